From an optimization exercise on the open Yosys and OpenROAD flow, aimed at small area; shortcuts taken in it are not production practice. RTL that was checked went through simulation tests only; none was proved equivalent to the original. Order is by start time. A run may have started before the one above it ended, and the first run may already hold edits. The series may have gaps, and a smaller design here may also do less where the tests do not look. For runs 1 to 3, only the layout was checked, not whether the RTL still works. No activity file was given, so power comes from the tool's default toggle rates.

[flow/run.sh]
#!/bin/bash
# synth_recipe.tcl (not shown) runs the flow's synth.tcl, then flattens the netlist and writes it again
# the make line also repeats each setting of config.mk as NAME=value (left out here)
make -C /OpenROAD-flow-scripts/flow DESIGN_CONFIG=/design/flow/config.mk WORK_HOME=/design/flow/orfs CLKGATE_MAP_FILE= SYNTH_SCRIPT=/design/flow/synth_recipe.tcl finish
[flow/config.mk]
export PLATFORM = sky130hd
export DESIGN_NAME = riscv_simple_datapath
export DESIGN_NICKNAME = riscv_simple_datapath
export VERILOG_FILES = /design/flow/design.v
export SDC_FILE = /design/flow/constraint.sdc
export NUM_CORES = 4
export LEC_CHECK = 0
export CAP_MARGIN = 20
export CORE_MARGIN = 2
export CORE_UTILIZATION = 40
export SETUP_SLACK_MARGIN = 0.3
export SLEW_MARGIN = 20
[flow/constraint.sdc]
create_clock -name core_clock -period 11.0 [get_ports {clk}]
set_input_delay 2.2000 -clock core_clock [delete_from_list [all_inputs] [get_ports {clk}]]
set_output_delay 2.2000 -clock core_clock [all_outputs]
set_load 0.01 [all_outputs]
[flow/design.v]
`timescale 1ns / 1ps
localparam[31:0] INIT_PC_VALUE = 32'h00400000;
localparam[31:0] DEFAULT_PC_UPDATE = 32'h00000004; 
localparam ONE = 2'b01;
localparam ZERO = 2'b00;
localparam S_TYPE = 7'b0100011;
localparam SB_TYPE = 7'b1100011;
`timescale 1ns / 1ps
localparam[3:0] AND_OP = 4'b0000;
localparam[3:0] OR_OP = 4'b0001; 
localparam[3:0] ADD_OP = 4'b0010;
localparam[3:0] SUB_OP = 4'b0011; 
localparam[3:0] LESS_THAN_OP = 4'b0111;
localparam[3:0] X_OR_OP = 4'b1101; 
`timescale 1ns / 1ps
 `timescale 1ns / 1ps
module alu(
output logic [31:0] result,
input wire logic[31:0] op1,
input wire logic[31:0] op2,
input wire logic[3:0] alu_op
    );
always_comb
begin
    case(alu_op)
        AND_OP:
            result = op1 & op2;
        OR_OP:
            result = op1 | op2;
        ADD_OP:
            result = op1 + op2;
        SUB_OP:
            result = op1 - op2;
        LESS_THAN_OP:
            result = $signed(op1) < $signed(op2);
        X_OR_OP:
            result = op1 ^ op2;
        default:
            result = op1 + op2;
    endcase
end
endmodule
`timescale 1ns / 1ps
module regfile(
    output logic[31:0] regReadDataA,
    output logic[31:0] regReadDataB,
    input wire logic clk,
    input wire logic [4:0] regAddrA,
    input wire logic [4:0] regAddrB,
    input wire logic [4:0] regAddrWrite,
    input wire logic [31:0] regWriteData,
    input wire logic regWrite
    );
    localparam ZERO = 0;
    logic[31:0] register[31:0];
    always_ff@(posedge clk) 
    begin
        regReadDataA <= (regAddrA == ZERO) ? ZERO : register[regAddrA];
        regReadDataB <= (regAddrB == ZERO) ? ZERO : register[regAddrB];
        if (regWrite && (regAddrWrite != ZERO)) 
        begin
            register[regAddrWrite] <= (regWriteData);
            if (regAddrA == regAddrWrite)
                regReadDataA <= regWriteData;
            if (regAddrB == regAddrWrite)
                regReadDataB <= regWriteData;
        end
    end
endmodule
`timescale 1ns / 1ps
 `timescale 1ns / 1ps
module riscv_simple_datapath #(parameter [31:0] INITIAL_PC = INIT_PC_VALUE) (
    output logic[31:0] PC,               
    output logic Zero,                   
    output logic[31:0] dAddress,         
    output logic[31:0] dWriteData,       
    output logic[31:0] WriteBackData,    
    input wire logic clk,                
    input wire logic rst,                
    input wire logic[31:0] instruction,  
    input wire logic PCSrc,              
    input wire logic ALUSrc,             
    input wire logic RegWrite,           
    input wire logic MemtoReg,           
    input logic[31:0] dReadData,        
    input wire logic[3:0] ALUCtrl,       
    input wire logic loadPC              
    );
    logic[31:0] regReadDataA;
    logic[31:0] regReadDataB;
    logic [4:0] regAddrA;
    logic [4:0] regAddrB;
    logic [4:0] regAddrWrite;
    logic [31:0] regWriteData;
    logic [31:0] immediate_I;
    logic [31:0] immediate_S;
    logic[31:0] op1;
    logic[31:0] ALUsrc_signal_out;
    logic[31:0] result;
    logic[31:0] branch_offset;
    logic[6:0] opCode;
    regfile myRegFile(
        regReadDataA,    
        regReadDataB,   
        clk,             
        regAddrA,        
        regAddrB,        
        regAddrWrite,    
        regWriteData,
        RegWrite         
    );
    alu myALU(
        result,              
        regReadDataA,        
        ALUsrc_signal_out,   
        ALUCtrl              
    );
    assign dAddress = result;
    assign dWriteData = regReadDataB;
    always_comb
    begin
        if(opCode == S_TYPE)
        begin
            ALUsrc_signal_out = (ALUSrc ? immediate_S : regReadDataB);
        end
        else if (opCode == SB_TYPE)
        begin
           ALUsrc_signal_out = (ALUSrc ? immediate_S : regReadDataB);  
        end
        else
        begin
            ALUsrc_signal_out = (ALUSrc ? immediate_I : regReadDataB);           
        end
    end
    assign regAddrA = instruction[19:15];
    assign regAddrB = instruction[24:20];
    assign regAddrWrite = instruction[11:7];
    assign opCode = instruction[6:0];
    assign immediate_I = 32'(signed'(instruction[31:20]));
    assign immediate_S = {{20{instruction[31]}},{instruction[31:25]},{instruction[11:7]}};   
    assign branch_offset = (immediate_S);
    always_comb
    begin
        if(result == ZERO)
            Zero = ONE;
        else
            Zero = ZERO;
    end
    assign regWriteData = (MemtoReg ? dReadData : result);
    assign WriteBackData = regWriteData;
    always_ff@(posedge clk)
    begin
        if(rst)
            PC <= INITIAL_PC;
        else if (loadPC)
        begin
            if(PCSrc)
                PC <= PC + branch_offset;   
            else
                PC <= PC + DEFAULT_PC_UPDATE;   
        end     
    end
endmodule
==> results of run 1 <==
## logic make-up after synthesis
group | after synthesis | synth area share [%]
AND/OR/NAND/NOR | 624 | 5.08
XOR/XNOR | 40 | 0.596
buffers and inverters | 431 | 2.79
flip-flops | 1120 | 55.5
AO/OA/AOI/OAI | 946 | 10.6
multiplexers | 787 | 22.6
other | 1 | 0.00638
adder cells (fa/ha/maj) | 132 | 2.85
## power by group through the flow
stage / sequential (mW) / combinational (mW) / clock (mW)
3_5_place_dp: 5.18 / 2.47 / 0
5_1_grt: 5.10 / 2.69 / 4.28
4_1_cts: 5.09 / 2.49 / 4.11
3_3_place_gp: 5.18 / 2.46 / 0
6_report: 5.10 / 2.52 / 4.06
2_1_floorplan: 5.16 / 1.35 / 0
## state kept, by name, indices dropped and copies added, names as in the netlist
register,count
myRegFile.register,1024
PC,32
myRegFile.regReadDataB,32
myRegFile.regReadDataA,32
## synth_stat cells (20+ instances only)
| cell type | instances | area share [%] |
|---|---|---|
| a211oi_1 | 34 | 0.43 |
| a21o_1 | 27 | 0.34 |
| a21oi_1 | 213 | 1.8 |
| a221oi_1 | 74 | 1.1 |
| a22oi_1 | 88 | 1.1 |
| a31oi_1 | 22 | 0.23 |
| buf_1 | 73 | 0.47 |
| clkbuf_1 | 211 | 1.3 |
| dfxtp_1 | 96 | 3.3 |
| edfxtp_1 | 1024 | 52 |
| ha_1 | 129 | 2.7 |
| inv_1 | 137 | 0.87 |
| mux2_2 | 74 | 1.4 |
| mux2i_1 | 289 | 4.9 |
| mux4_2 | 424 | 16 |
| nand2_1 | 126 | 0.80 |
| nand2b_1 | 40 | 0.43 |
| nand3_1 | 64 | 0.54 |
| nor2_1 | 214 | 1.4 |
| nor2b_1 | 20 | 0.21 |
| nor3_1 | 46 | 0.39 |
| o211ai_1 | 62 | 0.79 |
| o21ai_0 | 231 | 2.0 |
| o22ai_1 | 39 | 0.41 |
| or3_1 | 21 | 0.22 |
| xnor2_1 | 24 | 0.36 |
## worst max-delay path, delay by kind of cell
family / cells / cell delay (ps)
adders and majority gates: 1 / 460
and+or+nand+nor: 5 / 2080
buffers and inverters: 6 / 1820
AOI/OAI and AO/OA: 5 / 1850
## path summary, 6_finish.rpt
kind | from | end | slack, ps | cells after the start
worst min-delay path | PC[0] | PC[0] | 500 | 2
worst max-delay path | ALUSrc | Zero | 360 | 17
worst max register to register | myRegFile.regReadDataB[1] | myRegFile.register[26][27] | 5550 | 21
worst min register to register | PC[0] | PC[0] | 500 | 2
## layer usage
metal  GRT usage (%)  up-vias  wire [um]
met3            6.05      426      20700
li1                -    17100          -
met4            10.3        6       8570
met2            41.3     2176      92300
met1            35.6    21000      79700
met5               0        -         51
## area by class of cell
| cell class | instances | share of cell area [%] |
|---|---|---|
| tap | 1917 | 3.52 |
| antenna | 3 | 0.0110 |
| inverter | 139 | 0.770 |
| clock inverter | 82 | 1.32 |
| sequential | 1120 | 47.9 |
| timing repair buffer | 414 | 5.36 |
| multi-input combinational | 2561 | 36.7 |
| clock buffer | 137 | 4.43 |
## cell usage in the layout (no fill, tap or decap), types with 96 or more instances in the layout
| cell type | instances |
|---|---|
| clkdlybuf4s50_1 | 185 |
| mux2i_1 | 288 |
| nor2_1 | 180 |
| nand2_1 | 126 |
| mux4_2 | 424 |
| buf_4 | 213 |
| a21oi_1 | 206 |
| ha_1 | 129 |
| edfxtp_1 | 1024 |
| inv_1 | 136 |
| dfxtp_1 | 96 |
| o21ai_0 | 225 |
| clkbuf_16 | 118 |
## what timing repair did
item                                    in CTS  in global routing
pin swaps                                    7                  1
buffers inserted                             0                  1
gates resized for setup                     19                  4
endpoints found under the setup margin       1                  3
endpoints found under the hold margin        0                  0
==> impl_summary.txt, run 1 <==
----------------------------------------------------
[Finish]
  Share of layout cells above drive strength 1 ... roughly 22%
  Final non-filler cell area ... 68200 sq um
  Sequential standard cell area ... ~33000 sq um
  Net count, final ... approximately 4600
  FILL cells ... about 13000
  Area Growth Syn to Fin ... 16.0%
  Non-Filler Instances ... 6373
  Multi-input logic area ... between 20000 and 30000 sq um
  Post-layout utilization of the core ... 46.8%

[Run status]
  Run status ... finished clean

[Timing]
  Final worst clock skew ... about 55 ps
  Setup total negative slack ... 0 ps
  Max-slew headroom ... about a quarter
  Max frequency ... 0.0940 GHz
  RSZ-0062 raised after global routing ... true
  Crit path setup slack, layout ... around 360 ps
  Worst-margin pin slew ... about 1100 ps
  Hold slack ... 504 ps
  Clock period minus final worst setup slack ... 10640 ps
  Total setup violations reported at the end of the flow ... 0
  Ratio of final minimum period to clock period ... 96.8%
  Hold Violations, Final ... 0
  Count of final max-slew check failures ... 0

[Pwr]
  Sum of internal, switching and leakage power ... ~12 mW
  Net switching share of the total power ... between 20% and 30%
  NetSw ... between 3 and 4 mW
  Power share of the combinational group ... about 22%
  Static leakage ... roughly 23 nW
  Pwr dens ... 171 nW/um^2
  P_int ... ~8.3 mW
  Power share of the clock group ... between 30% and 40%
  Flop pwr share ... between 40% and 50%
  Worst vdd ir ... between 0.1 and 0.15 mV

[Route]
  Via-to-Cell Ratio ... approximately 6.4
  Routed length per instance ... between 30 and 40 um
  Number of DRC violations after detailed routing ... 0
  Remaining number of nets flagged by the antenna check after routing ... 0
  WL final ... 201 mm
  Iter 0 DRT Violations ... 5269
  DR pass1 iterations ... 11
  Total vias in the final route ... a little over 40000

[Global route]
  Overflow after GRT ... 0
  Largest net degree at the start of global routing ... 130
  Global-route wire length before repair ... ~290 mm
  Vias in the first global route ... a little under 40000
  Number of antenna violations at the first check in global routing ... 10
  Global-route total usage across every layer ... about a quarter

[Synth]
  Top FF cell, synth ... edfxtp_1
  Number of enable flip-flop cells after synthesis ... ~1000
  Synthesized instance count ... between 4000 and 5000
  Cell area after synthesis ... 58800 sq um
  Share of the yosys chip area belonging to registers ... between 50% and 60%
  FF+latch count, synth ... 1120
  Syn_area_per_cell ... approximately 14 sq um
  Ys async rst share ... 0%
  Post-synthesis cell type count ... between 80 and 90
  Synth Warn # ... 3

[Die]
  Starting density of the core ... 40.3%
  Std cell rows ... 140
  Standard cell core area ... 146000 sq um
  Die Wd ... 387 um
  Die outline area ... 150000 sq um
  Ports placed on the boundary ... between 200 and 250
  Height of the die ... ~390 um

[Clocking]
  Clock transition time at the flip-flop clock pins of the worst setup and hold paths ... 60 ps
  TritonCTS buffer count ... 117
  Latest clock arrival within the worst-skew pair ... roughly 770 ps
  H-tree level count ... 3
  CTS tree ... yes
  Root buffer cell ... clkbuf_16
  Max clock buf depth ... 3
  Hold-fix buffers, CTS ... 0
  TritonCTS Sinks ... about 1100

[Worst setup path]
  Cells along the critical path ... clkdlybuf4s50_1 > buf_12 > clkinvlp_4 > a21oi_1 > ha_1 > nor4_1 > o311ai_4 > buf_4 > a21o_1 > o311ai_0 > nor4b_1 > o21ai_0 > or2_2 > or4_1 > nor4bb_2 > buf_4 > dlygate4sd2_1
  Critical path class ... in2out
  Crit path DAT ... between 8000 and 9000 ps
  Data required time of the worst path ... a little under 9000 ps
  Kind of start point of the critical path ... input pin
  Maximum fanout encountered on the critical timing path ... 18
  Most common cell type on the critical path ... buf_4
  CP peak stage delay ... around 700 ps
  Worst setup EP type ... output port
  Slowest library cell on the worst path ... o311ai_0

[Placed design]
  Setup Slack @ Placement ... -1.72 ps
  Final weighted congestion in routability-driven placement ... 0.960
  Placed Instances ... around 6000
  Instance area at placement ... between 60000 and 70000 sq um
  Half-perimeter wire length of the detailed placement result ... approximately 120 mm
  Count of port buffers added during placement ... about 200

[Flow run]
  Max-cap check violation count ... 0

[Worst hold path]
  Worst min path class ... reg2reg

----------------------------------------------------
==> inputs of run 2 (changes only) <==
==> flow/design.v (replaced) <==
`timescale 1ns / 1ps
localparam[31:0] INIT_PC_VALUE = 32'h00400000;
localparam[31:0] DEFAULT_PC_UPDATE = 32'h00000004; 
localparam ONE = 2'b01;
localparam ZERO = 2'b00;
localparam S_TYPE = 7'b0100011;
localparam SB_TYPE = 7'b1100011;
`timescale 1ns / 1ps
localparam[3:0] AND_OP = 4'b0000;
localparam[3:0] OR_OP = 4'b0001; 
localparam[3:0] ADD_OP = 4'b0010;
localparam[3:0] SUB_OP = 4'b0011; 
localparam[3:0] LESS_THAN_OP = 4'b0111;
localparam[3:0] X_OR_OP = 4'b1101; 
`timescale 1ns / 1ps
 `timescale 1ns / 1ps
module alu(
output logic [31:0] result,
input wire logic[31:0] op1,
input wire logic[31:0] op2,
input wire logic[3:0] alu_op
    );
logic is_and, is_or, is_xor, is_slt, is_sub;
logic [31:0] op2_x;
logic [31:0] sum;
logic lt;
assign is_and = (alu_op == AND_OP);
assign is_or  = (alu_op == OR_OP);
assign is_xor = (alu_op == X_OR_OP);
assign is_slt = (alu_op == LESS_THAN_OP);
assign is_sub = (alu_op == SUB_OP) || is_slt;
assign op2_x = is_sub ? ~op2 : op2;
assign sum = op1 + op2_x + {31'd0, is_sub};
assign lt = (op1[31] ^ op2[31]) ? op1[31] : sum[31];
always_comb
begin
    if (is_and)
        result = op1 & op2;
    else if (is_or)
        result = op1 | op2;
    else if (is_xor)
        result = op1 ^ op2;
    else if (is_slt)
        result = {31'd0, lt};
    else
        result = sum;
end
endmodule
`timescale 1ns / 1ps
module regfile(
    output logic[31:0] regReadDataA,
    output logic[31:0] regReadDataB,
    input wire logic clk,
    input wire logic [4:0] regAddrA,
    input wire logic [4:0] regAddrB,
    input wire logic [4:0] regAddrWrite,
    input wire logic [31:0] regWriteData,
    input wire logic regWrite
    );
    logic [4:0] addrA_q, addrB_q;
    logic [31:0] register [1:31];
    logic [31:1] selA, selB;
    logic [31:0] readA, readB;
    always_ff @(posedge clk)
    begin
        addrA_q <= regAddrA;
        addrB_q <= regAddrB;
    end
    genvar i;
    generate
        for (i = 1; i < 32; i = i + 1) begin : g_reg
            logic we;
            assign we = regWrite && (regAddrWrite == i);
            always_ff @(posedge clk)
                register[i] <= ({32{we}} & regWriteData) | ({32{~we}} & register[i]);
            assign selA[i] = (addrA_q == i);
            assign selB[i] = (addrB_q == i);
        end
    endgenerate
    always_comb
    begin
        readA = 32'd0;
        readB = 32'd0;
        for (int k = 1; k < 32; k = k + 1) begin
            readA = readA | ({32{selA[k]}} & register[k]);
            readB = readB | ({32{selB[k]}} & register[k]);
        end
    end
    assign regReadDataA = readA;
    assign regReadDataB = readB;
endmodule
`timescale 1ns / 1ps
 `timescale 1ns / 1ps
module riscv_simple_datapath #(parameter [31:0] INITIAL_PC = INIT_PC_VALUE) (
    output logic[31:0] PC,               
    output logic Zero,                   
    output logic[31:0] dAddress,         
    output logic[31:0] dWriteData,       
    output logic[31:0] WriteBackData,    
    input wire logic clk,                
    input wire logic rst,                
    input wire logic[31:0] instruction,  
    input wire logic PCSrc,              
    input wire logic ALUSrc,             
    input wire logic RegWrite,           
    input wire logic MemtoReg,           
    input logic[31:0] dReadData,         
    input wire logic[3:0] ALUCtrl,       
    input wire logic loadPC              
    );
    logic[31:0] regReadDataA;
    logic[31:0] regReadDataB;
    logic[31:0] regWriteData;
    logic[31:0] immediate_I;
    logic[31:0] immediate_S;
    logic[31:0] op2;
    logic[31:0] result;
    logic[6:0] opCode;
    logic use_S;
    regfile myRegFile(
        .regReadDataA(regReadDataA),
        .regReadDataB(regReadDataB),
        .clk(clk),
        .regAddrA(instruction[19:15]),
        .regAddrB(instruction[24:20]),
        .regAddrWrite(instruction[11:7]),
        .regWriteData(regWriteData),
        .regWrite(RegWrite)
    );
    alu myALU(
        .result(result),
        .op1(regReadDataA),
        .op2(op2),
        .alu_op(ALUCtrl)
    );
    assign opCode = instruction[6:0];
    assign immediate_I = {{20{instruction[31]}}, instruction[31:20]};
    assign immediate_S = {{20{instruction[31]}}, instruction[31:25], instruction[11:7]};
    assign use_S = (opCode == S_TYPE) || (opCode == SB_TYPE);
    assign op2 = ALUSrc ? (use_S ? immediate_S : immediate_I) : regReadDataB;
    assign dAddress = result;
    assign dWriteData = regReadDataB;
    assign Zero = (result == 32'd0);
    assign regWriteData = MemtoReg ? dReadData : result;
    assign WriteBackData = regWriteData;
    always_ff @(posedge clk)
    begin
        if (rst)
            PC <= INITIAL_PC;
        else if (loadPC)
            PC <= PC + (PCSrc ? immediate_S : DEFAULT_PC_UPDATE);
    end
endmodule
==> run 2 against run 1 <==
Against the previous run:
- combinational power down 19%
- cell count down 9.1%
- non-clock buffer count up 38
- critical endpoint unchanged
- clock-buffer cell count down 18
- still clean
- routed wire length up 21%
- sequential share of layout area up 4.2 points
- largest cell class unchanged
- critical path type is now reg2out
- register-to-register slack worse by 2200 ps
- synthesized cell count down 7.4%
- design area down 14%
==> impl_summary.txt, run 2 <==
----------------------------------------------------
[Run status]
  Run status ... finished clean

[Placed design]
  Instance area at placement ... ~55000 sq um
  Count of port buffers added during placement ... between 150 and 200
  Half-perimeter wire length of the detailed placement result ... ~140 mm
  Placed Instances ... between 5000 and 6000
  Setup Slack @ Placement ... about 260 ps
  Final weighted congestion in routability-driven placement ... roughly 0.96

[Route]
  Iter 0 DRT Violations ... approximately 8500
  Number of DRC violations after detailed routing ... 0
  Remaining number of nets flagged by the antenna check after routing ... 0
  WL final ... 243 mm
  Via-to-Cell Ratio ... between 7 and 8
  Routed length per instance ... around 42 um
  DR pass1 iterations ... 10
  Total vias in the final route ... around 43000

[Worst setup path]
  Data required time of the worst path ... a little under 9000 ps
  Slowest library cell on the worst path ... nor2_4
  Critical path class ... reg2out
  Crit path DAT ... approximately 8500 ps
  R2R setup slack ... between 3000 and 4000 ps
  Worst setup EP type ... output port
  Most common cell type on the critical path ... nand4_1
  Kind of start point of the critical path ... register
  Maximum fanout encountered on the critical timing path ... 19
  Cells along the critical path ... nand2b_1 > nor2_4 > buf_4 > a22oi_1 > nand4_1 > or4_1 > ha_1 > nand4_1 > nand2_1 > a41oi_1 > or3b_2 > a31o_2 > or2_2 > a211o_1 > nor4_1 > and4bb_1 > nand4b_1 > nor3_2 > clkdlybuf4s50_1
  CP peak stage delay ... approximately 1200 ps

[Timing]
  Hold Violations, Final ... 0
  Setup total negative slack ... 0 ps
  Total setup violations reported at the end of the flow ... 0
  Ratio of final minimum period to clock period ... between 90% and 100%
  Hold slack ... between 500 and 600 ps
  RSZ-0062 raised after global routing ... false
  Clock period minus final worst setup slack ... approximately 11000 ps
  Count of final max-slew check failures ... 0
  Max-slew headroom ... between 7 and 8%
  Worst-margin pin slew ... 1380 ps
  Final worst clock skew ... roughly 52 ps
  Max frequency ... 0.0937 GHz
  Crit path setup slack, layout ... roughly 330 ps

[Die]
  Die outline area ... 126000 sq um
  Die Wd ... approximately 360 um
  Ports placed on the boundary ... about 200
  Standard cell core area ... ~120000 sq um
  Height of the die ... 355 um
  Starting density of the core ... between 40% and 50%
  Std cell rows ... 128

[Global route]
  Largest net degree at the start of global routing ... 57
  Number of antenna violations at the first check in global routing ... 11
  Vias in the first global route ... 40200
  Global-route total usage across every layer ... 37.3%
  Global-route wire length before repair ... roughly 330 mm
  Overflow after GRT ... 0

[Finish]
  Most common cell after layout, fill and taps aside ... edfxtp_1
  Post-layout utilization of the core ... roughly half
  Most frequent cells in the layout ... edfxtp_1, a22oi_1, buf_4
  Area Growth Syn to Fin ... 19.3%
  Net count, final ... between 4000 and 5000
  Final non-filler cell area ... around 59000 sq um
  Share of layout cells above drive strength 1 ... around 14%
  FILL cells ... 10700
  Non-Filler Instances ... approximately 5800

[Pwr]
  Pwr dens ... between 150 and 200 nW/um^2
  Worst vdd ir ... ~0.14 mV
  Static leakage ... around 20 nW
  Sum of internal, switching and leakage power ... 10.5 mW

[Synth]
  Post-synthesis cell type count ... 78
  Leading area contributor after synthesis ... edfxtp_1
  Number of enable flip-flop cells after synthesis ... ~990
  Area share of the largest cell type after synthesis ... 60.4%
  Synth cell count leaders ... edfxtp_1, a22oi_1, clkbuf_1, nor2_1
  Syn_area_per_cell ... approximately 13 sq um
  Synth Warn # ... 4
  Synthesized instance count ... ~3800
  Most frequently used cell type in the post-synthesis netlist ... edfxtp_1
  FF+latch count, synth ... approximately 1000
  Leading post-synthesis cells by cell area ... edfxtp_1, a22oi_1, a221oi_1
  Top FF cell, synth ... edfxtp_1
  Cell area after synthesis ... just under 50000 sq um
  Ys async rst share ... 0%
  Share of the yosys chip area belonging to registers ... between 60% and 70%

[Clocking]
  Max clock buf depth ... 3
  Root buffer cell ... clkbuf_16
  TritonCTS buffer count ... 106
  Clock transition time at the flip-flop clock pins of the worst setup and hold paths ... around 60 ps
  Latest clock arrival within the worst-skew pair ... between 700 and 800 ps
  CTS tree ... yes
  H-tree level count ... 3
  TritonCTS Sinks ... around 1000

[Flow run]
  Max-cap check violation count ... 0

[Worst hold path]
  Worst min path class ... reg2reg

----------------------------------------------------
run 2: worst paths after layout:
kind / start / depth (start not counted) / endpoint
min: PC[24] / 2 / PC[24]
min reg2reg: PC[24] / 2 / PC[24]
max: myRegFile.addrA_q[4] / 19 / Zero
max reg2reg: myRegFile.addrA_q[4] / 20 / register
run 2: layout make-up:
class / count / area, sq um / share of cell area [%]
Antenna cell: 10 / 25.0 / 0.0425
Clock buffer: 119 / 2720 / 4.63
Clock inverter: 73 / 877 / 1.49
Inverter: 108 / 405 / 0.689
Multi-Input combinational cell: 2372 / 18000 / 30.7
Sequential cell: 1034 / 30600 / 52.1
Tap cell: 1625 / 2030 / 3.46
Timing Repair Buffer: 452 / 4080 / 6.93
run 2: cell families after synthesis:
group,synth area share [%]
and+or+nand+nor,8.76
DFF,62.1
buffers and inverters,2.92
xor gates and xnor gates,1.23
adders and majority gates,3.25
muxes,1.98
AOI/OAI and AO/OA,19.7
run 2: critical path: cells and delay by family (launching register included):
kind                       cells  cell delay, ps
and+or+nand+nor               12            4830
buffers and inverters          2             940
AOI/OAI and AO/OA              4             820
DFF                            1             720
adders and majority gates      1             420
run 2: power breakdown:
group	internal (mW)	switching, mW
Combinational	0.703	1.35
Sequential	4.66	0.0397
Clock	2.17	1.64
run 2: timing repair:
item                                    in CTS  in global routing
pin swaps                                    0                 15
setup buffers                                0                 22
hold buffers                                 0                  0
endpoints found under the setup margin       2                  9
gates resized for setup                      4                 22
run 2: layer usage:
layer	global-route usage, %	share of wire, %
met1	44.6	33
met2	53.3	40
met3	18.1	18
met4	24.0	8.9
met5	1.62	0.18
==> inputs of run 3 (changes only) <==
--- a/flow/design.v
+++ b/flow/design.v
@@ -47,6 +47,26 @@
 end
 endmodule
 `timescale 1ns / 1ps
+module rf_bit_next(
+    output logic d,
+    input wire logic we,
+    input wire logic wd,
+    input wire logic hold,
+    input wire logic q
+    );
+    assign d = (we & wd) | (hold & q);
+endmodule
+module rf_read3(
+    output logic y_n,
+    input wire logic s0,
+    input wire logic d0,
+    input wire logic s1,
+    input wire logic d1,
+    input wire logic s2,
+    input wire logic d2
+    );
+    assign y_n = ~((s0 & d0) | (s1 & d1) | (s2 & d2));
+endmodule
 module regfile(
     output logic[31:0] regReadDataA,
     output logic[31:0] regReadDataB,
@@ -58,36 +78,46 @@
     input wire logic regWrite
     );
     logic [4:0] addrA_q, addrB_q;
-    logic [31:0] register [1:31];
+    logic [31:0] regq [1:31];
     logic [31:1] selA, selB;
-    logic [31:0] readA, readB;
     always_ff @(posedge clk)
     begin
         addrA_q <= regAddrA;
         addrB_q <= regAddrB;
     end
-    genvar i;
+    genvar i, j, g;
     generate
         for (i = 1; i < 32; i = i + 1) begin : g_reg
-            logic we;
+            logic we, hold;
+            logic [31:0] r;
+            logic [31:0] d;
             assign we = regWrite && (regAddrWrite == i);
+            assign hold = ~we;
+            for (j = 0; j < 32; j = j + 1) begin : g_bit
+                rf_bit_next u_next(.d(d[j]), .we(we), .wd(regWriteData[j]), .hold(hold), .q(r[j]));
+            end
             always_ff @(posedge clk)
-                register[i] <= ({32{we}} & regWriteData) | ({32{~we}} & register[i]);
+                r <= d;
+            assign regq[i] = r;
             assign selA[i] = (addrA_q == i);
             assign selB[i] = (addrB_q == i);
         end
+        for (j = 0; j < 32; j = j + 1) begin : g_col
+            logic [9:0] a_n, b_n;
+            for (g = 0; g < 10; g = g + 1) begin : g_grp
+                rf_read3 u_a(.y_n(a_n[g]),
+                    .s0(selA[3*g+1]), .d0(regq[3*g+1][j]),
+                    .s1(selA[3*g+2]), .d1(regq[3*g+2][j]),
+                    .s2(selA[3*g+3]), .d2(regq[3*g+3][j]));
+                rf_read3 u_b(.y_n(b_n[g]),
+                    .s0(selB[3*g+1]), .d0(regq[3*g+1][j]),
+                    .s1(selB[3*g+2]), .d1(regq[3*g+2][j]),
+                    .s2(selB[3*g+3]), .d2(regq[3*g+3][j]));
+            end
+            assign regReadDataA[j] = ~(&a_n) | (selA[31] & regq[31][j]);
+            assign regReadDataB[j] = ~(&b_n) | (selB[31] & regq[31][j]);
+        end
     endgenerate
-    always_comb
-    begin
-        readA = 32'd0;
-        readB = 32'd0;
-        for (int k = 1; k < 32; k = k + 1) begin
-            readA = readA | ({32{selA[k]}} & register[k]);
-            readB = readB | ({32{selB[k]}} & register[k]);
-        end
-    end
-    assign regReadDataA = readA;
-    assign regReadDataB = readB;
 endmodule
 `timescale 1ns / 1ps
  `timescale 1ns / 1ps
--- a/flow/config.mk
+++ b/flow/config.mk
@@ -5,8 +5,11 @@
 export SDC_FILE = /design/flow/constraint.sdc
 export NUM_CORES = 4
 export LEC_CHECK = 0
-export CAP_MARGIN = 20
+export CAP_MARGIN = 10
 export CORE_MARGIN = 2
 export CORE_UTILIZATION = 40
-export SETUP_SLACK_MARGIN = 0.3
-export SLEW_MARGIN = 20
+export CTS_BUF_LIST = sky130_fd_sc_hd__clkbuf_4 sky130_fd_sc_hd__clkbuf_8
+export SETUP_SLACK_MARGIN = 0.1
+export SLEW_MARGIN = 10
+export SYNTH_HIERARCHICAL = 1
+export SYNTH_MINIMUM_KEEP_SIZE = 0
==> run 3 against run 2 <==
Against the previous run:
- critical endpoint unchanged
- synthesized area shrank 6.5%
- largest power group unchanged
- fmax shrank 0.46%
- setup slack lost 50 ps
- routed wire length shrank 3.5%
==> impl_summary.txt, run 3 <==
----------------------------------------------------
[Global route]
  Largest net degree at the start of global routing ... 45
  Global-route total usage across every layer ... between 30% and 40%
  Number of antenna violations at the first check in global routing ... 17
  Vias in the first global route ... between 40000 and 50000
  Overflow after GRT ... 0
  Global-route wire length before repair ... ~330 mm

[Synth]
  Syn_area_per_cell ... roughly 11 sq um
  Cell area after synthesis ... ~46000 sq um
  Ys async rst share ... 0%
  Synth cell count leaders ... dfxtp_1, a22o_1, a222oi_1, nor2_1, nand2_1
  Leading area contributor after synthesis ... dfxtp_1
  Post-synthesis cell type count ... slightly below 100
  Top FF cell, synth ... dfxtp_1
  Area share of the largest cell type after synthesis ... 44.9%
  Synth Warn # ... 11
  Most frequently used cell type in the post-synthesis netlist ... dfxtp_1
  Number of enable flip-flop cells after synthesis ... 0
  Synthesized instance count ... roughly 4300
  FF+latch count, synth ... roughly 1000
  Share of the yosys chip area belonging to registers ... between 40% and 50%
  Leading post-synthesis cells by cell area ... dfxtp_1, a22o_1, a222oi_1

[Die]
  Height of the die ... approximately 340 um
  Starting density of the core ... 40.3%
  Ports placed on the boundary ... just over 200
  Std cell rows ... ~120
  Standard cell core area ... 114000 sq um
  Die outline area ... between 100000 and 150000 sq um
  Die Wd ... between 300 and 400 um

[Route]
  Via-to-Cell Ratio ... 7.49
  Remaining number of nets flagged by the antenna check after routing ... 0
  Number of DRC violations after detailed routing ... 0
  Total vias in the final route ... between 40000 and 50000
  DR pass1 iterations ... 14
  Iter 0 DRT Violations ... between 9000 and 10000
  Routed length per instance ... ~37 um
  WL final ... between 200 and 250 mm

[Flow run]
  Max-cap check violation count ... 0

[Worst setup path]
  Crit path DAT ... approximately 8500 ps
  Slowest library cell on the worst path ... nor2_4
  Maximum fanout encountered on the critical timing path ... 20
  Critical register-to-register path startpoint ... myRegFile.addrB_q[3]
  Critical path class ... reg2out
  R2R depth ... 22
  Cells along the critical path ... or3_2 > nor2_4 > a222oi_1 > nand4_1 > a2111o_1 > nor2_1 > a21oi_1 > xnor2_1 > ha_1 > o21ai_1 > a2111oi_2 > a21oi_1 > or4_1 > a21oi_1 > or4_1 > nand3_1 > nor4_1 > nand4_1 > nor2_1 > clkdlybuf4s50_1
  Worst setup EP type ... output port
  CP peak stage delay ... a little over 900 ps
  Kind of start point of the critical path ... register
  Worst Setup SP ... myRegFile.addrB_q[0]
  Data required time of the worst path ... slightly below 9000 ps
  Most common cell type on the critical path ... a21oi_1

[Worst hold path]
  Worst hold path startpoint ... myRegFile.g_reg[11].r[31]
  Hold Path Stages ... 1
  Worst min path class ... reg2reg

[Clocking]
  Clock transition time at the flip-flop clock pins of the worst setup and hold paths ... ~60 ps
  Hold-fix buffers, CTS ... 0
  CTS tree ... yes
  Max clock buf depth ... 3
  TritonCTS buffer count ... 175
  H-tree level count ... 4
  Latest clock arrival within the worst-skew pair ... roughly 910 ps
  TritonCTS Sinks ... 1034
  Root buffer cell ... clkbuf_8

[Finish]
  Area Growth Syn to Fin ... 20.5%
  Largest registers in the final layout ... myRegFile.g.r: 992 flops, PC: 32 flops
  Post-layout utilization of the core ... 48.6%
  FILL cells ... around 11000
  Most common cell after layout, fill and taps aside ... dfxtp_1
  Share of layout cells above drive strength 1 ... between 10% and 20%
  Final non-filler cell area ... ~56000 sq um
  Multi-input logic area ... 25200 sq um
  Non-Filler Instances ... 6385
  Net count, final ... a little under 5000
  Sequential standard cell area ... 20700 sq um
  Most frequent cells in the layout ... dfxtp_1, a22o_1, a222oi_1
  Register with the highest flop count ... myRegFile.g.r
  Number of flip-flops under the largest register name ... between 900 and 1000

[Placed design]
  Half-perimeter wire length of the detailed placement result ... ~150 mm
  Final weighted congestion in routability-driven placement ... ~0.96
  Placed Instances ... ~6000
  Instance area at placement ... about 50000 sq um
  Count of port buffers added during placement ... just under 200

[Timing]
  Final worst clock skew ... 47.6 ps
  Total setup violations reported at the end of the flow ... 0
  RSZ-0062 raised after global routing ... false
  Count of final max-slew check failures ... 0
  Setup total negative slack ... 0 ps
  Max frequency ... 0.0933 GHz
  Ratio of final minimum period to clock period ... a little over nine tenths
  Worst-margin pin slew ... between 1000 and 1500 ps
  Clock period minus final worst setup slack ... about 11000 ps
  Hold Violations, Final ... 0
  Max-slew headroom ... about 10%

[Run status]
  Run status ... finished clean

[Pwr]
  Worst vdd ir ... 0.159 mV
  Pwr dens ... 233 nW/um^2
  Static leakage ... about 22 nW

----------------------------------------------------
[run 3: worst paths after layout]
path | end | slack (ps)
setup / recovery | Zero | 280
hold / removal | myRegFile.g_reg[11].r[31] | 490
setup reg to reg | myRegFile.g_reg[21].r[18] | 3430
hold reg to reg | myRegFile.g_reg[11].r[31] | 490
[run 3: logic make-up after synthesis]
kind of cell / count (synthesis) / share of synthesized area, %
xor gates and xnor gates: 75 / 1.42
muxes: 69 / 1.61
AOI/OAI and AO/OA: 2026 / 39.0
and+or+nand+nor: 730 / 8.00
buffers and inverters: 202 / 1.94
adders and majority gates: 115 / 3.15
DFF: 1034 / 44.9
[run 3: worst max-delay path, delay by kind of cell (launching register included)]
family | cells | cell delay, ps
adders and majority gates | 1 | 340
xor gates and xnor gates | 1 | 130
buffers and inverters | 1 | 560
DFF | 1 | 380
and+or+nand+nor | 10 | 4010
AOI/OAI and AO/OA | 7 | 2190
[run 3: repair_timing]
| action | 4_1_cts | 5_1_grt |
|---|---|---|
| setup endpoints to repair | 0 | 6 |
| resized for setup | 0 | 11 |
| buffers inserted | 0 | 7 |
[run 3: per-module statistics from Yosys (local to each module, per instance)]
module                 copies in the design  area (sq um)  flip-flops and latches  cells
regfile                                   1         22800                    1002   1458
alu                                       1          4300                       0    645
riscv_simple_datapath                     1          3960                      32    516
rf_read3                                640          10.0                       0      1
rf_bit_next                             992          8.76                       0      1
[run 3: where the power goes]
group	internal, mW	leakage (nW)	total, mW	switching, mW
combinational	1.44	11.8	3.51	2.07
clock	2.15	2.08	3.87	1.72
sequential	4.76	8.58	5.56	0.799
[run 3: area by class of cell]
type | count | area share [%]
timing repair buffer | 387 | 6.19
clock buffer | 276 | 6.29
clock inverter | 45 | 0.786
inverter | 109 | 0.736
multi-input combinational | 3018 | 45.3
sequential | 1034 | 37.2
tap | 1512 | 3.40
antenna | 4 | 0.0180
[run 3: layer usage]
metal	vias to the layer above	global-route usage (%)	wire length, um
met5	-	1.12	277
met2	4072	51.7	92100
met4	20	24.3	17800
li1	19600	-	-
met3	994	15.5	36500
met1	23100	48.4	87700
[run 3: through the flow]
step                      power (mW)  hold slack [ps]  setup slack (ps)
final                           12.9              494               276
after global routing            13.4              505               137
after CTS                       12.8              495               227
after detailed placement        8.92              477               400
after global placement          8.85              472               374
after floorplan                 7.35              460              2520
==> inputs of run 4 (changes only) <==
--- a/flow/design.v
+++ b/flow/design.v
@@ -21,30 +21,55 @@
 input wire logic[3:0] alu_op
     );
 logic is_and, is_or, is_xor, is_slt, is_sub;
-logic [31:0] op2_x;
-logic [31:0] sum;
+logic gen_en, prop_en, carry_en;
+logic [31:0] bx, p, g, t;
+logic [31:0] G;
+logic [31:0] c;
+logic [31:0] r;
 logic lt;
 assign is_and = (alu_op == AND_OP);
 assign is_or  = (alu_op == OR_OP);
 assign is_xor = (alu_op == X_OR_OP);
 assign is_slt = (alu_op == LESS_THAN_OP);
 assign is_sub = (alu_op == SUB_OP) || is_slt;
-assign op2_x = is_sub ? ~op2 : op2;
-assign sum = op1 + op2_x + {31'd0, is_sub};
-assign lt = (op1[31] ^ op2[31]) ? op1[31] : sum[31];
-always_comb
-begin
-    if (is_and)
-        result = op1 & op2;
-    else if (is_or)
-        result = op1 | op2;
-    else if (is_xor)
-        result = op1 ^ op2;
-    else if (is_slt)
-        result = {31'd0, lt};
-    else
-        result = sum;
-end
+assign gen_en   = is_and | is_or;
+assign prop_en  = ~(is_and | is_slt);
+assign carry_en = ~(is_and | is_or | is_xor | is_slt);
+assign bx = op2 ^ {32{is_sub}};
+assign p = op1 ^ bx;
+assign g = op1 & bx;
+logic [31:0] G0;
+assign G0 = {g[31:1], g[0] | (p[0] & is_sub)};
+genvar k, i;
+generate
+    for (k = 0; k < 9; k = k + 1) begin : g_lvl
+        localparam int S = (k < 5) ? (1 << k) : (8 >> (k - 5));
+        logic [31:0] Gi, Pi, Go, Po;
+        if (k == 0) begin : g_in0
+            assign Gi = G0;
+            assign Pi = p;
+        end else begin : g_in
+            assign Gi = g_lvl[k - 1].Go;
+            assign Pi = g_lvl[k - 1].Po;
+        end
+        for (i = 0; i < 32; i = i + 1) begin : g_bit
+            if ((k < 5 && i % (2 * S) == 2 * S - 1) ||
+                (k >= 5 && i >= 3 * S - 1 && (i - (3 * S - 1)) % (2 * S) == 0)) begin : g_node
+                assign Go[i] = Gi[i] | (Pi[i] & Gi[i - S]);
+                assign Po[i] = Pi[i] & Pi[i - S];
+            end else begin : g_pass
+                assign Go[i] = Gi[i];
+                assign Po[i] = Pi[i];
+            end
+        end
+    end
+endgenerate
+assign G = g_lvl[8].Go;
+assign c = {G[30:0], is_sub};
+assign t = (g & {32{gen_en}}) | (p & {32{prop_en}});
+assign r = t ^ (c & {32{carry_en}});
+assign lt = p[31] ? ~c[31] : op1[31];
+assign result = {r[31:1], is_slt ? lt : r[0]};
 endmodule
 `timescale 1ns / 1ps
 module rf_bit_next(
--- a/flow/config.mk
+++ b/flow/config.mk
@@ -9,6 +9,8 @@
 export CORE_MARGIN = 2
 export CORE_UTILIZATION = 40
 export CTS_BUF_LIST = sky130_fd_sc_hd__clkbuf_4 sky130_fd_sc_hd__clkbuf_8
+export CTS_CLUSTER_DIAMETER = 50
+export CTS_CLUSTER_SIZE = 24
 export SETUP_SLACK_MARGIN = 0.1
 export SLEW_MARGIN = 10
 export SYNTH_HIERARCHICAL = 1
==> run 4 against run 3 <==
Against the previous run:
- clock power fell by 19%
- synthesized area is 4.8% lower
- setup slack improved by 390 ps
- clock-buffer cell count fell by 155
- still clean on timing, DRC and antenna
- synthesized cell count is 8.6% lower
- core utilization fell by 0.93 points
- sequential power about the same
- hold slack improved by 5.6 ps
- design area is 6.6% lower
- register-to-register slack improved by 110 ps
- global-route usage fell by 0.87 points
==> impl_summary.txt, run 4 <==
----------------------------------------------------
[Die]
  Std cell rows ... ~120
  Ports placed on the boundary ... slightly above 200
  Starting density of the core ... just over 40%
  Standard cell core area ... between 100000 and 150000 sq um
  Height of the die ... 335 um
  Die outline area ... 112000 sq um
  Die Wd ... between 300 and 400 um

[Clocking]
  Hold-fix buffers, CTS ... 0
  Post-CTS repair timing setup buffer count ... 0
  Cells resized by post-CTS repair ... 0
  TritonCTS buffer count ... 113
  TritonCTS Sinks ... 1034
  H-tree level count ... 3
  CTS tree ... yes
  Clock transition time at the flip-flop clock pins of the worst setup and hold paths ... approximately 90 ps
  Max clock buf depth ... 3
  Root buffer cell ... clkbuf_8
  Latest clock arrival within the worst-skew pair ... 900 ps

[Finish]
  Share of layout cells above drive strength 1 ... roughly 12%
  Post-layout utilization of the core ... 47.7%
  Area Growth Syn to Fin ... 18.2%
  Most frequent cells in the layout ... dfxtp_1, a22o_1, a222oi_1
  Largest registers in the final layout ... myRegFile.g.r: 992 flops, PC: 32 flops
  Most common cell after layout, fill and taps aside ... dfxtp_1
  Register with the highest flop count ... myRegFile.g.r
  Net count, final ... between 4000 and 5000
  Final non-filler cell area ... between 50000 and 60000 sq um
  Number of flip-flops under the largest register name ... between 900 and 1000
  Non-Filler Instances ... approximately 5800

[Pwr]
  Sum of internal, switching and leakage power ... 11.9 mW
  Power share of the combinational group ... between 20% and 30%
  P_int ... around 7.5 mW
  Power share of the clock group ... roughly a quarter
  Net switching share of the total power ... between 30% and 40%
  NetSw ... about 4.4 mW
  Pwr dens ... between 200 and 250 nW/um^2
  Worst vdd ir ... 0.122 mV
  Static leakage ... about 20 nW
  Flop pwr share ... approximately 47%

[Worst setup path]
  CP peak stage delay ... around 770 ps
  Critical path class ... reg2out
  Data required time of the worst path ... around 8800 ps
  Slowest library cell on the worst path ... nand2b_1
  Worst setup EP type ... output port
  Cell class contributing the biggest share of worst-path delay ... compound AO/OA/AOI/OAI gates
  Cells along the critical path ... nand2b_1 > nor2_4 > buf_4 > a222oi_1 > nand4_1 > a2111o_1 > inv_1 > o21ai_0 > xnor2_1 > ha_1 > a21oi_1 > o21ai_0 > a221oi_1 > o21a_4 > o211ai_4 > a21boi_2 > o21ai_0 > a311oi_1 > mux2_2 > clkdlybuf4s50_1
  Critical register-to-register path startpoint ... myRegFile.addrB_q[1]
  Crit path DAT ... 8130 ps
  Maximum fanout encountered on the critical timing path ... 21
  Kind of start point of the critical path ... register
  Most common cell type on the critical path ... o21ai_0
  Crit path buffers/inverters ... 3
  Worst Setup SP ... myRegFile.addrB_q[1]

[Worst hold path]
  Worst min path class ... reg2reg
  Worst hold path startpoint ... myRegFile.g_reg[29].r[24]

[Synth]
  Share of synthesized cell area in and, or, nand and nor gates ... 7.39%
  Cell area after synthesis ... ~44000 sq um
  Ys async rst share ... 0%
  Top FF cell, synth ... dfxtp_1
  Leading post-synthesis cells by cell area ... dfxtp_1, a22o_1, a222oi_1
  Mux share of post-synthesis cell area ... 1.69%
  Synth cell count leaders ... dfxtp_1, a22o_1, a222oi_1, nor2_1, nand2_1
  FF+latch count, synth ... just over 1000
  Syn_area_per_cell ... roughly 11 sq um
  Most frequently used cell type in the post-synthesis netlist ... dfxtp_1
  Post-synthesis adder-cell area fraction ... between 1 and 1.5%
  Area share of the largest cell type after synthesis ... roughly 47%
  Complex-gate fraction of the synthesized area ... 39.5%
  Leading area contributor after synthesis ... dfxtp_1
  XOR/XNOR share of the synthesized area ... under 10%
  Number of enable flip-flop cells after synthesis ... 0
  Main combinational cell family by area after synthesis ... compound AO/OA/AOI/OAI gates
  Post-synthesis cell type count ... 90
  Synthesized instance count ... between 3000 and 4000
  Synth Warn # ... 10
  Share of the yosys chip area belonging to registers ... around 47%

[Run status]
  Run status ... finished clean

[Route]
  Number of DRC violations after detailed routing ... 0
  DR pass1 iterations ... 14
  Remaining number of nets flagged by the antenna check after routing ... 0
  Routed length per instance ... ~37 um
  Total vias in the final route ... roughly 44000
  Via-to-Cell Ratio ... 7.66
  Iter 0 DRT Violations ... about 9500
  WL final ... 217 mm

[Timing]
  Max-slew headroom ... a little over 9%
  Worst-margin pin slew ... approximately 1400 ps
  Setup total negative slack ... 0 ps
  Hold slack ... between 500 and 600 ps
  Max frequency ... 0.0968 GHz
  Crit path setup slack, layout ... 667 ps
  RSZ-0062 raised after global routing ... false
  Hold Violations, Final ... 0
  Final worst clock skew ... between 100 and 150 ps
  Count of final max-slew check failures ... 0
  Total setup violations reported at the end of the flow ... 0
  Clock period minus final worst setup slack ... 10330 ps
  Ratio of final minimum period to clock period ... between 90% and 100%

[Placed design]
  Half-perimeter wire length of the detailed placement result ... approximately 130 mm
  Setup Slack @ Placement ... 1070 ps
  Count of port buffers added during placement ... roughly 200
  Instance area at placement ... roughly 49000 sq um
  Placed Instances ... approximately 5600
  Final weighted congestion in routability-driven placement ... ~0.97

[Global route]
  Largest net degree at the start of global routing ... 45
  Overflow after GRT ... 0
  Number of antenna violations at the first check in global routing ... 20
  Global-route total usage across every layer ... a little under two fifths
  Global-route wire length before repair ... between 300 and 400 mm
  Vias in the first global route ... around 41000

[Flow run]
  Max-cap check violation count ... 0

----------------------------------------------------
-- run 4: cell count changes after synthesis, moves of 22 or more --
cell     delta
inv_1      -73
ha_1       -63
nand2_1    -44
a21oi_1    -40
nor2_1     -23
o21ai_0    -22
-- run 4: kinds of logic after synthesis --
kind of cell,Yosys count
AO/OA/AOI/OAI,1918
flip-flops,1034
AND/OR/NAND/NOR,629
buffers and inverters,107
XOR/XNOR,78
multiplexers,69
adder cells (fa/ha/maj),51
-- run 4: routing by layer --
layer | vias to the layer above | share of wire (%) | global-route usage [%]
met5 | - | 0.072 | 0
met2 | 3721 | 40 | 51.3
met3 | 836 | 15 | 13.7
met1 | 21600 | 37 | 47.3
met4 | 24 | 7.5 | 24.4
li1 | 18200 | - | -
-- run 4: final cells by class --
class,count,area [sq um]
antenna,5,12.5
timing repair buffer,350,3120
clock buffer,121,1640
inverter,35,131
tap,1414,1770
sequential,1034,20700
multi-input combinational,2745,23300
fill,9901,57000
clock inverter,93,1180
-- run 4: power by group through the flow --
| stage | clock [mW] | sequential, mW | combinational, mW |
|---|---|---|---|
| floorplan | 0 | 5.39 | 1.79 |
| global placement | 0 | 5.55 | 3.05 |
| detailed placement | 0 | 5.57 | 3.09 |
| CTS | 3.15 | 5.51 | 3.10 |
| global route | 3.30 | 5.66 | 3.33 |
| finish | 3.14 | 5.55 | 3.21 |
-- run 4: path summary, 6_finish.rpt --
kind | to | slack [ps] | depth (start not counted)
max | WriteBackData[0] | 670 | 20
min | myRegFile.g_reg[29].r[24] | 500 | 1
max reg2reg | myRegFile.g_reg[9].r[0] | 3540 | 21
min reg2reg | myRegFile.g_reg[29].r[24] | 500 | 1
-- run 4: Yosys stat by module (local to each module, per instance) --
module | area [sq um] | copies in the design
regfile | 22800 | 1
alu | 2080 | 1
rf_bit_next | 8.76 | 992
rf_read3 | 10.0 | 640
riscv_simple_datapath | 3960 | 1
-- run 4: worst reg2reg max path, cell delays in order, from the launching register on --
cell and delay (ps):
dfxtp_1 410, nand2b_1 770, nor2_4 270, buf_4 390
a222oi_1 430, nand4_1 520, a2111o_1 590, inv_1 90
o21ai_0 100, xnor2_1 200, ha_1 350, a21oi_1 150
o21ai_0 170, a221oi_1 370, o21a_4 260, o211ai_4 110
a21boi_2 270, o21ai_0 170, a311oi_1 530, mux2_2 510
buf_4 470, a22o_1 230
==> inputs of run 5 (changes only) <==
==> flow/flow/run.sh (new file) <==
#!/bin/bash
# The standard layout (standard.sh), with two changes to the ORFS
# settings: the port buffers are buf_1 cells rather than the default
# buffer, and power recovery after global routing downsizes gates that
# have slack. Every tool's output goes to standard.log in the work folder.
set -euo pipefail
cat >> "$FLOW_CONFIG" <<'CFG'
export BUFFER_PORTS_ARGS = -buffer_cell sky130_fd_sc_hd__buf_1
export RECOVER_POWER = 100
CFG
bash standard.sh > standard.log 2>&1
==> flow/standard.sh (new file) <==
#!/bin/bash
# synth_recipe.tcl (not shown) runs the flow's synth.tcl, then flattens the netlist and writes it again
# the make line also repeats each setting of config.mk as NAME=value (left out here)
make -C /OpenROAD-flow-scripts/flow DESIGN_CONFIG=/design/flow/config.mk WORK_HOME=/design/flow/orfs CLKGATE_MAP_FILE= SYNTH_SCRIPT=/design/flow/synth_recipe.tcl "${@:-finish}"
--- a/flow/config.mk
+++ b/flow/config.mk
@@ -15,3 +15,5 @@
 export SLEW_MARGIN = 10
 export SYNTH_HIERARCHICAL = 1
 export SYNTH_MINIMUM_KEEP_SIZE = 0
+export BUFFER_PORTS_ARGS = -buffer_cell sky130_fd_sc_hd__buf_1
+export RECOVER_POWER = 100
removed: flow/run.sh
==> run 5 against run 4 <==
Against the previous run:
- now fails the layout checks on max-capacitance violations, max-slew violations
- largest power group unchanged
- core utilization shrank 1.3 points
- first-iteration DRC count grew 1.1%
- fmax shrank 4.2%
- flip-flop and latch count is the same
==> impl_summary.txt, run 5 <==
----------------------------------------------------
[Route]
  Via-to-Cell Ratio ... 7.67
  Remaining number of nets flagged by the antenna check after routing ... 0
  Total vias in the final route ... 44500
  Number of DRC violations after detailed routing ... 0
  WL final ... ~220 mm
  Routed length per instance ... roughly 38 um
  DR pass1 iterations ... 11
  Iter 0 DRT Violations ... 9630

[Die]
  Std cell rows ... 121
  Starting density of the core ... between 40% and 50%
  Die Wd ... between 300 and 400 um
  Die outline area ... approximately 110000 sq um
  Height of the die ... 335 um
  Standard cell core area ... between 100000 and 150000 sq um
  Ports placed on the boundary ... 204

[Placed design]
  Final weighted congestion in routability-driven placement ... slightly below 1
  Count of port buffers added during placement ... approximately 200
  Instance area at placement ... ~48000 sq um
  Half-perimeter wire length of the detailed placement result ... between 100 and 150 mm

[Worst setup path]
  Slowest library cell on the worst path ... nor2_1
  Cell class contributing the biggest share of worst-path delay ... simple AND/OR/NAND/NOR gates
  Data required time of the worst path ... around 8800 ps
  Most common cell type on the critical path ... nor2_1
  Crit path DAT ... 8590 ps
  Kind of start point of the critical path ... register
  Worst setup EP type ... output port
  Critical register-to-register path startpoint ... myRegFile.addrB_q[4]
  Crit path buffers/inverters ... 2
  CP peak stage delay ... around 1400 ps
  Reg2reg end ... myRegFile.g_reg[21].r[23]
  Cells along the critical path ... nand2b_1 > nor2_1 > buf_4 > a222oi_1 > nand4_1 > a2111o_1 > nor2_1 > a21oi_1 > xnor2_1 > ha_1 > nor2_1 > a311oi_4 > a21o_1 > a222oi_1 > a31oi_1 > mux2_1 > buf_1
  R2R depth ... 22
  R2R setup slack ... ~1700 ps
  Critical path class ... reg2out
  Maximum fanout encountered on the critical timing path ... 22

[Run status]
  Layout check fault list ... max-capacitance violations, max-slew violations
  Run status ... complete, but fails checks

[Finish]
  Most frequent cells in the layout ... dfxtp_1, a22o_1, a222oi_1
  Area Growth Syn to Fin ... 14.9%
  Number of flip-flops under the largest register name ... around 1000
  Final non-filler cell area ... 50400 sq um
  Most common cell after layout, fill and taps aside ... dfxtp_1
  Net count, final ... 4398
  Register with the highest flop count ... myRegFile.g.r
  Post-layout utilization of the core ... 46.3%
  Largest registers in the final layout ... myRegFile.g.r: 992 flops, PC: 32 flops
  Share of layout cells above drive strength 1 ... 11.0%

[Timing]
  Hold Violations, Final ... 0
  Hold slack ... ~500 ps
  Worst-margin pin slew ... 2240 ps
  Max frequency ... roughly 0.09 GHz
  Final worst clock skew ... roughly 120 ps
  Setup total negative slack ... 0 ps
  RSZ-0062 raised after global routing ... false
  Total setup violations reported at the end of the flow ... 0
  Count of final max-slew check failures ... roughly 710
  Max-slew headroom ... -49.2%
  Ratio of final minimum period to clock period ... a little over nine tenths
  Clock period minus final worst setup slack ... 10790 ps

[Synth]
  Area share of the largest cell type after synthesis ... 47.2%
  Most frequently used cell type in the post-synthesis netlist ... dfxtp_1
  Syn_area_per_cell ... between 10 and 15 sq um
  Leading area contributor after synthesis ... dfxtp_1
  Leading post-synthesis cells by cell area ... dfxtp_1, a22o_1, a222oi_1
  Synthesized instance count ... slightly below 4000
  FF+latch count, synth ... between 1000 and 1500
  Cell area after synthesis ... between 40000 and 50000 sq um
  Post-synthesis cell type count ... 90
  Ys async rst share ... 0%
  Synth Warn # ... 10
  Number of enable flip-flop cells after synthesis ... 0
  Top FF cell, synth ... dfxtp_1
  Synth cell count leaders ... dfxtp_1, a22o_1, a222oi_1, nor2_1, nand2_1
  Share of the yosys chip area belonging to registers ... between 40% and 50%

[Worst hold path]
  Worst hold path startpoint ... myRegFile.g_reg[23].r[8]
  Worst min path class ... reg2reg
  Hold Path Stages ... 1
  Hold EP ... myRegFile.g_reg[23].r[8]

[Clocking]
  Max clock buf depth ... 3
  H-tree level count ... 3
  Cells resized by post-CTS repair ... 0
  Post-CTS repair timing setup buffer count ... 0
  TritonCTS Sinks ... between 1000 and 1500
  Root buffer cell ... clkbuf_8
  CTS tree ... yes
  Hold-fix buffers, CTS ... 0
  Clock transition time at the flip-flop clock pins of the worst setup and hold paths ... roughly 90 ps
  Latest clock arrival within the worst-skew pair ... approximately 900 ps
  TritonCTS buffer count ... 111

[Global route]
  Global-route total usage across every layer ... about 37%
  Global-route wire length before repair ... between 300 and 400 mm
  Largest net degree at the start of global routing ... 45
  Vias in the first global route ... a little over 40000
  Number of antenna violations at the first check in global routing ... 25
  Overflow after GRT ... 0

[Flow run]
  Max-cap check violation count ... 23

[Pwr]
  Worst vdd ir ... 0.116 mV
  Static leakage ... 19.8 nW
  Pwr dens ... ~230 nW/um^2

----------------------------------------------------
run 5: cell counts after synthesis:
Identical to the previous run, type by type.
run 5: how the worst max path moves through the flow:
| stage | from | endpoint | slack (ps) | cells after the start |
|---|---|---|---|---|
| finish | myRegFile.addrB_q[4] | WriteBackData[4] | 210 | 17 |
| global route | myRegFile.addrB_q[1] | WriteBackData[0] | 390 | 21 |
| CTS | myRegFile.addrB_q[4] | WriteBackData[0] | 1150 | 21 |
| detailed placement | instruction[3] | WriteBackData[0] | 1830 | 18 |
| global placement | instruction[3] | WriteBackData[0] | 1850 | 18 |
| floorplan | instruction[3] | WriteBackData[0] | 2820 | 17 |
run 5: cell type report:
cell class,count,area [sq um]
clock inverters,88,1090
fillers,10100,58400
repair buffers,345,1760
well taps,1414,1770
multi-input cells,2745,23300
clock buffers,123,1670
flip-flops and latches,1034,20700
diodes,10,25.0
inverters,35,131
run 5: metrics by stage:
step | std cells | power [mW] | setup WS, ps
after floorplan | 3886 | 7.18 | 2820
after global placement | 5573 | 8.37 | 1850
after detailed placement | 5573 | 8.43 | 1830
after CTS | 5784 | 11.5 | 1150
after global routing | 5786 | 12.0 | 393
final | 5794 | 11.6 | 210
run 5: report_power, final:
group	leakage, nW	internal, mW	switching [mW]
clock network	1.36	1.41	1.70
registers	8.58	4.76	0.797
logic	9.83	1.12	1.83
run 5: worst reg2reg max path, delay by kind of cell (launching register included):
| family | cells | cell delay (ps) |
|---|---|---|
| compound gates | 9 | 2200 |
| mux | 1 | 470 |
| flops | 1 | 360 |
| fa+ha+maj | 1 | 250 |
| buf+inv | 2 | 2190 |
| simple gates | 7 | 3210 |
| xor+xnor | 2 | 490 |
run 5: cells by family (layout without fill, tap and decap cells):
logic type,count (synthesis),in the layout,share of synthesized area (%)
compound gates,1918,1918,39.5
flops,1034,1034,47.2
simple gates,629,629,7.39
buf+inv,107,591,1.20
xor+xnor,78,78,1.56
mux,69,69,1.69
fa+ha+maj,51,51,1.47
other cells,0,10,0
run 5: layer usage:
metal	GRT usage (%)	routed length, um	up-vias
met5	0.564	226	-
met4	22.9	15900	26
met3	15.6	34400	827
met2	51.5	87700	3646
met1	46.0	79500	21800
li1	-	-	18200
run 5: per-module statistics from Yosys, one instance, submodules excluded:
module	cells	copies in the design
alu	280	1
regfile	1458	1
rf_bit_next	1	992
rf_read3	1	640
riscv_simple_datapath	516	1
==> inputs of run 6 (changes only) <==
--- a/flow/design.v
+++ b/flow/design.v
@@ -198,11 +198,51 @@
     assign Zero = (result == 32'd0);
     assign regWriteData = MemtoReg ? dReadData : result;
     assign WriteBackData = regWriteData;
+    pc_reg #(.INITIAL_PC(INITIAL_PC)) myPC(
+        .PC(PC),
+        .clk(clk),
+        .rst(rst),
+        .loadPC(loadPC),
+        .PCSrc(PCSrc),
+        .offset(immediate_S[11:0])
+    );
+endmodule
+module pc_reg #(parameter [31:0] INITIAL_PC = INIT_PC_VALUE) (
+    output logic[31:0] PC,
+    input wire logic clk,
+    input wire logic rst,
+    input wire logic loadPC,
+    input wire logic PCSrc,
+    input wire logic[11:0] offset
+    );
+    logic[11:0] inc_lo;
+    logic[12:0] sum_lo;
+    logic sign;
+    logic[31:12] z;
+    logic[31:12] t;
+    logic toggle;
+    logic[31:0] pc_next;
+    assign inc_lo = PCSrc ? offset : DEFAULT_PC_UPDATE[11:0];
+    assign sum_lo = {1'b0, PC[11:0]} + {1'b0, inc_lo};
+    assign sign = PCSrc & offset[11];
+    assign z = PC[31:12] ^ {20{sign}};
+    assign toggle = sum_lo[12] ^ sign;
+    genvar i;
+    generate
+        for (i = 12; i < 32; i = i + 1) begin : g_hi
+            if (i == 12) begin : g_first
+                assign t[i] = toggle;
+            end else begin : g_next
+                assign t[i] = t[i - 1] & z[i - 1];
+            end
+        end
+    endgenerate
+    assign pc_next = {PC[31:12] ^ t, sum_lo[11:0]};
     always_ff @(posedge clk)
     begin
         if (rst)
             PC <= INITIAL_PC;
         else if (loadPC)
-            PC <= PC + (PCSrc ? immediate_S : DEFAULT_PC_UPDATE);
+            PC <= pc_next;
     end
 endmodule
==> flow/flow/run.sh (replaced) <==
#!/bin/bash
# The standard layout (standard.sh), with these changes to the ORFS
# settings:
# - the port buffers are buf_1 cells rather than the default buffer;
# - clock tree synthesis inserts no dummy loads (same arguments as ORFS's
#   cts.tcl builds from config.mk otherwise);
# Every tool's output goes to standard.log in the work folder.
set -euo pipefail
cat >> "$FLOW_CONFIG" <<'CFG'
export BUFFER_PORTS_ARGS = -buffer_cell sky130_fd_sc_hd__buf_1
export CTS_ARGS = -sink_clustering_enable -repair_clock_nets -sink_clustering_size 24 -sink_clustering_max_diameter 50 -buf_list {sky130_fd_sc_hd__clkbuf_4 sky130_fd_sc_hd__clkbuf_8} -dont_use_dummy_load
CFG
bash standard.sh > standard.log 2>&1
--- a/flow/config.mk
+++ b/flow/config.mk
@@ -16,4 +16,4 @@
 export SYNTH_HIERARCHICAL = 1
 export SYNTH_MINIMUM_KEEP_SIZE = 0
 export BUFFER_PORTS_ARGS = -buffer_cell sky130_fd_sc_hd__buf_1
-export RECOVER_POWER = 100
+export CTS_ARGS = -sink_clustering_enable -repair_clock_nets -sink_clustering_size 24 -sink_clustering_max_diameter 50 -buf_list {sky130_fd_sc_hd__clkbuf_4 sky130_fd_sc_hd__clkbuf_8} -dont_use_dummy_load
==> run 6 against run 5 <==
Against the previous run:
- the run now finishes clean
- sequential share of layout area increased by 1.6 points
- synthesized area decreased by 2.0%
- cell count shrank 3.7%
- non-clock buffer count up 3
- clock-buffer cell count shrank 10
- routed wire length fell by 2.3%
- setup slack better by 590 ps
- via count decreased by 2.6%
- sequential power about the same
- first-iteration DRC count is 0.77% higher
- combinational power is essentially flat
- critical path type unchanged
- critical endpoint is now Zero
- largest cell class unchanged
- largest power group unchanged
- highest routed layer unchanged
==> impl_summary.txt, run 6 <==
----------------------------------------------------
[Worst setup path]
  Crit path DAT ... around 8000 ps
  Cells along the critical path ... nand2b_1 > nor2_4 > buf_4 > a222oi_1 > nand4_1 > a2111o_1 > nor2_1 > a31oi_1 > xnor2_1 > ha_1 > nor2_1 > a311oi_2 > and3_1 > o2111ai_1 > and2_1 > o2111ai_4 > nand4_2 > nand2_1 > a311oi_1 > buf_4 > nor4_1 > nand4_1 > nor2_1 > buf_1
  Slowest library cell on the worst path ... nand2b_1
  Kind of start point of the critical path ... register
  Cell class contributing the biggest share of worst-path delay ... simple AND/OR/NAND/NOR gates
  Critical path class ... reg2out
  CP peak stage delay ... about 730 ps
  Most common cell type on the critical path ... nor2_1
  Data required time of the worst path ... 8800 ps
  Maximum fanout encountered on the critical timing path ... 20
  Worst setup EP type ... output port
  Crit path buffers/inverters ... 3

[Global route]
  Vias in the first global route ... between 30000 and 40000
  Number of antenna violations at the first check in global routing ... 23
  Global-route wire length before repair ... about 290 mm
  Largest net degree at the start of global routing ... 35
  Global-route total usage across every layer ... 36.4%
  Overflow after GRT ... 0

[Clocking]
  Latest clock arrival within the worst-skew pair ... 860 ps
  Max clock buf depth ... 3
  Hold-fix buffers, CTS ... 0
  CTS tree ... yes
  Clock transition time at the flip-flop clock pins of the worst setup and hold paths ... approximately 80 ps
  Root buffer cell ... clkbuf_8
  H-tree level count ... 3
  TritonCTS Sinks ... around 1000
  Cells resized by post-CTS repair ... 0
  Post-CTS repair timing setup buffer count ... 0
  TritonCTS buffer count ... ~110

[Pwr]
  Worst vdd ir ... around 0.1 mV
  Static leakage ... between 15 and 20 nW
  Pwr dens ... approximately 220 nW/um^2

[Finish]
  FILL cells ... between 10000 and 15000
  Register with the highest flop count ... myRegFile.g.r
  Area Growth Syn to Fin ... 12.9%
  Post-layout utilization of the core ... between 40% and 50%
  Net count, final ... around 4300
  Number of flip-flops under the largest register name ... just under 1000
  Most common cell after layout, fill and taps aside ... dfxtp_1
  Most frequent cells in the layout ... dfxtp_1, a22o_1, a222oi_1
  Largest registers in the final layout ... myRegFile.g.r: 992 flops, myPC.PC: 32 flops
  Share of layout cells above drive strength 1 ... ~10%
  Final non-filler cell area ... ~50000 sq um

[Synth]
  Top FF cell, synth ... dfxtp_1
  Synth Warn # ... 10
  Post-synthesis cell type count ... 73
  Area share of the largest cell type after synthesis ... around 48%
  Synth cell count leaders ... dfxtp_1, a22o_1, a222oi_1, nor2_1, nand2_1
  Most frequently used cell type in the post-synthesis netlist ... dfxtp_1
  Share of the yosys chip area belonging to registers ... 48.1%
  Leading area contributor after synthesis ... dfxtp_1
  Ys async rst share ... 0%
  Leading post-synthesis cells by cell area ... dfxtp_1, a22o_1, a222oi_1
  Syn_area_per_cell ... 11.4 sq um
  Number of enable flip-flop cells after synthesis ... 0
  Cell area after synthesis ... 43000 sq um
  FF+latch count, synth ... 1034
  Synthesized instance count ... 3762

[Route]
  Iter 0 DRT Violations ... between 9000 and 10000
  DR pass1 iterations ... 14
  Via-to-Cell Ratio ... between 7 and 8
  Number of DRC violations after detailed routing ... 0
  WL final ... 213 mm
  Remaining number of nets flagged by the antenna check after routing ... 0
  Total vias in the final route ... about 43000
  Routed length per instance ... around 38 um

[Placed design]
  Instance area at placement ... ~47000 sq um
  Final weighted congestion in routability-driven placement ... around 0.97
  Half-perimeter wire length of the detailed placement result ... around 130 mm
  Count of port buffers added during placement ... a little under 200

[Timing]
  Final worst clock skew ... 137 ps
  Ratio of final minimum period to clock period ... roughly 93%
  Hold slack ... between 400 and 500 ps
  Max frequency ... slightly below 0.1 GHz
  RSZ-0062 raised after global routing ... false
  Setup total negative slack ... 0 ps
  Worst-margin pin slew ... between 1000 and 1500 ps
  Count of final max-slew check failures ... 0
  Clock period minus final worst setup slack ... a little over 10000 ps
  Max-slew headroom ... ~6%
  Hold Violations, Final ... 0
  Total setup violations reported at the end of the flow ... 0

[Die]
  Height of the die ... 332 um
  Starting density of the core ... a little over 40%
  Die Wd ... 332 um
  Std cell rows ... 120
  Die outline area ... ~110000 sq um
  Ports placed on the boundary ... roughly 200
  Standard cell core area ... around 110000 sq um

[Flow run]
  Max-cap check violation count ... 0

[Run status]
  Run status ... finished clean

[Worst hold path]
  Worst min path class ... reg2reg

----------------------------------------------------
[run 6: changes by cell type in the layout (fill, tap and decap cells not counted), moves of 10 or more]
cell / delta
nor2_1: -31
clkinv_4: -13
xnor2_1: -10
clkinvlp_4: -15
buf_1: +12
mux2_1: -24
clkbuf_1: -34
bufinv_16: -12
inv_6: -19
buf_4: +27
mux2i_1: -18
mux2_2: +19
[run 6: cell families after synthesis]
kind of cell / after synthesis / synth area share [%]
mux: 51 / 1.34
buf+inv: 93 / 1.07
compound gates: 1906 / 40.0
flops: 1034 / 48.1
fa+ha+maj: 45 / 1.33
xor+xnor: 68 / 1.38
simple gates: 565 / 6.77
[run 6: report_power, final]
part | leakage, nW | internal, mW | switching, mW
Combinational | 9.58 | 1.13 | 1.82
Clock | 0.813 | 0.905 | 1.34
Sequential | 8.58 | 4.76 | 0.787
[run 6: worst paths after layout]
path	from	slack, ps	endpoint	cells past startpoint
worst max-delay path	myRegFile.addrB_q[4]	800	Zero	24
worst min-delay path	myRegFile.g_reg[17].r[19]	500	myRegFile.g_reg[17].r[19]	1
worst max register to register	myRegFile.addrB_q[1]	3490	myRegFile.g_reg[26].r[28]	20
worst min register to register	myRegFile.g_reg[17].r[19]	500	myRegFile.g_reg[17].r[19]	1
[run 6: metal layers]
layer | wire (um) | GRT usage [%] | up-vias | share of wire (%)
met3 | 33500 | 14.1 | 774 | 16
met5 | 165 | 0 | - | 0.078
li1 | - | - | 17700 | -
met4 | 15100 | 22.8 | 26 | 7.1
met1 | 77400 | 45.9 | 21100 | 36
met2 | 86500 | 51.8 | 3721 | 41
[run 6: final cells by class]
type / instances / area, sq um / area share, %
timing repair buffer: 348 / 1870 / 3.85
tap: 1403 / 1760 / 3.61
clock buffer: 113 / 1560 / 3.20
inverter: 34 / 128 / 0.263
sequential: 1034 / 20700 / 42.6
antenna: 12 / 30.0 / 0.0618
multi-input combinational: 2635 / 22500 / 46.4
[run 6: through the flow]
| step | power [mW] | setup slack [ps] | cells |
|---|---|---|---|
| after floorplan | 7.14 | 2860 | 3762 |
| after global placement | 8.33 | 2060 | 5454 |
| after detailed placement | 8.39 | 1980 | 5454 |
| after CTS | 10.6 | 1090 | 5567 |
| after global routing | 11.1 | 550 | 5571 |
| final | 10.7 | 795 | 5579 |
[run 6: Yosys stat by module (local to each module, per instance), excerpt]
module                 flops+latches  cell area (sq um)
regfile                         1002              22800
rf_read3                           0               10.0
rf_bit_next                        0               8.76
alu                                0               2070
riscv_simple_datapath              0                916
==> inputs of run 7 (changes only) <==
--- a/flow/flow/run.sh
+++ b/flow/flow/run.sh
@@ -8,6 +8,6 @@
 set -euo pipefail
 cat >> "$FLOW_CONFIG" <<'CFG'
 export BUFFER_PORTS_ARGS = -buffer_cell sky130_fd_sc_hd__buf_1
-export CTS_ARGS = -sink_clustering_enable -repair_clock_nets -sink_clustering_size 24 -sink_clustering_max_diameter 50 -buf_list {sky130_fd_sc_hd__clkbuf_4 sky130_fd_sc_hd__clkbuf_8} -dont_use_dummy_load
+export CTS_ARGS = -sink_clustering_enable -repair_clock_nets -sink_clustering_size 18 -sink_clustering_max_diameter 50 -buf_list {sky130_fd_sc_hd__clkbuf_4 sky130_fd_sc_hd__clkbuf_8} -dont_use_dummy_load
 CFG
 bash standard.sh > standard.log 2>&1
==> flow/config.mk (replaced) <==
export PLATFORM = sky130hd
export DESIGN_NAME = riscv_simple_datapath
export DESIGN_NICKNAME = riscv_simple_datapath
export VERILOG_FILES = /design/flow/design.v
export SDC_FILE = /design/flow/constraint.sdc
export NUM_CORES = 4
export LEC_CHECK = 0
export CAP_MARGIN = 10
export CORE_MARGIN = 2
export CORE_UTILIZATION = 40
export CTS_BUF_LIST = sky130_fd_sc_hd__clkbuf_4 sky130_fd_sc_hd__clkbuf_8
export CTS_CLUSTER_DIAMETER = 50
export CTS_CLUSTER_SIZE = 18
export PLACE_DENSITY = 0.8
export SETUP_SLACK_MARGIN = 0.1
export SLEW_MARGIN = 10
export SYNTH_HIERARCHICAL = 1
export SYNTH_MINIMUM_KEEP_SIZE = 0
export BUFFER_PORTS_ARGS = -buffer_cell sky130_fd_sc_hd__buf_1
export CTS_ARGS = -sink_clustering_enable -repair_clock_nets -sink_clustering_size 18 -sink_clustering_max_diameter 50 -buf_list {sky130_fd_sc_hd__clkbuf_4 sky130_fd_sc_hd__clkbuf_8} -dont_use_dummy_load
==> run 7 against run 6 <==
Against the previous run:
- the layout now fails its checks (negative setup slack)
- combinational power down 3%
- setup slack got worse by 860 ps
- first-iteration DRC count is 20% higher
- flip-flop and latch count unchanged
- core utilization down 0.53 points
- sequential share of layout area increased by 0.50 points
- critical path depth fell by 3
- total power fell by 2.8%
- cell count down 0.82%
- highest routed layer unchanged
==> impl_summary.txt, run 7 <==
----------------------------------------------------
[Run status]
  Run status ... complete, but fails checks
  Layout check fault list ... negative setup slack

[Route]
  Via-to-Cell Ratio ... about 8.0
  Iter 0 DRT Violations ... 11600
  Total vias in the final route ... 44400
  WL final ... 196 mm
  DR pass1 iterations ... 15
  Routed length per instance ... 35.5 um
  Number of DRC violations after detailed routing ... 0
  Remaining number of nets flagged by the antenna check after routing ... 0

[Placed design]
  Setup Slack @ Placement ... between 1000 and 1500 ps
  Placed Instances ... 5433
  Count of port buffers added during placement ... 199
  Final weighted congestion in routability-driven placement ... approximately 1.0
  Half-perimeter wire length of the detailed placement result ... about 120 mm

[Die]
  Die outline area ... ~110000 sq um
  Standard cell core area ... approximately 110000 sq um
  Die Wd ... ~330 um
  Ports placed on the boundary ... ~200
  Height of the die ... between 300 and 400 um
  Std cell rows ... 120
  Starting density of the core ... roughly 40%

[Finish]
  Share of layout cells above drive strength 1 ... a little under a tenth
  Register with the highest flop count ... myRegFile.g.r
  Sequential standard cell area ... 20700 sq um
  Number of flip-flops under the largest register name ... 992
  Non-Filler Instances ... about 5500
  Largest registers in the final layout ... myRegFile.g.r: 992 flops, myPC.PC: 32 flops
  Multi-input logic area ... between 20000 and 25000 sq um
  Area Growth Syn to Fin ... 11.6%
  Net count, final ... 4243
  Most frequent cells in the layout ... dfxtp_1, a22o_1, a222oi_1
  Most common cell after layout, fill and taps aside ... dfxtp_1
  FILL cells ... 9842

[Synth]
  Share of synthesized cell area in and, or, nand and nor gates ... 6.77%
  XOR/XNOR share of the synthesized area ... under 10%
  FF+latch count, synth ... approximately 1000
  Syn_area_per_cell ... 11.4 sq um
  Area share of the largest cell type after synthesis ... around half
  Number of enable flip-flop cells after synthesis ... 0
  Share of the yosys chip area belonging to registers ... about half
  Complex-gate fraction of the synthesized area ... about two fifths
  Mux share of post-synthesis cell area ... 1.34%
  Cell area after synthesis ... ~43000 sq um
  Synth Warn # ... 10
  Ys async rst share ... 0%
  Post-synthesis adder-cell area fraction ... 1.33%
  Main combinational cell family by area after synthesis ... compound AO/OA/AOI/OAI gates
  Synth cell count leaders ... dfxtp_1, a22o_1, a222oi_1, nor2_1, nand2_1
  Synthesized instance count ... 3762
  Leading area contributor after synthesis ... dfxtp_1
  Most frequently used cell type in the post-synthesis netlist ... dfxtp_1
  Post-synthesis cell type count ... 73
  Top FF cell, synth ... dfxtp_1
  Leading post-synthesis cells by cell area ... dfxtp_1, a22o_1, a222oi_1

[Timing]
  Final worst clock skew ... around 170 ps
  Worst-margin pin slew ... roughly 1400 ps
  RSZ-0062 raised after global routing ... false
  Ratio of final minimum period to clock period ... 101%
  Max-slew headroom ... 7.10%
  Crit path setup slack, layout ... -61.6 ps
  Count of final max-slew check failures ... 0
  Max frequency ... about 0.090 GHz
  Hold slack ... a little under 500 ps
  Hold Violations, Final ... 0
  Clock period minus final worst setup slack ... ~11000 ps
  Total setup violations reported at the end of the flow ... 1

[Worst setup path]
  Number of cells on the critical path ... 21
  Cells along the critical path ... nand2b_1 > nor2_2 > buf_4 > a222oi_1 > nand4_1 > a2111o_1 > mux2_2 > xnor2_1 > ha_1 > a21oi_1 > o21ai_0 > a221oi_1 > and2_1 > o2111ai_4 > nand4_2 > nand2_1 > a311oi_1 > nor4_1 > nand4_1 > nor2_1 > buf_1
  Worst setup EP type ... output port
  CP peak stage delay ... a little under 1000 ps
  R2R depth ... 20
  Critical path class ... reg2out
  Kind of start point of the critical path ... register
  Maximum fanout encountered on the critical timing path ... 18
  Data required time of the worst path ... roughly 8800 ps
  Crit path DAT ... between 8000 and 9000 ps
  Crit path buffers/inverters ... 2
  Cell class contributing the biggest share of worst-path delay ... compound AO/OA/AOI/OAI gates
  R2R setup slack ... 2530 ps
  Slowest library cell on the worst path ... a221oi_1
  Most common cell type on the critical path ... nand4_1

[Pwr]
  Power share of the combinational group ... between 20% and 30%
  P_int ... around 6.6 mW
  Power share of the clock group ... between 10% and 20%
  Static leakage ... 18.7 nW
  Net switching share of the total power ... a little over a third
  Flop pwr share ... roughly 53%
  Worst vdd ir ... 0.111 mV
  NetSw ... ~3.8 mW
  Pwr dens ... ~220 nW/um^2

[Clocking]
  TritonCTS buffer count ... a little over 90
  Hold-fix buffers, CTS ... 0
  Post-CTS repair timing setup buffer count ... 0
  H-tree level count ... 3
  Root buffer cell ... clkbuf_8
  Latest clock arrival within the worst-skew pair ... about 840 ps
  Max clock buf depth ... 3
  Cells resized by post-CTS repair ... 0
  TritonCTS Sinks ... 1034
  CTS tree ... yes
  Clock transition time at the flip-flop clock pins of the worst setup and hold paths ... around 60 ps

[Global route]
  Overflow after GRT ... 0
  Vias in the first global route ... 40800
  Global-route wire length before repair ... between 200 and 300 mm
  Largest net degree at the start of global routing ... 35
  Global-route total usage across every layer ... roughly a third
  Number of antenna violations at the first check in global routing ... 13

[Worst hold path]
  Hold Path Stages ... 2
  Worst min path class ... reg2reg

[Flow run]
  Max-cap check violation count ... 0

----------------------------------------------------
[run 7: cell counts after synthesis]
No cell type changed its count.
[run 7: cell type report]
cell class / instances / area share (%)
multi-input combinational: 2635 / 46.8
sequential: 1034 / 43.1
tap: 1403 / 3.66
timing repair buffer: 327 / 3.56
clock buffer: 91 / 2.61
inverter: 34 / 0.266
antenna: 9 / 0.0469
[run 7: cell families after synthesis]
kind of cell | count (synthesis)
AO/OA/AOI/OAI | 1906
flip-flops | 1034
XOR/XNOR | 68
AND/OR/NAND/NOR | 565
buffers and inverters | 93
adder cells (fa/ha/maj) | 45
multiplexers | 51
[run 7: per-module statistics from Yosys (local to each module, per instance), excerpt]
module	cells	copies in the design	area, sq um	flops+latches
alu	277	1	2070	0
regfile	1458	1	22800	1002
rf_bit_next	1	992	8.76	0
rf_read3	1	640	10.0	0
riscv_simple_datapath	126	1	916	0
[run 7: metal layers]
layer | vias up | GRT usage (%) | routed length [um]
met5 | - | 2.30 | 532
met4 | 22 | 18.4 | 15400
li1 | 17600 | - | -
met1 | 21000 | 40.1 | 66700
met3 | 1167 | 17.5 | 37600
met2 | 4568 | 46.4 | 76000
[run 7: path summary, 6_finish.rpt]
kind / start / endpoint
worst max register to register: myRegFile.addrB_q[1] / myRegFile.g_reg[14].r[0]
worst min-delay path: myPC.PC[10] / myPC.PC[10]
worst max-delay path: myRegFile.addrB_q[1] / Zero
worst min register to register: myPC.PC[10] / myPC.PC[10]
[run 7: metrics by stage]
step                      area (sq um)  total power [mW]  TNS (ps)  util (%)
after CTS                        48000              10.2         0      44.9
after global placement           46700              8.16         0      43.7
final                            48000              10.4     -61.6      44.9
after global routing             48000              10.7         0      44.9
after floorplan                  43000              7.14         0         -
after detailed placement         46700              8.29         0      43.7
[run 7: worst register-to-register path: cells and delay by family, from the launching register on]
kind / cells / cell delay, ps
muxes: 2 / 790
AOI/OAI and AO/OA: 8 / 3520
xor gates and xnor gates: 1 / 130
DFF: 1 / 430
and+or+nand+nor: 6 / 2340
buffers and inverters: 2 / 880
adders and majority gates: 1 / 340
[run 7: power by group through the flow]
| stage | clock network (mW) | logic, mW | registers, mW |
|---|---|---|---|
| finish | 1.99 | 2.88 | 5.56 |
| global route | 2.10 | 2.97 | 5.66 |
| CTS | 1.97 | 2.72 | 5.51 |
| detailed placement | 0 | 2.71 | 5.57 |
| global placement | 0 | 2.64 | 5.52 |
| floorplan | 0 | 1.76 | 5.38 |
==> inputs of run 8 (changes only) <==
--- a/flow/design.v
+++ b/flow/design.v
@@ -92,6 +92,20 @@
     );
     assign y_n = ~((s0 & d0) | (s1 & d1) | (s2 & d2));
 endmodule
+module rf_and2(
+    output logic y,
+    input wire logic a,
+    input wire logic b
+    );
+    assign y = a & b;
+endmodule
+module rf_nand2(
+    output logic y_n,
+    input wire logic a,
+    input wire logic b
+    );
+    assign y_n = ~(a & b);
+endmodule
 module regfile(
     output logic[31:0] regReadDataA,
     output logic[31:0] regReadDataB,
@@ -104,43 +118,62 @@
     );
     logic [4:0] addrA_q, addrB_q;
     logic [31:0] regq [1:31];
-    logic [31:1] selA, selB;
+    logic [3:0] hiA, hiB, hiW;
+    logic [7:0] loA, loB, loW;
     always_ff @(posedge clk)
     begin
         addrA_q <= regAddrA;
         addrB_q <= regAddrB;
     end
-    genvar i, j, g;
+    genvar i, j, g, h;
     generate
+        for (i = 0; i < 4; i = i + 1) begin : g_hi
+            assign hiA[i] = (addrA_q[4:3] == i);
+            assign hiB[i] = (addrB_q[4:3] == i);
+            assign hiW[i] = regWrite && (regAddrWrite[4:3] == i);
+        end
+        for (i = 0; i < 8; i = i + 1) begin : g_lo
+            assign loA[i] = (addrA_q[2:0] == i);
+            assign loB[i] = (addrB_q[2:0] == i);
+            assign loW[i] = (regAddrWrite[2:0] == i);
+        end
+        for (h = 0; h < 2; h = h + 1) begin : g_half
+            logic [31:1] selA, selB, we, hold;
+            for (i = 1; i < 32; i = i + 1) begin : g_dec
+                rf_and2 u_selA(.y(selA[i]), .a(hiA[i / 8]), .b(loA[i % 8]));
+                rf_and2 u_selB(.y(selB[i]), .a(hiB[i / 8]), .b(loB[i % 8]));
+                rf_and2 u_we(.y(we[i]), .a(hiW[i / 8]), .b(loW[i % 8]));
+                rf_nand2 u_hold(.y_n(hold[i]), .a(hiW[i / 8]), .b(loW[i % 8]));
+            end
+        end
         for (i = 1; i < 32; i = i + 1) begin : g_reg
-            logic we, hold;
             logic [31:0] r;
             logic [31:0] d;
-            assign we = regWrite && (regAddrWrite == i);
-            assign hold = ~we;
             for (j = 0; j < 32; j = j + 1) begin : g_bit
-                rf_bit_next u_next(.d(d[j]), .we(we), .wd(regWriteData[j]), .hold(hold), .q(r[j]));
+                rf_bit_next u_next(.d(d[j]), .we(g_half[j / 16].we[i]), .wd(regWriteData[j]),
+                    .hold(g_half[j / 16].hold[i]), .q(r[j]));
             end
             always_ff @(posedge clk)
                 r <= d;
             assign regq[i] = r;
-            assign selA[i] = (addrA_q == i);
-            assign selB[i] = (addrB_q == i);
         end
         for (j = 0; j < 32; j = j + 1) begin : g_col
             logic [9:0] a_n, b_n;
+            logic [31:1] sA, sB;
+            assign sA = g_half[j / 16].selA;
+            assign sB = g_half[j / 16].selB;
             for (g = 0; g < 10; g = g + 1) begin : g_grp
                 rf_read3 u_a(.y_n(a_n[g]),
-                    .s0(selA[3*g+1]), .d0(regq[3*g+1][j]),
-                    .s1(selA[3*g+2]), .d1(regq[3*g+2][j]),
-                    .s2(selA[3*g+3]), .d2(regq[3*g+3][j]));
+                    .s0(sA[3*g+1]), .d0(regq[3*g+1][j]),
+                    .s1(sA[3*g+2]), .d1(regq[3*g+2][j]),
+                    .s2(sA[3*g+3]), .d2(regq[3*g+3][j]));
                 rf_read3 u_b(.y_n(b_n[g]),
-                    .s0(selB[3*g+1]), .d0(regq[3*g+1][j]),
-                    .s1(selB[3*g+2]), .d1(regq[3*g+2][j]),
-                    .s2(selB[3*g+3]), .d2(regq[3*g+3][j]));
-            end
-            assign regReadDataA[j] = ~(&a_n) | (selA[31] & regq[31][j]);
-            assign regReadDataB[j] = ~(&b_n) | (selB[31] & regq[31][j]);
+                    .s0(sB[3*g+1]), .d0(regq[3*g+1][j]),
+                    .s1(sB[3*g+2]), .d1(regq[3*g+2][j]),
+                    .s2(sB[3*g+3]), .d2(regq[3*g+3][j]));
+            end
+            assign regReadDataA[j] = ~(&a_n) | (sA[31] & regq[31][j]);
+            assign regReadDataB[j] = ~(&b_n) | (sB[31] & regq[31][j]);
         end
     endgenerate
 endmodule
@@ -216,33 +249,83 @@
     input wire logic[11:0] offset
     );
     logic[11:0] inc_lo;
-    logic[12:0] sum_lo;
+    logic[12:0] c;
     logic sign;
-    logic[31:12] z;
-    logic[31:12] t;
-    logic toggle;
+    logic[32:12] t;
     logic[31:0] pc_next;
     assign inc_lo = PCSrc ? offset : DEFAULT_PC_UPDATE[11:0];
-    assign sum_lo = {1'b0, PC[11:0]} + {1'b0, inc_lo};
     assign sign = PCSrc & offset[11];
-    assign z = PC[31:12] ^ {20{sign}};
-    assign toggle = sum_lo[12] ^ sign;
+    assign c[0] = 1'b0;
+    assign t[12] = loadPC & (c[12] ^ sign);
     genvar i;
     generate
+        for (i = 0; i < 12; i = i + 1) begin : g_lo
+            if (INITIAL_PC[i]) begin : g_one
+                pc_lo_bit1 u_bit(.d(pc_next[i]), .cout(c[i + 1]), .pc(PC[i]), .a(inc_lo[i]),
+                    .cin(c[i]), .load(loadPC), .rst(rst));
+            end else begin : g_zero
+                pc_lo_bit0 u_bit(.d(pc_next[i]), .cout(c[i + 1]), .pc(PC[i]), .a(inc_lo[i]),
+                    .cin(c[i]), .load(loadPC), .rst(rst));
+            end
+        end
         for (i = 12; i < 32; i = i + 1) begin : g_hi
-            if (i == 12) begin : g_first
-                assign t[i] = toggle;
-            end else begin : g_next
-                assign t[i] = t[i - 1] & z[i - 1];
+            if (INITIAL_PC[i]) begin : g_one
+                pc_hi_bit1 u_bit(.d(pc_next[i]), .tout(t[i + 1]), .pc(PC[i]), .s(sign),
+                    .tin(t[i]), .rst(rst));
+            end else begin : g_zero
+                pc_hi_bit0 u_bit(.d(pc_next[i]), .tout(t[i + 1]), .pc(PC[i]), .s(sign),
+                    .tin(t[i]), .rst(rst));
             end
         end
     endgenerate
-    assign pc_next = {PC[31:12] ^ t, sum_lo[11:0]};
     always_ff @(posedge clk)
-    begin
-        if (rst)
-            PC <= INITIAL_PC;
-        else if (loadPC)
-            PC <= pc_next;
-    end
-endmodule
+        PC <= pc_next;
+endmodule
+module pc_lo_bit0(
+    output logic d,
+    output logic cout,
+    input wire logic pc,
+    input wire logic a,
+    input wire logic cin,
+    input wire logic load,
+    input wire logic rst
+    );
+    logic sum;
+    assign {cout, sum} = {1'b0, pc} + {1'b0, a} + {1'b0, cin};
+    assign d = ~rst & (load ? sum : pc);
+endmodule
+module pc_lo_bit1(
+    output logic d,
+    output logic cout,
+    input wire logic pc,
+    input wire logic a,
+    input wire logic cin,
+    input wire logic load,
+    input wire logic rst
+    );
+    logic sum;
+    assign {cout, sum} = {1'b0, pc} + {1'b0, a} + {1'b0, cin};
+    assign d = rst | (load ? sum : pc);
+endmodule
+module pc_hi_bit0(
+    output logic d,
+    output logic tout,
+    input wire logic pc,
+    input wire logic s,
+    input wire logic tin,
+    input wire logic rst
+    );
+    assign tout = tin & (pc ^ s);
+    assign d = ~rst & (pc ^ tin);
+endmodule
+module pc_hi_bit1(
+    output logic d,
+    output logic tout,
+    input wire logic pc,
+    input wire logic s,
+    input wire logic tin,
+    input wire logic rst
+    );
+    assign tout = tin & (pc ^ s);
+    assign d = rst | (pc ^ tin);
+endmodule
--- a/flow/flow/run.sh
+++ b/flow/flow/run.sh
@@ -8,6 +8,6 @@
 set -euo pipefail
 cat >> "$FLOW_CONFIG" <<'CFG'
 export BUFFER_PORTS_ARGS = -buffer_cell sky130_fd_sc_hd__buf_1
-export CTS_ARGS = -sink_clustering_enable -repair_clock_nets -sink_clustering_size 18 -sink_clustering_max_diameter 50 -buf_list {sky130_fd_sc_hd__clkbuf_4 sky130_fd_sc_hd__clkbuf_8} -dont_use_dummy_load
+export CTS_ARGS = -sink_clustering_enable -repair_clock_nets -sink_clustering_size 24 -sink_clustering_max_diameter 50 -buf_list {sky130_fd_sc_hd__clkbuf_4 sky130_fd_sc_hd__clkbuf_8} -dont_use_dummy_load
 CFG
 bash standard.sh > standard.log 2>&1
==> flow/config.mk (replaced) <==
export PLATFORM = sky130hd
export DESIGN_NAME = riscv_simple_datapath
export DESIGN_NICKNAME = riscv_simple_datapath
export VERILOG_FILES = /design/flow/design.v
export SDC_FILE = /design/flow/constraint.sdc
export NUM_CORES = 4
export LEC_CHECK = 0
export CAP_MARGIN = 10
export CORE_MARGIN = 2
export CORE_UTILIZATION = 40
export CTS_BUF_LIST = sky130_fd_sc_hd__clkbuf_4 sky130_fd_sc_hd__clkbuf_8
export CTS_CLUSTER_DIAMETER = 50
export CTS_CLUSTER_SIZE = 24
export SETUP_SLACK_MARGIN = 0.1
export SLEW_MARGIN = 10
export SYNTH_HIERARCHICAL = 1
export SYNTH_MINIMUM_KEEP_SIZE = 0
export BUFFER_PORTS_ARGS = -buffer_cell sky130_fd_sc_hd__buf_1
export CTS_ARGS = -sink_clustering_enable -repair_clock_nets -sink_clustering_size 24 -sink_clustering_max_diameter 50 -buf_list {sky130_fd_sc_hd__clkbuf_4 sky130_fd_sc_hd__clkbuf_8} -dont_use_dummy_load
==> run 8 against run 7 <==
Against the previous run:
- now clean on timing, DRC and antenna
- total power grew 3.5%
- die area grew 0.65%
- flip-flop and latch count stayed put
- cell count shrank 0.58%
- synthesized cell count is 0.35% lower
- critical path type unchanged
- largest cell class unchanged
- highest routed layer unchanged
==> impl_summary.txt, run 8 <==
----------------------------------------------------
[Timing]
  Final worst clock skew ... 152 ps
  Worst-margin pin slew ... between 1000 and 1500 ps
  Clock period minus final worst setup slack ... about 10000 ps
  Crit path setup slack, layout ... 965 ps
  Max-slew headroom ... between 10% and 20%
  Total setup violations reported at the end of the flow ... 0
  RSZ-0062 raised after global routing ... false
  Setup total negative slack ... 0 ps
  Hold Violations, Final ... 0
  Ratio of final minimum period to clock period ... approximately nine tenths
  Count of final max-slew check failures ... 0
  Max frequency ... between 0.09 and 0.1 GHz

[Die]
  Height of the die ... ~330 um
  Starting density of the core ... roughly two fifths
  Ports placed on the boundary ... 204
  Die Wd ... between 300 and 400 um
  Standard cell core area ... between 100000 and 150000 sq um
  Die outline area ... about 110000 sq um
  Std cell rows ... 120

[Clocking]
  Root buffer cell ... clkbuf_8
  Hold-fix buffers, CTS ... 0
  CTS tree ... yes
  Cells resized by post-CTS repair ... 0
  TritonCTS buffer count ... approximately 110
  TritonCTS Sinks ... approximately 1000
  H-tree level count ... 3
  Clock transition time at the flip-flop clock pins of the worst setup and hold paths ... around 60 ps
  Latest clock arrival within the worst-skew pair ... slightly below 900 ps
  Max clock buf depth ... 3
  Post-CTS repair timing setup buffer count ... 0

[Placed design]
  Final weighted congestion in routability-driven placement ... ~1.0
  Instance area at placement ... 46100 sq um
  Count of port buffers added during placement ... 199
  Setup Slack @ Placement ... ~92 ps
  Half-perimeter wire length of the detailed placement result ... approximately 130 mm

[Flow run]
  Max-cap check violation count ... 0

[Finish]
  Multi-input logic area ... ~22000 sq um
  Largest registers in the final layout ... myRegFile.g.r: 992 flops, myPC.PC: 32 flops
  Final non-filler cell area ... approximately 48000 sq um
  Post-layout utilization of the core ... 44.4%
  Most common cell after layout, fill and taps aside ... dfxtp_1
  Net count, final ... ~4200
  Most frequent cells in the layout ... dfxtp_1, a22o_1, a222oi_1
  Register with the highest flop count ... myRegFile.g.r
  Share of layout cells above drive strength 1 ... between 6 and 7%
  Area Growth Syn to Fin ... 10.0%
  Number of flip-flops under the largest register name ... about 990
  Sequential standard cell area ... just over 20000 sq um
  FILL cells ... a little over 10000

[Worst setup path]
  Cells along the critical path ... and3b_1 > and2_1 > a222oi_1 > nand4_1 > a2111o_1 > nor2_1 > a31oi_1 > xnor2_1 > ha_1 > nor3_1 > a311oi_2 > and3_1 > o2111ai_1 > and2_1 > o31ai_2 > a21o_1 > a22oi_1 > xor2_1 > mux2_2 > buf_4 > buf_1
  Crit path buffers/inverters ... 2
  Kind of start point of the critical path ... register
  Cell class contributing the biggest share of worst-path delay ... simple AND/OR/NAND/NOR gates
  Most common cell type on the critical path ... and2_1
  Worst setup EP type ... output port
  CP peak stage delay ... approximately 800 ps
  Data required time of the worst path ... 8800 ps
  Slowest library cell on the worst path ... a222oi_1
  Maximum fanout encountered on the critical timing path ... 32
  Crit path DAT ... between 7000 and 8000 ps
  Critical path class ... reg2out

[Global route]
  Largest net degree at the start of global routing ... 39
  Global-route wire length before repair ... ~280 mm
  Number of antenna violations at the first check in global routing ... 19
  Overflow after GRT ... 0
  Global-route total usage across every layer ... 34.3%
  Vias in the first global route ... 38100

[Pwr]
  Static leakage ... roughly 19 nW
  Pwr dens ... about 230 nW/um^2
  Worst vdd ir ... roughly 0.34 mV

[Route]
  DR pass1 iterations ... 13
  WL final ... 201 mm
  Number of DRC violations after detailed routing ... 0
  Total vias in the final route ... approximately 42000
  Via-to-Cell Ratio ... between 7 and 8
  Remaining number of nets flagged by the antenna check after routing ... 0
  Routed length per instance ... ~37 um
  Iter 0 DRT Violations ... between 10000 and 15000

[Worst hold path]
  Worst min path class ... reg2reg

[Synth]
  Syn_area_per_cell ... between 10 and 15 sq um
  Synth Warn # ... 10
  Synthesized instance count ... between 3000 and 4000
  Cell area after synthesis ... between 40000 and 50000 sq um

[Run status]
  Run status ... finished clean

----------------------------------------------------
[run 8: cell count changes in the layout (fill, tap and decap cells not counted), moves of 12 or more]
cell / delta
and2_1: +199
o21ai_0: -12
buf_4: -63
nand3_1: -13
clkbuf_8: +16
xnor2_1: +13
xor2_1: +14
ha_1: -12
a21oi_1: -26
nor2_4: -71
nor2_2: -19
[run 8: path summary, 6_finish.rpt]
| kind | from | to | slack (ps) | cells after the start |
|---|---|---|---|---|
| max | myRegFile.addrB_q[2] | WriteBackData[23] | 960 | 21 |
| min | myRegFile.g_reg[23].r[3] | myRegFile.g_reg[23].r[3] | 500 | 1 |
| max reg2reg | myPC.PC[0] | myPC.PC[31] | 2380 | 35 |
| min reg2reg | myRegFile.g_reg[23].r[3] | myRegFile.g_reg[23].r[3] | 500 | 1 |
[run 8: per-layer routing]
layer  up-vias  routed length, um  GRT usage [%]
met5         -                115              0
met4        20              16100           22.2
li1      17400                  -              -
met2      3373              82600           49.2
met1     20700              75600           45.0
met3       688              26400           9.81
[run 8: final cells by class]
cell class              count  area share [%]
well taps                1403            3.68
repair buffers            264            2.60
multi-input cells        2656            46.9
diodes                     14          0.0735
flip-flops and latches   1034            43.4
clock buffers             107            3.09
inverters                  23           0.181
[run 8: power breakdown]
| part | internal [mW] | total (mW) | switching, mW |
|---|---|---|---|
| Clock | 0.859 | 2.19 | 1.33 |
| Combinational | 1.14 | 3.05 | 1.91 |
| Sequential | 4.76 | 5.56 | 0.805 |
| Total | 6.76 | 10.8 | 4.04 |
[run 8: metrics by stage]
stage               hold slack [ps]  instances  total power, mW
CTS                             496       5487             10.6
finish                          498       5501             10.8
floorplan                       460       3749             7.12
detailed placement              478       5380             8.49
global placement                472       5380             8.44
global route                    511       5491             11.1
==> inputs of run 9 (changes only) <==
--- a/flow/flow/run.sh
+++ b/flow/flow/run.sh
@@ -8,6 +8,6 @@
 set -euo pipefail
 cat >> "$FLOW_CONFIG" <<'CFG'
 export BUFFER_PORTS_ARGS = -buffer_cell sky130_fd_sc_hd__buf_1
-export CTS_ARGS = -sink_clustering_enable -repair_clock_nets -sink_clustering_size 24 -sink_clustering_max_diameter 50 -buf_list {sky130_fd_sc_hd__clkbuf_4 sky130_fd_sc_hd__clkbuf_8} -dont_use_dummy_load
+export CTS_ARGS = -sink_clustering_enable -repair_clock_nets -sink_clustering_size 10 -sink_clustering_max_diameter 40 -buf_list {sky130_fd_sc_hd__clkbuf_4} -dont_use_dummy_load
 CFG
 bash standard.sh > standard.log 2>&1
==> flow/config.mk (replaced) <==
export PLATFORM = sky130hd
export DESIGN_NAME = riscv_simple_datapath
export DESIGN_NICKNAME = riscv_simple_datapath
export VERILOG_FILES = /design/flow/design.v
export SDC_FILE = /design/flow/constraint.sdc
export NUM_CORES = 4
export LEC_CHECK = 0
export CAP_MARGIN = 10
export CORE_MARGIN = 2
export CORE_UTILIZATION = 55
export CTS_BUF_LIST = sky130_fd_sc_hd__clkbuf_4
export CTS_CLUSTER_DIAMETER = 40
export CTS_CLUSTER_SIZE = 10
export PLACE_DENSITY = 0.7
export SETUP_SLACK_MARGIN = 0.5
export SLEW_MARGIN = 10
export SYNTH_HIERARCHICAL = 1
export SYNTH_MINIMUM_KEEP_SIZE = 0
export BUFFER_PORTS_ARGS = -buffer_cell sky130_fd_sc_hd__buf_1
export CTS_ARGS = -sink_clustering_enable -repair_clock_nets -sink_clustering_size 10 -sink_clustering_max_diameter 40 -buf_list {sky130_fd_sc_hd__clkbuf_4} -dont_use_dummy_load
==> run 9 against run 8 <==
Against the previous run:
- still clean on timing, DRC and antenna
- clock power down 14%
- synthesized cell count did not move
- fmax fell by 4.1%
- cell count fell by 6.1%
- critical path depth grew 2
- critical path type unchanged
==> impl_summary.txt, run 9 <==
----------------------------------------------------
[Clocking]
  Latest clock arrival within the worst-skew pair ... around 1100 ps
  Clock transition time at the flip-flop clock pins of the worst setup and hold paths ... roughly 70 ps
  H-tree level count ... 4
  Max clock buf depth ... 3
  CTS tree ... yes
  Root buffer cell ... clkbuf_4
  TritonCTS buffer count ... about 140
  TritonCTS Sinks ... roughly 1000

[Worst setup path]
  Data required time of the worst path ... 8800 ps
  Worst setup EP type ... output port
  Critical path class ... reg2out
  Kind of start point of the critical path ... register
  Maximum fanout encountered on the critical timing path ... 16
  Crit path DAT ... between 8000 and 9000 ps

[Run status]
  Run status ... finished clean

[Route]
  Number of DRC violations after detailed routing ... 0
  Routed length per instance ... between 30 and 40 um
  Remaining number of nets flagged by the antenna check after routing ... 0
  DR pass1 iterations ... 14
  Via-to-Cell Ratio ... between 8 and 9
  WL final ... about 180 mm
  Total vias in the final route ... around 42000
  Iter 0 DRT Violations ... approximately 9800

[Global route]
  Overflow after GRT ... 0
  Number of antenna violations at the first check in global routing ... 8
  Global-route wire length before repair ... between 200 and 300 mm
  Largest net degree at the start of global routing ... 35
  Vias in the first global route ... ~38000
  Global-route total usage across every layer ... between 40% and 50%

[Timing]
  Ratio of final minimum period to clock period ... 95.2%
  Count of final max-slew check failures ... 0
  Hold Violations, Final ... 0
  Crit path setup slack, layout ... approximately 530 ps
  Max-slew headroom ... a little under 8%
  Worst-margin pin slew ... between 1000 and 1500 ps
  Final worst clock skew ... about 140 ps
  Max frequency ... between 0.09 and 0.1 GHz
  Clock period minus final worst setup slack ... 10470 ps
  Hold slack ... 502 ps
  RSZ-0062 raised after global routing ... true
  Setup total negative slack ... 0 ps
  Total setup violations reported at the end of the flow ... 0

[Flow run]
  Max-cap check violation count ... 0

[Die]
  Die outline area ... a little over 80000 sq um
  Standard cell core area ... ~78000 sq um
  Ports placed on the boundary ... approximately 200
  Std cell rows ... ~100
  Starting density of the core ... 55.7%
  Die Wd ... around 280 um
  Height of the die ... between 200 and 300 um

[Placed design]
  Placed Instances ... about 5000
  Count of port buffers added during placement ... just under 200
  Setup Slack @ Placement ... -31.4 ps
  Instance area at placement ... roughly 46000 sq um
  Final weighted congestion in routability-driven placement ... 1.05
  Half-perimeter wire length of the detailed placement result ... 117 mm

[Synth]
  Syn_area_per_cell ... roughly 12 sq um
  Synth Warn # ... 10
  Synthesized instance count ... around 3700
  Cell area after synthesis ... 43300 sq um

[Pwr]
  Worst vdd ir ... 0.185 mV
  Sum of internal, switching and leakage power ... about 10 mW
  Pwr dens ... 220 nW/um^2
  Static leakage ... about 19 nW

[Finish]
  Most frequent cells in the layout ... dfxtp_1, a22o_1, a222oi_1
  Area Growth Syn to Fin ... 8.07%
  FILL cells ... between 6000 and 7000
  Most common cell after layout, fill and taps aside ... dfxtp_1
  Largest registers in the final layout ... myRegFile.g.r: 992 flops, myPC.PC: 32 flops
  Share of layout cells above drive strength 1 ... 6.95%
  Register with the highest flop count ... myRegFile.g.r
  Non-Filler Instances ... slightly above 5000
  Net count, final ... 4236
  Number of flip-flops under the largest register name ... between 900 and 1000
  Post-layout utilization of the core ... roughly 60%
  Final non-filler cell area ... between 40000 and 50000 sq um

[Worst hold path]
  Worst min path class ... reg2reg

----------------------------------------------------
==> run 9: worst paths after layout <==
| kind | from | end | slack [ps] | cells past startpoint |
|---|---|---|---|---|
| max | myRegFile.addrB_q[3] | Zero | 530 | 23 |
| min | myRegFile.g_reg[17].r[11] | myRegFile.g_reg[17].r[11] | 500 | 1 |
| max reg2reg | myPC.PC[0] | myPC.PC[31] | 2130 | 35 |
| min reg2reg | myRegFile.g_reg[17].r[11] | myRegFile.g_reg[17].r[11] | 500 | 1 |
==> run 9: what timing repair did <==
action                     4_1_cts  5_1_grt
setup endpoints to repair        0        8
hold buffers                     0        0
resized for setup                0        7
setup buffers                    0        2
==> run 9: cell type report <==
class,count,area [sq um],area share [%]
multi-input cells,2656,22400,47.9
clock buffers,144,1080,2.31
repair buffers,258,1210,2.58
well taps,1040,1300,2.78
inverters,23,86.3,0.184
diodes,13,32.5,0.0695
flip-flops and latches,1034,20700,44.2
==> run 9: metal layers <==
metal / GRT usage (%) / wire length [um] / vias up
met2: 57.2 / 71400 / 3880
met3: 15.8 / 30300 / 595
met5: 0.774 / 123 / -
met4: 23.3 / 12200 / 8
li1: - / - / 17500
met1: 58.4 / 68800 / 20300
==> run 9: power by group <==
part | switching (mW) | total, mW | leakage [nW] | internal (mW)
Combinational | 1.74 | 2.86 | 9.56 | 1.12
Clock | 1.27 | 1.88 | 0.663 | 0.602
Sequential | 0.806 | 5.56 | 8.58 | 4.75
==> run 9: worst max-delay path, stage by stage, from the launching register on <==
cell       delay [ps]
dfxtp_1           440
nor2b_2           990
and2_1            740
a222oi_1          230
nand4_1           270
a2111o_1          210
nor2_1             70
a31oi_1           510
xnor2_1           150
ha_1              340
nor3_1             80
a311oi_2          270
and3_1            270
o2111ai_1         280
and2_2            390
o2111ai_4         240
nand4_2           140
nand2_1           140
a311oi_1          110
buf_4             210
nor4_1            260
nand4_1           440
nor2_1            260
buf_1             190

==> static timing again, ports no longer ideal <==
Ports are ideal in the flow. The routed layouts listed here were re-timed in OpenROAD.
Step 1: set_driving_cell puts a clkbuf_16 on clk and a buf_2 on each other input, an assumption about the parent block.
Step 2 moves the port delays by t, midway between the first and last clock arrival at a register: inputs arrive t later, outputs are due t later. That takes back most of the time a late clock gives input paths.
a / b / c = ideal ports / drivers / drivers and shift; a / b = the first two.
| run | t (ns) | slack for setup (ns) | worst setup path at the end | worst slew at a driven data input, ns | cell pins on the clock port's net |
|---|---|---|---|---|---|
| run 1 | 0.823 | 0.356 / 0.320 / 0.320 | input to output | 0.20 | 1 |
| run 2 | 0.794 | 0.326 / 0.246 / 0.466 | input to output | 0.07 | 1 |
| run 3 | 0.967 | 0.276 / 0.195 / 0.484 | input to output | 0.05 | 1 |
| run 4 | 0.917 | 0.667 / 0.594 / 0.764 | input to output | 0.12 | 1 |
| run 5 | 0.926 | 0.210 / 0.139 / 1.065 | register to output | 0.15 | 1 |
| run 6 | 0.864 | 0.795 / 0.727 / 1.591 | register to output | 0.10 | 1 |
| run 7 | 0.836 | -0.062 / -0.141 / 0.695 | register to output | 0.14 | 1 |
| run 8 | 0.896 | 0.965 / 0.885 / 0.128 | input to register | 0.10 | 1 |
| run 9 | 1.107 | 0.533 / 0.465 / -0.046 | input to register | 0.17 | 1 |
Met with ideal ports but missed after step 2: setup timing in run 9. The setup slack of run 8, which loses most, moves by -0.080 ns with the drivers and by -0.837 ns with both steps.
